Background: an optimization exercise with open tools, aiming at small area, a short achievable clock period and few clock cycles. Do not read the settings as production practice.
RTL that was checked went through simulation tests only; none was proved equivalent to the original.
Runs are listed by start time; runs that overlapped did not see each other's results, and the first one shown may already differ from the original design.
Not every run is shown, and edits may drop behaviour that the tests do not exercise.
For runs 2 to 6, only the layout was checked, not whether the RTL still works.
Power and IR drop assume default switching activity.

==> design.v <==
package rv32cpu_type;
    typedef struct packed {
        logic   [31:0]      pc;
        logic   [31:0]      ir;
        logic   [1:0]       br_predicted;
    } instr_queue_entry_t;
    typedef struct packed {
        logic               valid;
        logic               rd_valid;
        logic               regf_we;
        logic   [4:0]       rd_s;
        logic   [31:0]      rd_v;
        logic   [31:0]      pc;
        logic               br;
        logic   [1:0]       br_predicted;
        logic               br_actual;
    } rob_entry_t;
    typedef struct packed {
        logic               valid;
        logic   [31:0]      rd_v;
        logic   [4:0]       rob_id;
    } cdb_entry_t;
    typedef struct packed {
        logic               valid;
        logic               br_en;
        logic               jalr;
        logic   [31:0]      pc_jalr;
        logic   [4:0]       rob_id;
    } br_entry_t;
    typedef struct packed {
        logic   [31:0]          inst;
        logic                   valid;  
        logic   [31:0]          pc;
        logic   [4:0]           ard_s;  
        logic   [2:0]           funct3;
        logic   [31:0]          imm;
        logic   [2:0]           funct;  
        logic   [6:0]           funct7;
        logic   [4:0]           ars1_s;
        logic   [4:0]           ars2_s;
        logic   [31:0]          rs1_val;
        logic   [31:0]          rs2_val;
        logic                   regf_we;
    } decode_t;
    typedef struct packed {
        logic         valid;
        logic [2:0]   funct3;
        logic         funct7;
        logic         rs1_renamed; 
        logic [31:0]  rs1_data;
        logic         rs2_renamed; 
        logic [31:0]  rs2_data;
        logic   [4:0] rob_id;
    } rs_entry_t;
    typedef struct packed {
        logic         valid;
        logic         committed;
        logic         resolved;
        logic [2:0]   funct3;
        logic [3:0]   mask;
        logic         rs1_renamed; 
        logic [31:0]  rs1_data;
        logic         rs2_renamed; 
        logic [31:0]  rs2_data;
        logic [11:0]  imm;
        logic   [4:0] rob_id;
    } rs_store_entry_t;
    typedef struct packed {
        logic         valid;
        logic [2:0]   funct3;
        logic         rs1_renamed; 
        logic [31:0]  rs1_data;
        logic [11:0]  imm;
        logic         store_resolved;
        logic [3:0]   store_id;
        logic   [4:0] rob_id;
    } rs_load_entry_t;
    typedef struct packed {
        logic           valid;
        logic   [63:0]  order;
        logic   [31:0]  inst;
        logic   [4:0]   rs1_addr;
        logic   [4:0]   rs2_addr;
        logic           rs1_renamed;
        logic           rs2_renamed;
        logic   [31:0]  rs1_rdata;
        logic   [31:0]  rs2_rdata;
        logic           regf_we;
        logic   [4:0]   rd_addr;
        logic   [31:0]  rd_v;
        logic   [31:0]  pc_rdata;
        logic   [31:0]  pc_wdata;
        logic   [31:0]  mem_addr;
        logic   [3:0]   mem_rmask;
        logic   [3:0]   mem_wmask;
        logic   [31:0]  mem_rdata;
        logic   [31:0]  mem_wdata;
    } monitor_t;
    typedef enum logic [2:0] {
        op_f_alu     =3'b000,
        op_f_mult    =3'b001,
        op_f_div     =3'b010,
        op_f_br      =3'b011,
        op_f_load    =3'b100,
        op_f_store   =3'b101
    } funct_t;
    typedef enum logic [6:0] {
        op_b_lui       = 7'b0110111,  
        op_b_auipc     = 7'b0010111,  
        op_b_jal       = 7'b1101111,  
        op_b_jalr      = 7'b1100111,  
        op_b_br        = 7'b1100011,  
        op_b_load      = 7'b0000011,  
        op_b_store     = 7'b0100011,  
        op_b_imm       = 7'b0010011,  
        op_b_reg       = 7'b0110011   
    } rv32i_opcode;
    typedef enum logic [2:0] {
        arith_f3_add   = 3'b000,  
        arith_f3_sll   = 3'b001,
        arith_f3_slt   = 3'b010,
        arith_f3_sltu  = 3'b011,
        arith_f3_xor   = 3'b100,
        arith_f3_sr    = 3'b101,  
        arith_f3_or    = 3'b110,
        arith_f3_and   = 3'b111
    } arith_f3_t;
    typedef enum logic [2:0]{
        mul_f3_mul     = 3'b000,
        mul_f3_mulh    = 3'b001,  
        mul_f3_mulhsu  = 3'b010,  
        mul_f3_mulhu   = 3'b011,  
        mul_f3_div     = 3'b100,
        mul_f3_divu    = 3'b101,
        mul_f3_rem     = 3'b110,  
        mul_f3_remu    = 3'b111   
    } mul_div_f3_t;
    typedef enum logic [6:0] {
        base           = 7'b0000000,
        multiply       = 7'b0000001,
        variant        = 7'b0100000
    } funct7_t;
    typedef enum logic [2:0] {
        load_f3_lb     = 3'b000,
        load_f3_lh     = 3'b001,
        load_f3_lw     = 3'b010,
        load_f3_lbu    = 3'b100,
        load_f3_lhu    = 3'b101
    } load_f3_t;
    typedef enum logic [2:0] {
        store_f3_sb    = 3'b000,
        store_f3_sh    = 3'b001,
        store_f3_sw    = 3'b010
    } store_f3_t;
    typedef enum logic [2:0] {
        branch_f3_beq  = 3'b000,
        branch_f3_bne  = 3'b001,
        branch_f3_blt  = 3'b100,
        branch_f3_bge  = 3'b101,
        branch_f3_bltu = 3'b110,
        branch_f3_bgeu = 3'b111
    } branch_f3_t;
    typedef enum logic [2:0] {
        alu_op_add     = 3'b000,
        alu_op_sll     = 3'b001,
        alu_op_sra     = 3'b010,
        alu_op_sub     = 3'b011,
        alu_op_xor     = 3'b100,
        alu_op_srl     = 3'b101,
        alu_op_or      = 3'b110,
        alu_op_and     = 3'b111
    } alu_ops;
    typedef union packed {
        logic [31:0] word;
        struct packed {
            logic [11:0] i_imm;
            logic [4:0]  rs1;
            logic [2:0]  funct3;
            logic [4:0]  rd;
            rv32i_opcode opcode;
        } i_type;
        struct packed {
            logic [6:0]  funct7;
            logic [4:0]  rs2;
            logic [4:0]  rs1;
            logic [2:0]  funct3;
            logic [4:0]  rd;
            rv32i_opcode opcode;
        } r_type;
        struct packed {
            logic [11:5] imm_s_top;
            logic [4:0]  rs2;
            logic [4:0]  rs1;
            logic [2:0]  funct3;
            logic [4:0]  imm_s_bot;
            rv32i_opcode opcode;
        } s_type;
        struct packed {
            logic [31:25] imm_b_top;
            logic [4:0] rs2;
            logic [4:0] rs1;
            logic [2:0] funct3;
            logic [11:7] imm_b_bot;
            rv32i_opcode opcode;
        } b_type;
        struct packed {
            logic [31:12] imm;
            logic [4:0]   rd;
            rv32i_opcode  opcode;
        } j_type;
        struct packed {
            logic [31:12] imm;
            logic [4:0]   rd;
            rv32i_opcode  opcode;
        } u_type;                
    } instr_t;
endpackage
module alu32
(
    input   logic   [31:0]      a, b,
    input   logic   [2:0]       op_funct3,
    input   logic               op_funct7,
    output  logic   [31:0]      out
);
    always_comb begin
        unique case (op_funct3)
            rv32cpu_type::arith_f3_add: out = a + (b ^ {32{op_funct7}}) + {31'd0, op_funct7};
            rv32cpu_type::arith_f3_sll: out = a << b[4:0];
            rv32cpu_type::arith_f3_slt: out = (signed'(a) < signed'(b)) ? 32'd1 : 32'd0;
            rv32cpu_type::arith_f3_sltu: out = (unsigned'(a) < unsigned'(b)) ? 32'd1 : 32'd0;
            rv32cpu_type::arith_f3_xor: out = a ^ b;
            rv32cpu_type::arith_f3_sr: out = (op_funct7) ? unsigned'(signed'(a) >>> b[4:0]) : a >> b[4:0];
            rv32cpu_type::arith_f3_or: out = a | b;
            rv32cpu_type::arith_f3_and: out = a & b;
            default: out = 'x;
        endcase
    end
endmodule
module arithmetic_station
#(
    parameter INDEX_WIDTH = 3,                                                       
    parameter WRITE_PORTS_IN = 4,                                                     
    parameter FUNC_UNITS = 2,
    localparam QUEUE_SIZE = 1 << INDEX_WIDTH
)
(
    input logic clk,
    input logic rst,
    input logic [1:0] enqueue,
    input logic [2*76-1:0] data_in,                                                  
    input logic [WRITE_PORTS_IN*38-1:0] broadcast,                                   
    output logic [FUNC_UNITS*38-1:0] data_out,                                       
    output logic [1:0] full
);                                    
    localparam FUNC_INDEX                      = $clog2(FUNC_UNITS);
    logic               slots_valid[0:QUEUE_SIZE-1];
    logic   [2:0]       slots_funct3[0:QUEUE_SIZE-1];
    logic               slots_funct7[0:QUEUE_SIZE-1];
    logic               slots_rs1_renamed[0:QUEUE_SIZE-1];
    logic   [31:0]      slots_rs1_data[0:QUEUE_SIZE-1];
    logic               slots_rs2_renamed[0:QUEUE_SIZE-1];
    logic   [31:0]      slots_rs2_data[0:QUEUE_SIZE-1];
    logic   [4:0]       slots_rob_id[0:QUEUE_SIZE-1];
    rv32cpu_type::rs_entry_t alu_slots_0, alu_slots_1;
    rv32cpu_type::rs_entry_t data_in_0, data_in_1;
    rv32cpu_type::cdb_entry_t bc_0, bc_1, bc_2, bc_3;
    rv32cpu_type::cdb_entry_t data_out_0, data_out_1;
    logic [INDEX_WIDTH-1:0] vacant[0:1], tree2[0:3], tree3[0:1], trees2[0:3], trees3[0:1];
    logic [31:0] tree1[0:7], trees1[0:7];
    logic                   assigned[0:1], treev1[0:7], treev2[0:3], treev3[0:1], treesv1[0:7], treesv2[0:3], treesv3[0:1];
    logic [31:0]            alu_out_0, alu_out_1, temp_i;
    logic                   invalidate[0:QUEUE_SIZE-1];
    logic                   cdb_valid[0:WRITE_PORTS_IN+FUNC_UNITS-1];
    logic   [4:0]           cdb_rob_id[0:WRITE_PORTS_IN+FUNC_UNITS-1];
    logic   [31:0]          cdb_rd_v[0:WRITE_PORTS_IN+FUNC_UNITS-1];
    assign data_in_0 = data_in[75:0];
    assign data_in_1 = data_in[151:76];
    assign bc_0 = broadcast[37:0];
    assign bc_1 = broadcast[75:38];
    assign bc_2 = broadcast[113:76];
    assign bc_3 = broadcast[151:114];
    assign data_out = {data_out_1, data_out_0};
    alu32 alu_array_0(
        .a(alu_slots_0.rs1_data),
        .b(alu_slots_0.rs2_data),
        .op_funct3(alu_slots_0.funct3),
        .op_funct7(alu_slots_0.funct7),
        .out(alu_out_0)
    );
    alu32 alu_array_1(
        .a(alu_slots_1.rs1_data),
        .b(alu_slots_1.rs2_data),
        .op_funct3(alu_slots_1.funct3),
        .op_funct7(alu_slots_1.funct7),
        .out(alu_out_1)
    );
    always_comb begin
        for (integer d = 0; d < 2; d++) vacant[d] = '0;
        for (integer d = 0; d < 2; d++) assigned[d] = 1'b1;
        for (integer d = 0; d < QUEUE_SIZE; d++) invalidate[d] = 1'b0;
        temp_i = '0;
        data_out_0 = '0;
        data_out_1 = '0;
        alu_slots_0 = '0;
        alu_slots_1 = '0;
        for (integer d = 0; d < 8; d++) begin tree1[d] = '0; trees1[d] = '0; treev1[d] = 1'b0; treesv1[d] = 1'b0; end
        for (integer d = 0; d < 4; d++) begin tree2[d] = '0; trees2[d] = '0; treev2[d] = 1'b0; treesv2[d] = 1'b0; end
        for (integer d = 0; d < 2; d++) begin tree3[d] = '0; trees3[d] = '0; treev3[d] = 1'b0; treesv3[d] = 1'b0; end
        for (integer unsigned i = 0; i < QUEUE_SIZE; i+=2) begin
            if(slots_valid[i] && ~slots_rs1_renamed[i] && ~slots_rs2_renamed[i]) begin
                tree1[i/2] = i;
                treev1[i/2] = 1'b1;
            end
            else if(slots_valid[i+1'b1] && ~slots_rs1_renamed[i+1'b1] && ~slots_rs2_renamed[i+1'b1]) begin
                tree1[i/2] = i+1'b1;
                treev1[i/2] = 1'b1;
            end
            else begin
                tree1[i/2] = '0;
                treev1[i/2] = 1'b0;
            end
            if(slots_valid[i+1'b1] && ~slots_rs1_renamed[i+1'b1] && ~slots_rs2_renamed[i+1'b1]) begin
                trees1[i/2] = i+1'b1;
                treesv1[i/2] = 1'b1;
            end
            else if(slots_valid[i] && ~slots_rs1_renamed[i] && ~slots_rs2_renamed[i]) begin
                trees1[i/2] = i;
                treesv1[i/2] = 1'b1;
            end
            else begin
                trees1[i/2] = '0;
                treesv1[i/2] = 1'b0;
            end
        end
        for(integer unsigned i = 0; i < 8; i+=2) begin
            if(treev1[i]) begin
                tree2[i/2] = tree1[i][INDEX_WIDTH-1:0];
                treev2[i/2] = 1'b1;
            end
            else if(treev1[i+1'b1]) begin
                tree2[i/2] = tree1[i+1'b1][INDEX_WIDTH-1:0];
                treev2[i/2] = 1'b1;
            end
            else begin
                tree2[i/2] = '0;
                treev2[i/2] = 1'b0;
            end
            if(treesv1[i+1'b1]) begin
                trees2[i/2] = trees1[i+1'b1][INDEX_WIDTH-1:0];
                treesv2[i/2] = 1'b1;
            end
            else if(treesv1[i]) begin
                trees2[i/2] = trees1[i][INDEX_WIDTH-1:0];
                treesv2[i/2] = 1'b1;
            end
            else begin
                trees2[i/2] = '0;
                treesv2[i/2] = 1'b0;
            end
        end
        for(integer unsigned i = 0; i < 4; i+=2) begin
            if(treev2[i]) begin
                tree3[i/2] = tree2[i];
                treev3[i/2] = 1'b1;
            end
            else if(treev2[i+1'b1]) begin
                tree3[i/2] = tree2[i+1'b1];
                treev3[i/2] = 1'b1;
            end
            else begin
                tree3[i/2] = '0;
                treev3[i/2] = 1'b0;
            end
            if(treesv2[i+1'b1]) begin
                trees3[i/2] = trees2[i+1'b1];
                treesv3[i/2] = 1'b1;
            end
            else if(treesv2[i]) begin
                trees3[i/2] = trees2[i];
                treesv3[i/2] = 1'b1;
            end
            else begin
                trees3[i/2] = '0;
                treesv3[i/2] = 1'b0;
            end
        end
        if(treev3[0]) begin
            alu_slots_0 = {slots_valid[tree3[0]], slots_funct3[tree3[0]], slots_funct7[tree3[0]], slots_rs1_renamed[tree3[0]], slots_rs1_data[tree3[0]],
                           slots_rs2_renamed[tree3[0]], slots_rs2_data[tree3[0]], slots_rob_id[tree3[0]]};
            data_out_0.valid = 1'b1;
            data_out_0.rob_id = alu_slots_0.rob_id;
            data_out_0.rd_v = alu_out_0;
            invalidate[tree3[0]] = 1'b1;
        end
        else if(treev3[1]) begin
            alu_slots_0 = {slots_valid[tree3[1]], slots_funct3[tree3[1]], slots_funct7[tree3[1]], slots_rs1_renamed[tree3[1]], slots_rs1_data[tree3[1]],
                           slots_rs2_renamed[tree3[1]], slots_rs2_data[tree3[1]], slots_rob_id[tree3[1]]};
            data_out_0.valid = 1'b1;
            data_out_0.rob_id = alu_slots_0.rob_id;
            data_out_0.rd_v = alu_out_0;
            invalidate[tree3[1]] = 1'b1;
        end
        if(treesv3[1]) begin
            alu_slots_1 = {slots_valid[trees3[1]], slots_funct3[trees3[1]], slots_funct7[trees3[1]], slots_rs1_renamed[trees3[1]], slots_rs1_data[trees3[1]],
                           slots_rs2_renamed[trees3[1]], slots_rs2_data[trees3[1]], slots_rob_id[trees3[1]]};
            data_out_1.valid = 1'b1;
            data_out_1.rob_id = alu_slots_1.rob_id;
            data_out_1.rd_v = alu_out_1;
            invalidate[trees3[1]] = 1'b1;
        end
        else if(treesv3[0]) begin
            alu_slots_1 = {slots_valid[trees3[0]], slots_funct3[trees3[0]], slots_funct7[trees3[0]], slots_rs1_renamed[trees3[0]], slots_rs1_data[trees3[0]],
                           slots_rs2_renamed[trees3[0]], slots_rs2_data[trees3[0]], slots_rob_id[trees3[0]]};
            data_out_1.valid = 1'b1;
            data_out_1.rob_id = alu_slots_1.rob_id;
            data_out_1.rd_v = alu_out_1;
            invalidate[trees3[0]] = 1'b1;
        end
        for (integer unsigned i = 0; i < QUEUE_SIZE; i++) begin
            if (~slots_valid[i]) begin
                assigned[1] = assigned[0];
                assigned[0] = '0;
                temp_i = i;
                vacant[1] = vacant[0];
                vacant[0] = temp_i[INDEX_WIDTH-1:0];
            end
        end
        full[0] = assigned[0];
        full[1] = assigned[1];
    end
    always_comb begin
        cdb_valid[0] = bc_0.valid; cdb_rob_id[0] = bc_0.rob_id; cdb_rd_v[0] = bc_0.rd_v;
        cdb_valid[1] = bc_1.valid; cdb_rob_id[1] = bc_1.rob_id; cdb_rd_v[1] = bc_1.rd_v;
        cdb_valid[2] = bc_2.valid; cdb_rob_id[2] = bc_2.rob_id; cdb_rd_v[2] = bc_2.rd_v;
        cdb_valid[3] = bc_3.valid; cdb_rob_id[3] = bc_3.rob_id; cdb_rd_v[3] = bc_3.rd_v;
        cdb_valid[4] = data_out_0.valid; cdb_rob_id[4] = data_out_0.rob_id; cdb_rd_v[4] = data_out_0.rd_v;
        cdb_valid[5] = data_out_1.valid; cdb_rob_id[5] = data_out_1.rob_id; cdb_rd_v[5] = data_out_1.rd_v;
    end
    always_ff @(posedge clk) begin
        if (rst) begin
            for (integer i = 0; i < QUEUE_SIZE; i++) begin
                slots_valid[i] <= '0;
                slots_funct3[i] <= '0;
                slots_funct7[i] <= '0;
                slots_rs1_renamed[i] <= '0;
                slots_rs1_data[i] <= '0;
                slots_rs2_renamed[i] <= '0;
                slots_rs2_data[i] <= '0;
                slots_rob_id[i] <= '0;
            end
        end else begin
            for (integer i = 0; i < QUEUE_SIZE; i++) begin
                if (slots_valid[i]) begin
                    for(integer j = 0; j < WRITE_PORTS_IN + FUNC_UNITS; j++) begin
                        if(slots_rs1_renamed[i] && cdb_valid[j] && slots_rs1_data[i][4:0] == cdb_rob_id[j]) begin
                            slots_rs1_data[i] <= cdb_rd_v[j];
                            slots_rs1_renamed[i] <= 1'b0;
                        end
                        if(slots_rs2_renamed[i] && cdb_valid[j] && slots_rs2_data[i][4:0] == cdb_rob_id[j]) begin
                            slots_rs2_data[i] <= cdb_rd_v[j];
                            slots_rs2_renamed[i] <= 1'b0;
                        end
                    end
                end
                if(invalidate[i]) begin
                    slots_valid[i] <= '0;
                    slots_funct3[i] <= '0;
                    slots_funct7[i] <= '0;
                    slots_rs1_renamed[i] <= '0;
                    slots_rs1_data[i] <= '0;
                    slots_rs2_renamed[i] <= '0;
                    slots_rs2_data[i] <= '0;
                    slots_rob_id[i] <= '0;
                end
            end
            if(enqueue[0]) begin
                slots_valid[vacant[0]] <= data_in_0.valid;
                slots_funct3[vacant[0]] <= data_in_0.funct3;
                slots_funct7[vacant[0]] <= data_in_0.funct7;
                slots_rs1_renamed[vacant[0]] <= data_in_0.rs1_renamed;
                slots_rs1_data[vacant[0]] <= data_in_0.rs1_data;
                slots_rs2_renamed[vacant[0]] <= data_in_0.rs2_renamed;
                slots_rs2_data[vacant[0]] <= data_in_0.rs2_data;
                slots_rob_id[vacant[0]] <= data_in_0.rob_id;
            end
            if(enqueue[1]) begin
                slots_valid[vacant[1]] <= data_in_1.valid;
                slots_funct3[vacant[1]] <= data_in_1.funct3;
                slots_funct7[vacant[1]] <= data_in_1.funct7;
                slots_rs1_renamed[vacant[1]] <= data_in_1.rs1_renamed;
                slots_rs1_data[vacant[1]] <= data_in_1.rs1_data;
                slots_rs2_renamed[vacant[1]] <= data_in_1.rs2_renamed;
                slots_rs2_data[vacant[1]] <= data_in_1.rs2_data;
                slots_rob_id[vacant[1]] <= data_in_1.rob_id;
            end
        end
    end
endmodule
==> run.sh <==
#!/bin/bash
# synth_recipe.tcl (not shown) runs the flow's synth.tcl, then flattens the netlist and writes it again
# the make line also repeats each setting of config.mk as NAME=value (left out here)
make -C /OpenROAD-flow-scripts/flow DESIGN_CONFIG=/design/flow/config.mk WORK_HOME=/design/flow/orfs CLKGATE_MAP_FILE= SYNTH_SCRIPT=/design/flow/synth_recipe.tcl finish
==> config.mk <==
export PLATFORM = sky130hd
export DESIGN_NAME = arithmetic_station
export DESIGN_NICKNAME = arithmetic_station
export VERILOG_FILES = /design/flow/design.v
export SDC_FILE = /design/flow/constraint.sdc
export NUM_CORES = 4
export LEC_CHECK = 0
export CAP_MARGIN = 20
export CORE_MARGIN = 2
export CORE_UTILIZATION = 18
export PLACE_DENSITY = 0.35
export SLEW_MARGIN = 20
==> constraint.sdc <==
create_clock -name core_clock -period 11.0 [get_ports {clk}]
set_input_delay 2.2000 -clock core_clock [delete_from_list [all_inputs] [get_ports {clk}]]
set_output_delay 2.2000 -clock core_clock [all_outputs]
set_load 0.01 [all_outputs]
==> results of run 1 <==
==> how the worst max path moves through the flow <==
stage,from,to,slack (ns),depth (start not counted)
after detailed placement,slots_valid[4]$_DFFE_PP_,data_out[73],0.89,23
after CTS,slots_valid[4]$_DFFE_PP_,data_out[73],0.08,23
after global placement,slots_valid[4]$_DFFE_PP_,data_out[73],0.77,23
final,slots_rs2_renamed[2]$_DFFE_PP_,data_out[26],0.17,24
after global routing,slots_rs2_renamed[2]$_DFFE_PP_,data_out[71],0.03,23
after floorplan,slots_valid[3]$_DFFE_PP_,data_out[35],2.24,31
==> layout by cell type, fill, tap and decap left out, types with 40 or more instances in the layout <==
master and instances:
nand3_1 226, diode_2 102, mux2i_1 623, a22oi_1 281, o21ai_1 62, or3_1 45
clkbuf_16 77, nor2_1 977, nor4_2 40, nand2_1 1140, buf_4 739, a222oi_1 88
o221ai_1 136, a21o_1 79, nor2b_1 56, nor4_1 45, a21oi_1 1138, nor3_1 167
o21ai_0 804, o2111ai_1 51, mux2_2 53, xor2_1 208, xnor2_1 390, nand2b_1 40
a22o_1 95, a31oi_1 190, a211oi_1 580, ha_1 254, edfxtp_1 608, a221oi_1 149
clkdlybuf4s50_1 352, mux4_2 41, o221a_2 43, a221o_1 46, and3_1 47, o22ai_1 53
o31ai_1 43, nand4_1 119, o211ai_1 285, inv_1 220
==> logic make-up (layout without fill, tap and decap cells) <==
group           after synthesis  in the layout  synth area share
compound gates             4513           4515            0.3542
xor+xnor                    598            598           0.06091
other cells                   0            102                 0
buf+inv                    1686           1519           0.08077
simple gates               3147           3147            0.1640
flops                       608            608            0.2123
mux                         718            718           0.09035
fa+ha+maj                   256            256           0.03742
==> per-stage QoR <==
step / power, uW / setup WS, ns / utilization / hold slack, ns / cell area, sq um
floorplan: 13460 / 2.245 / - / 0.9871 / 85990
global placement: 25360 / 0.7699 / 0.2082 / 1.131 / 98940
detailed placement: 25150 / 0.8934 / 0.2084 / 1.163 / 99030
CTS: 27890 / 0.07823 / 0.2136 / 1.176 / 101500
global route: 29270 / 0.02848 / 0.2142 / 1.237 / 101800
finish: 29230 / 0.1728 / 0.2146 / 1.204 / 102000
==> worst reg2reg max path, delay by kind of cell, from the launching register on <==
kind / cells / cell delay (ns)
AO/OA/AOI/OAI: 11 / 4.57
buffers and inverters: 5 / 1.58
AND/OR/NAND/NOR: 5 / 1.37
flip-flops: 1 / 0.45
adder cells (fa/ha/maj): 1 / 0.39
XOR/XNOR: 2 / 0.27
==> routing by layer <==
| metal | vias to the layer above | part of all wire | wire (um) | track usage |
|---|---|---|---|---|
| met1 | 55099 | 0.40 | 330200 | 0.4173 |
| met4 | 41 | 0.085 | 70540 | 0.2203 |
| li1 | 43179 | - | - | - |
| met2 | 9597 | 0.38 | 316100 | 0.4382 |
| met3 | 1925 | 0.14 | 114500 | 0.1409 |
| met5 | - | 0.00048 | 403 | 0.005601 |
==> power by group <==
group / leakage [uW] / internal, uW / total [uW] / switching (uW)
Combinational: 0.0273 / 6090 / 22900 / 16800
Sequential: 0.00641 / 3010 / 3590 / 575
Clock: 0.00119 / 1450 / 2720 / 1270
Total: 0.0349 / 10500 / 29200 / 18700
==> area by class of cell <==
cell class                      instances  share of cell area
Timing Repair Buffer                 1144             0.09753
Clock inverter                         44            0.004676
Inverter                              238            0.008811
Sequential cell                       608              0.1791
Antenna cell                          102            0.002504
Clock buffer                           93             0.01949
Tap cell                             6375             0.07824
Multi-Input combinational cell       9234              0.6097
==> timing repair <==
action                                  4_1_cts  5_1_grt
gates resized for setup                       0       16
endpoints found under the setup margin        0        7
buffers inserted                              0        9
==> registers in the layout (all words and copies together) (netlist names) <==
name               cells
slots_rob_id          40
slots_rs2_data       256
slots_funct3          24
slots_rs1_renamed      8
slots_funct7           8
slots_valid            8
slots_rs2_renamed      8
slots_rs1_data       256
==> results.sh, run 1 <==
export IMPL_synth_edf_count=608
export IMPL_io_pins=386
export IMPL_synth_seq_cells=608
export IMPL_tightest_slew_ns=1.322
export IMPL_hpwl_um=623400
export IMPL_synth_top_area_frac=0.2123
export IMPL_r2r_start="slots_rs2_renamed[2]$_DFFE_PP_"
export IMPL_hold_path_end="slots_valid[5]$_DFFE_PP_"
export IMPL_area_growth_pct=18.56
export IMPL_r2r_cells=24
export IMPL_worstHoldStart="slots_valid[5]$_DFFE_PP_"
export IMPL_drive_gt1_frac=0.1211
export IMPL_cp_common_cell="nand2_1"
export IMPL_regToRegSetupSlack_ns=1.93
export IMPL_synth_area_top_cells="edfxtp_1, mux2i_1, a21oi_1"
export IMPL_die_h_um=695.2
export IMPL_grtUsageTotal=0.3270
export IMPL_antenna_found_initial=121
export IMPL_ys_flop_type="edfxtp_1"
export IMPL_min_period_ns=10.83
export IMPL_setup_viol=0
export IMPL_ir_drop_mv=0.2455
export IMPL_cts_made_buffers=77
export IMPL_cp_max_fo=24
export IMPL_routed_wl_um=831700
export IMPL_drtIter0Drc=21474
export IMPL_cts_sinks=608
export IMPL_finalSetupTns_ns=0
export IMPL_place_congestion=1.066
export IMPL_status="complete, no violations"
export IMPL_cp_arrival_ns=8.63
export IMPL_cts_clk_slew_worst_paths_ns=0.07
export IMPL_rows=253
export IMPL_async_flop_share=0
export IMPL_syn_area_sq_mm=0.08599
export IMPL_synth_cell_type_count=121
export IMPL_crit_buf_inv=4
export IMPL_fp_dieW_um=695.2
export IMPL_yosysWarnings=20
export IMPL_clkLatencyLatePin_ns=0.75
export IMPL_hold_viol=0
export IMPL_max_slew_margin_rel=0.1146
export IMPL_slowest_delay_ns=0.74
export IMPL_viasPerCell=6.158
export IMPL_multi_input_area_sq_mm=0.06216
export IMPL_critPathTopFamily="compound AO/OA/AOI/OAI gates"
export IMPL_skew_ns=0.06355
export IMPL_grt_pass1_vias=96781
export IMPL_placedCellCount=17588
export IMPL_maxCapViolCount=0
export IMPL_synth_yosys_seq_area_share=0.2123
export IMPL_r2r_end="slots_rs1_data[7][26]$_DFFE_PP_"
export IMPL_die_area_sq_mm=0.4833
export IMPL_maxSlewViolCount=0
export IMPL_p_per_area_mw_per_mm2=286.7
export IMPL_root_buffer="clkbuf_16"
export IMPL_clk_path_buf_depth=3
export IMPL_path_cells="or3b_2 > a21oi_2 > o22a_4 > buf_4 > nand2_1 > a31oi_1 > nor2_1 > a31oi_1 > buf_4 > xnor2_1 > ha_1 > a21o_1 > a21o_1 > a21oi_1 > o2111ai_1 > nand2_1 > o21a_1 > nand2_1 > a21oi_1 > xor2_1 > a32oi_2 > nand2_1 > inv_1 > clkdlybuf4s50_1"
export IMPL_ff_latch_area_sq_mm=0.01826
export IMPL_cts_hold_buf=0
export IMPL_syn_mean_instance_area_sq_um=7.461
export IMPL_grt_pass1_wl_um=1055000
export IMPL_worst_hold_path_type="reg2reg"
export IMPL_cp_required_ns=8.80
export IMPL_nNetsFinal=11867
export IMPL_initial_core_util=0.1810
export IMPL_cts_tree="built"
export IMPL_layout_cells_non_filler=17838
export IMPL_synthTopCellsByCount="nand2_1, a21oi_1, nor2_1, clkbuf_1, o21ai_0"
export IMPL_rsz0062_at_grt="no"
export IMPL_drcViolationCount=0
export IMPL_wl_per_cell_um=46.62
export IMPL_syn_instance_count=11526
export IMPL_fillers=53156
export IMPL_power_leakage_uw=0.03491
export IMPL_slowest_stage="or3b_2"
export IMPL_end_kind="primary output"
export IMPL_max_freq_mhz=92.36
export IMPL_criticalPathCategory="reg2out"
export IMPL_start_kind="register"
export IMPL_yosysTopAreaCell="edfxtp_1"
export IMPL_yosysMostFrequentCell="nand2_1"
export IMPL_period_share=0.9843
export IMPL_num_vias=109841
export IMPL_hold_depth=2
export IMPL_globalRouteOverflowTotal=0
export IMPL_fp_coreArea_sq_mm=0.4751
export IMPL_h_tree_depth=3
export IMPL_port_buffers=385
export IMPL_grt_max_degree=115
export IMPL_drt_first_pass_iters=12
export IMPL_ant_nets=0
Testbench counts, summed over its fixed seeds: cycles 24,681.
==> inputs of run 2 (changes only) <==
==> design.v (replaced) <==
package rv32cpu_type;
    typedef struct packed {
        logic   [31:0]      pc;
        logic   [31:0]      ir;
        logic   [1:0]       br_predicted;
    } instr_queue_entry_t;
    typedef struct packed {
        logic               valid;
        logic               rd_valid;
        logic               regf_we;
        logic   [4:0]       rd_s;
        logic   [31:0]      rd_v;
        logic   [31:0]      pc;
        logic               br;
        logic   [1:0]       br_predicted;
        logic               br_actual;
    } rob_entry_t;
    typedef struct packed {
        logic               valid;
        logic   [31:0]      rd_v;
        logic   [4:0]       rob_id;
    } cdb_entry_t;
    typedef struct packed {
        logic               valid;
        logic               br_en;
        logic               jalr;
        logic   [31:0]      pc_jalr;
        logic   [4:0]       rob_id;
    } br_entry_t;
    typedef struct packed {
        logic   [31:0]          inst;
        logic                   valid;  
        logic   [31:0]          pc;
        logic   [4:0]           ard_s;  
        logic   [2:0]           funct3;
        logic   [31:0]          imm;
        logic   [2:0]           funct;  
        logic   [6:0]           funct7;
        logic   [4:0]           ars1_s;
        logic   [4:0]           ars2_s;
        logic   [31:0]          rs1_val;
        logic   [31:0]          rs2_val;
        logic                   regf_we;
    } decode_t;
    typedef struct packed {
        logic         valid;
        logic [2:0]   funct3;
        logic         funct7;
        logic         rs1_renamed; 
        logic [31:0]  rs1_data;
        logic         rs2_renamed; 
        logic [31:0]  rs2_data;
        logic   [4:0] rob_id;
    } rs_entry_t;
    typedef struct packed {
        logic         valid;
        logic         committed;
        logic         resolved;
        logic [2:0]   funct3;
        logic [3:0]   mask;
        logic         rs1_renamed; 
        logic [31:0]  rs1_data;
        logic         rs2_renamed; 
        logic [31:0]  rs2_data;
        logic [11:0]  imm;
        logic   [4:0] rob_id;
    } rs_store_entry_t;
    typedef struct packed {
        logic         valid;
        logic [2:0]   funct3;
        logic         rs1_renamed; 
        logic [31:0]  rs1_data;
        logic [11:0]  imm;
        logic         store_resolved;
        logic [3:0]   store_id;
        logic   [4:0] rob_id;
    } rs_load_entry_t;
    typedef struct packed {
        logic           valid;
        logic   [63:0]  order;
        logic   [31:0]  inst;
        logic   [4:0]   rs1_addr;
        logic   [4:0]   rs2_addr;
        logic           rs1_renamed;
        logic           rs2_renamed;
        logic   [31:0]  rs1_rdata;
        logic   [31:0]  rs2_rdata;
        logic           regf_we;
        logic   [4:0]   rd_addr;
        logic   [31:0]  rd_v;
        logic   [31:0]  pc_rdata;
        logic   [31:0]  pc_wdata;
        logic   [31:0]  mem_addr;
        logic   [3:0]   mem_rmask;
        logic   [3:0]   mem_wmask;
        logic   [31:0]  mem_rdata;
        logic   [31:0]  mem_wdata;
    } monitor_t;
    typedef enum logic [2:0] {
        op_f_alu     =3'b000,
        op_f_mult    =3'b001,
        op_f_div     =3'b010,
        op_f_br      =3'b011,
        op_f_load    =3'b100,
        op_f_store   =3'b101
    } funct_t;
    typedef enum logic [6:0] {
        op_b_lui       = 7'b0110111,  
        op_b_auipc     = 7'b0010111,  
        op_b_jal       = 7'b1101111,  
        op_b_jalr      = 7'b1100111,  
        op_b_br        = 7'b1100011,  
        op_b_load      = 7'b0000011,  
        op_b_store     = 7'b0100011,  
        op_b_imm       = 7'b0010011,  
        op_b_reg       = 7'b0110011   
    } rv32i_opcode;
    typedef enum logic [2:0] {
        arith_f3_add   = 3'b000,  
        arith_f3_sll   = 3'b001,
        arith_f3_slt   = 3'b010,
        arith_f3_sltu  = 3'b011,
        arith_f3_xor   = 3'b100,
        arith_f3_sr    = 3'b101,  
        arith_f3_or    = 3'b110,
        arith_f3_and   = 3'b111
    } arith_f3_t;
    typedef enum logic [2:0]{
        mul_f3_mul     = 3'b000,
        mul_f3_mulh    = 3'b001,  
        mul_f3_mulhsu  = 3'b010,  
        mul_f3_mulhu   = 3'b011,  
        mul_f3_div     = 3'b100,
        mul_f3_divu    = 3'b101,
        mul_f3_rem     = 3'b110,  
        mul_f3_remu    = 3'b111   
    } mul_div_f3_t;
    typedef enum logic [6:0] {
        base           = 7'b0000000,
        multiply       = 7'b0000001,
        variant        = 7'b0100000
    } funct7_t;
    typedef enum logic [2:0] {
        load_f3_lb     = 3'b000,
        load_f3_lh     = 3'b001,
        load_f3_lw     = 3'b010,
        load_f3_lbu    = 3'b100,
        load_f3_lhu    = 3'b101
    } load_f3_t;
    typedef enum logic [2:0] {
        store_f3_sb    = 3'b000,
        store_f3_sh    = 3'b001,
        store_f3_sw    = 3'b010
    } store_f3_t;
    typedef enum logic [2:0] {
        branch_f3_beq  = 3'b000,
        branch_f3_bne  = 3'b001,
        branch_f3_blt  = 3'b100,
        branch_f3_bge  = 3'b101,
        branch_f3_bltu = 3'b110,
        branch_f3_bgeu = 3'b111
    } branch_f3_t;
    typedef enum logic [2:0] {
        alu_op_add     = 3'b000,
        alu_op_sll     = 3'b001,
        alu_op_sra     = 3'b010,
        alu_op_sub     = 3'b011,
        alu_op_xor     = 3'b100,
        alu_op_srl     = 3'b101,
        alu_op_or      = 3'b110,
        alu_op_and     = 3'b111
    } alu_ops;
    typedef union packed {
        logic [31:0] word;
        struct packed {
            logic [11:0] i_imm;
            logic [4:0]  rs1;
            logic [2:0]  funct3;
            logic [4:0]  rd;
            rv32i_opcode opcode;
        } i_type;
        struct packed {
            logic [6:0]  funct7;
            logic [4:0]  rs2;
            logic [4:0]  rs1;
            logic [2:0]  funct3;
            logic [4:0]  rd;
            rv32i_opcode opcode;
        } r_type;
        struct packed {
            logic [11:5] imm_s_top;
            logic [4:0]  rs2;
            logic [4:0]  rs1;
            logic [2:0]  funct3;
            logic [4:0]  imm_s_bot;
            rv32i_opcode opcode;
        } s_type;
        struct packed {
            logic [31:25] imm_b_top;
            logic [4:0] rs2;
            logic [4:0] rs1;
            logic [2:0] funct3;
            logic [11:7] imm_b_bot;
            rv32i_opcode opcode;
        } b_type;
        struct packed {
            logic [31:12] imm;
            logic [4:0]   rd;
            rv32i_opcode  opcode;
        } j_type;
        struct packed {
            logic [31:12] imm;
            logic [4:0]   rd;
            rv32i_opcode  opcode;
        } u_type;                
    } instr_t;
endpackage
module alu32
(
    input   logic   [31:0]      a, b,
    input   logic   [2:0]       op_funct3,
    input   logic               op_funct7,
    output  logic   [31:0]      out
);
    logic        sub, left, arith;
    logic [31:0] bx, sum, sh_in, sh_out, sh_rev;
    logic        cout, lt, ltu;
    assign sub   = (op_funct3 == 3'b000) ? op_funct7 : op_funct3[1];
    assign bx    = b ^ {32{sub}};
    assign {cout, sum} = {1'b0, a} + {1'b0, bx} + {32'd0, sub};
    assign ltu   = ~cout;
    assign lt    = (a[31] ^ b[31]) ? a[31] : sum[31];
    assign left  = ~op_funct3[2];
    assign arith = op_funct7 & a[31];
    always_comb for (int i = 0; i < 32; i++) sh_in[i] = left ? a[31-i] : a[i];
    assign sh_out = $signed({arith & ~left, sh_in}) >>> b[4:0];
    always_comb for (int i = 0; i < 32; i++) sh_rev[i] = sh_out[31-i];
    always_comb begin
        case (op_funct3)
            3'b000: out = sum;
            3'b001: out = sh_rev;
            3'b010: out = {31'd0, lt};
            3'b011: out = {31'd0, ltu};
            3'b100: out = a ^ b;
            3'b101: out = sh_out;
            3'b110: out = a | b;
            default: out = a & b;
        endcase
    end
endmodule
module arithmetic_station
#(
    parameter N    = 2,      
    parameter AGE  = 0,      
    parameter SELF = 0       
)
(
    input  logic clk,
    input  logic rst,
    input  logic [1:0] enqueue,
    input  logic [151:0] data_in,
    input  logic [151:0] broadcast,
    output logic [75:0] data_out,
    output logic [1:0] full
);
    logic [N-1:0]        v, r1, r2, f7;
    logic [N-1:0][2:0]   f3;
    logic [N-1:0][31:0]  d1, d2;
    logic [N-1:0][4:0]   id;
    logic [N-1:0][N-1:0] older;      
    logic [N-1:0] rdy, g;
    always_comb begin
        rdy = v & ~r1 & ~r2;
        for (int i = 0; i < N; i++) begin
            g[i] = rdy[i];
            for (int j = 0; j < N; j++) if (j != i) begin
                if (AGE) begin
                    if (older[j][i]) g[i] = g[i] & ~rdy[j];
                end else if (j < i) g[i] = g[i] & ~rdy[j];
            end
        end
    end
    logic [31:0] a, b, y;
    logic [2:0]  op3;
    logic        op7;
    logic [4:0]  tag;
    always_comb begin
        a = '0; b = '0; op3 = '0; op7 = 1'b0; tag = '0;
        for (int i = 0; i < N; i++) begin
            a   = a   | ({32{g[i]}} & d1[i]);
            b   = b   | ({32{g[i]}} & d2[i]);
            op3 = op3 | ({3{g[i]}}  & f3[i]);
            op7 = op7 | (g[i] & f7[i]);
            tag = tag | ({5{g[i]}}  & id[i]);
        end
    end
    alu32 alu_0(.a(a), .b(b), .op_funct3(op3), .op_funct7(op7), .out(y));
    logic        qv;
    logic [31:0] qd;
    logic [4:0]  qt;
    always_ff @(posedge clk) begin
        if (rst) qv <= 1'b0;
        else     qv <= |g;
        qd <= y;
        qt <= tag;
    end
    assign data_out = {38'd0, qv, qd, qt};
    localparam NC = SELF ? 5 : 4;
    logic [NC-1:0]        cv;
    logic [NC-1:0][4:0]   ct;
    logic [NC-1:0][31:0]  cd;
    always_comb begin
        for (int j = 0; j < 4; j++) begin
            cv[j] = broadcast[38*j + 37];
            cd[j] = broadcast[38*j + 5 +: 32];
            ct[j] = broadcast[38*j +: 5];
        end
        if (SELF) begin
            cv[NC-1] = qv; cd[NC-1] = qd; ct[NC-1] = qt;
        end
    end
    logic [N-1:0] avail, e0, e1;
    logic         any0, any1;
    always_comb begin
        avail = ~v | g;
        any0 = 1'b0; any1 = 1'b0;
        for (int i = 0; i < N; i++) begin
            e0[i] = avail[i] & ~any0;
            e1[i] = avail[i] & any0 & ~any1;
            any1 = any1 | (avail[i] & any0);
            any0 = any0 | avail[i];
        end
    end
    assign full[0] = ~any0;
    assign full[1] = ~any1;
    logic [75:0] in0, in1;
    assign in0 = data_in[75:0];
    assign in1 = data_in[151:76];
    logic [N-1:0] we0, we1;
    assign we0 = enqueue[0] ? e0 : '0;
    assign we1 = enqueue[1] ? (enqueue[0] ? e1 : e0) : '0;
    always_ff @(posedge clk) begin
        for (int i = 0; i < N; i++) begin
            logic        m1, m2;
            logic [31:0] c1, c2;
            m1 = 1'b0; m2 = 1'b0; c1 = '0; c2 = '0;
            for (int j = 0; j < NC; j++) begin
                if (cv[j] && d1[i][4:0] == ct[j]) begin m1 = 1'b1; c1 = c1 | cd[j]; end
                if (cv[j] && d2[i][4:0] == ct[j]) begin m2 = 1'b1; c2 = c2 | cd[j]; end
            end
            if (we0[i]) begin
                f3[i] <= in0[74:72]; f7[i] <= in0[71]; id[i] <= in0[4:0];
                r1[i] <= in0[70]; d1[i] <= in0[69:38];
                r2[i] <= in0[37]; d2[i] <= in0[36:5];
            end else if (we1[i]) begin
                f3[i] <= in1[74:72]; f7[i] <= in1[71]; id[i] <= in1[4:0];
                r1[i] <= in1[70]; d1[i] <= in1[69:38];
                r2[i] <= in1[37]; d2[i] <= in1[36:5];
            end else begin
                if (r1[i] && m1) begin r1[i] <= 1'b0; d1[i] <= c1; end
                if (r2[i] && m2) begin r2[i] <= 1'b0; d2[i] <= c2; end
            end
            if (rst) v[i] <= 1'b0;
            else if (we0[i] || we1[i]) v[i] <= 1'b1;
            else if (g[i]) v[i] <= 1'b0;
            for (int j = 0; j < N; j++) begin
                if (we0[i] || we1[i]) older[i][j] <= we1[i] && we0[j];
                else if (we0[j] || we1[j]) older[i][j] <= 1'b1;
            end
        end
    end
endmodule
--- a/config.mk
+++ b/config.mk
@@ -9,4 +9,4 @@
 export CORE_MARGIN = 2
-export CORE_UTILIZATION = 18
-export PLACE_DENSITY = 0.35
+export CORE_UTILIZATION = 40
+export PLACE_DENSITY = 0.6
 export SLEW_MARGIN = 20
==> run 2 against run 1 <==
Still clean on timing, DRC and antenna. Fmax increased by 63%. Die area is 89% lower. Setup slack improved by 4.2 ns.
==> results.sh, run 2 <==
export IMPL_wl_met3_um=12500
export IMPL_cp_max_fo=47
export IMPL_wl_met1_um=39230
export IMPL_nNetsFinal=2890
export IMPL_layout_common_cells="clkdlybuf4s50_1, a21oi_1, edfxtp_1"
export IMPL_ir_drop_mv=0.1216
export IMPL_hpwl_um=70970
export IMPL_synth_yosys_seq_area_share=0.2682
export IMPL_clkLatencyLatePin_ns=0.49
export IMPL_p_per_area_mw_per_mm2=135.2
export IMPL_max_freq_mhz=150.5
export IMPL_drt_first_pass_iters=10
export IMPL_place_area_sq_mm=0.02344
export IMPL_syn_instance_count=2301
export IMPL_skew_ns=0.01401
export IMPL_cts_tree="built"
export IMPL_stdcell_area_sq_mm=0.02406
export IMPL_slowest_stage="a2111oi_1"
export IMPL_hold_ws_ns=0.4659
export IMPL_rows=81
export IMPL_yosysMostFrequentCell="a21oi_1"
export IMPL_start_kind="register"
export IMPL_synth_seq_cells=190
export IMPL_postLayoutCoreUtil=0.4924
export IMPL_synth_cell_type_count=89
export IMPL_status="complete, no violations"
export IMPL_synth_top_area_frac=0.2277
export IMPL_syn_mean_instance_area_sq_um=8.596
export IMPL_cp_common_cell="buf_4"
export IMPL_power_leakage_uw=0.009062
export IMPL_top_regs="d1: 64 flops, d2: 64 flops, qd: 32 flops"
export IMPL_synthTopCellsByCount="a21oi_1, clkbuf_1, edfxtp_1, o22ai_1, nand2_1"
export IMPL_final_common_cell="clkdlybuf4s50_1"
export IMPL_min_period_ns=6.645
export IMPL_cts_clk_slew_worst_paths_ns=0.08
export IMPL_grt_pass1_wl_um=142100
export IMPL_multi_input_area_sq_mm=0.01318
export IMPL_num_vias=22171
export IMPL_post_cts_buffers=0
export IMPL_ys_flop_type="edfxtp_1"
export IMPL_initial_core_util=0.4049
export IMPL_placedCellCount=3130
export IMPL_cts_hold_buf=0
export IMPL_synth_area_top_cells="edfxtp_1, a21oi_1, ha_1"
export IMPL_die_area_sq_mm=0.05125
export IMPL_maxSlewViolCount=0
export IMPL_slowest_delay_ns=0.85
export IMPL_async_flop_share=0
export IMPL_root_buffer="clkbuf_16"
export IMPL_cts_made_buffers=17
export IMPL_area_growth_pct=21.61
export IMPL_end_kind="register"
export IMPL_met2_length_um=41820
export IMPL_max_slew_margin_rel=0.2060
export IMPL_tightest_slew_ns=1.174
export IMPL_place_congestion=1.007
export IMPL_cp_required_ns=11.32
export IMPL_cts_resized=0
export IMPL_syn_area_sq_mm=0.01978
export IMPL_port_buffers=345
export IMPL_drcViolationCount=0
export IMPL_hold_viol=0
export IMPL_drive_gt1_frac=0.08123
export IMPL_wl_per_cell_um=31.06
export IMPL_routed_top_layer="met5"
export IMPL_fp_dieW_um=226.4
export IMPL_cts_sinks=190
export IMPL_drtIter0Drc=4391
export IMPL_grtUsageTotal=0.3764
export IMPL_grt_pass1_vias=20715
export IMPL_clk_path_buf_depth=2
export IMPL_routed_wl_um=98460
export IMPL_grt_max_degree=76
export IMPL_maxCapViolCount=0
export IMPL_fillers=4691
export IMPL_worst_hold_path_type="reg2reg"
export IMPL_die_h_um=226.4
export IMPL_ff_latch_area_sq_mm=0.005305
export IMPL_path_cells="buf_4 > or3b_2 > buf_4 > a31oi_1 > buf_4 > o21ai_4 > buf_4 > xnor2_1 > ha_1 > o2111ai_1 > a2111oi_1 > o211ai_1 > a21oi_1 > a211oi_1 > o21a_1 > o21ai_0 > a31oi_1"
export IMPL_io_pins=386
export IMPL_fp_coreArea_sq_mm=0.04885
export IMPL_setup_viol=0
export IMPL_yosysTopAreaCell="edfxtp_1"
export IMPL_synth_edf_count=150
export IMPL_yosysWarnings=2
export IMPL_cp_arrival_ns=6.97
export IMPL_h_tree_depth=4
export IMPL_rsz0062_at_grt="no"
export IMPL_criticalPathCategory="reg2reg"
export IMPL_regToRegSetupSlack_ns=4.36
export IMPL_globalRouteOverflowTotal=0
export IMPL_finalSetupTns_ns=0
export IMPL_ant_nets=0
export IMPL_layout_cells_non_filler=3170
export IMPL_antenna_found_initial=17
export IMPL_period_share=0.6041
export IMPL_viasPerCell=6.994
[run 2: cell count changes after synthesis, moves of 196 or more]
cell / previous run / this run
o211ai_1: 285 / 17
edfxtp_1: 608 / 150
xnor2_1: 390 / 62
buf_2: 218 / 22
mux2i_1: 623 / 100
a211oi_1: 586 / 22
a21oi_1: 1146 / 287
nand2_1: 1153 / 118
nand3_1: 232 / 26
nor2_1: 1008 / 111
o21ai_0: 810 / 57
clkbuf_1: 949 / 180
[run 2: logic make-up (layout without fill, tap and decap cells)]
family / after synthesis / count (layout) / share of synthesized area
muxes: 149 / 149 / 0.08381
buffers and inverters: 343 / 504 / 0.07787
other: 1 / 45 / 0.0001896
and+or+nand+nor: 414 / 414 / 0.1077
xor gates and xnor gates: 131 / 131 / 0.05800
DFF: 190 / 190 / 0.2682
AOI/OAI and AO/OA: 977 / 977 / 0.3432
adders and majority gates: 96 / 96 / 0.06110
[run 2: where the power goes]
| group | internal [uW] | switching, uW |
|---|---|---|
| Combinational | 638 | 979 |
| Sequential | 943 | 73.1 |
| Clock | 315 | 305 |
| Total | 1900 | 1360 |
[run 2: per-layer routing]
layer	up-vias	global-route usage
li1	9410	-
met1	10627	0.5130
met2	1817	0.5596
met3	299	0.09952
met4	18	0.1615
met5	-	0
[run 2: worst paths after layout]
path                                        to       startpoint  cells after the start
worst max-delay path            qd[28]$_DFF_P_  r1[0]$_DFFE_PP_                     17
worst min-delay path             qt[2]$_DFF_P_  id[7]$_DFFE_PP_                      1
worst max register to register  qd[28]$_DFF_P_  r1[0]$_DFFE_PP_                     17
worst min register to register   qt[2]$_DFF_P_  id[7]$_DFFE_PP_                      1
[run 2: critical path: cells and delay by family (launching register included)]
family | cells | cell delay (ns)
AOI/OAI and AO/OA | 10 | 3.46
xor gates and xnor gates | 1 | 0.16
adders and majority gates | 1 | 0.48
buffers and inverters | 4 | 1.75
DFF | 1 | 0.37
and+or+nand+nor | 1 | 0.25
[run 2: cell type report]
| type | instances | area share |
|---|---|---|
| clock buffers | 17 | 0.01768 |
| inverters | 73 | 0.01160 |
| repair buffers | 399 | 0.1612 |
| well taps | 664 | 0.03454 |
| multi-input cells | 1805 | 0.5478 |
| flip-flops and latches | 190 | 0.2205 |
| clock inverters | 15 | 0.005877 |
| diodes | 7 | 0.0007282 |
[run 2: through the flow]
step           worst slack, ns  total power [uW]
6_report                 4.355              3252
5_1_grt                  4.073              3382
4_1_cts                  4.255              3205
3_5_place_dp             4.305              2591
3_3_place_gp             4.450              2572
2_1_floorplan            5.596              1932
==> inputs of run 3 (changes only) <==
--- a/config.mk
+++ b/config.mk
@@ -11,2 +11,3 @@
 export PLACE_DENSITY = 0.6
+export SETUP_SLACK_MARGIN = 5
 export SLEW_MARGIN = 20
==> run 3 against run 2 <==
Utilization rose by 0.087 points. Cell area rose by 0.18%. Highest routed layer unchanged. Critical endpoint unchanged. Power rose by 0.13%. Wire length rose by 0.32%. Sequential share of layout area barely moved. Global-route usage barely moved. Largest power group unchanged. Count of clock-buffer cells in the layout did not move. Register-to-register slack improved by 0.80 ns. Clock skew rose by 0.0031 ns. Combinational power barely moved. Clock power barely moved. Still clean on timing, DRC and antenna.
==> results.sh, run 3 <==
export IMPL_cp_max_fo=36
export IMPL_synth_area_top_cells="edfxtp_1, a21oi_1, ha_1"
export IMPL_grt_max_degree=76
export IMPL_worst_hold_path_type="reg2reg"
export IMPL_area_growth_pct=21.83
export IMPL_io_pins=386
export IMPL_finalSetupTns_ns=0
export IMPL_synthTopCellsByCount="a21oi_1, clkbuf_1, edfxtp_1, o22ai_1, nand2_1"
export IMPL_maxSlewViolCount=0
export IMPL_yosysTopAreaCell="edfxtp_1"
export IMPL_placedCellCount=3130
export IMPL_synth_top_area_frac=0.2277
export IMPL_h_tree_depth=4
export IMPL_crit_buf_inv=3
export IMPL_synth_cell_type_count=89
export IMPL_cp_arrival_ns=6.17
export IMPL_period_share=0.5312
export IMPL_cts_made_buffers=17
export IMPL_num_vias=22183
export IMPL_ant_nets=0
export IMPL_wl_per_cell_um=31.16
export IMPL_slowest_delay_ns=0.55
export IMPL_max_freq_mhz=171.1
export IMPL_drcViolationCount=0
export IMPL_setup_viol=0
export IMPL_syn_instance_count=2301
export IMPL_slowest_stage="or3b_2"
export IMPL_layout_cells_non_filler=3170
export IMPL_drive_gt1_frac=0.08243
export IMPL_cp_required_ns=11.32
export IMPL_grt_pass1_wl_um=142100
export IMPL_final_common_cell="clkdlybuf4s50_1"
export IMPL_ys_flop_type="edfxtp_1"
export IMPL_fp_coreArea_sq_mm=0.04885
export IMPL_viasPerCell=6.998
export IMPL_drt_first_pass_iters=10
export IMPL_max_slew_margin_rel=0.2485
export IMPL_path_cells="or3b_2 > nor2_2 > buf_4 > a22oi_1 > buf_4 > o21ai_4 > buf_6 > xnor2_1 > ha_1 > o2111ai_1 > a2111oi_4 > o211ai_1 > a21oi_2 > a211oi_1 > o21a_1 > o21ai_0 > a31oi_1"
export IMPL_root_buffer="clkbuf_16"
export IMPL_post_cts_buffers=0
export IMPL_drtIter0Drc=4222
export IMPL_rows=81
export IMPL_grtUsageTotal=0.3763
export IMPL_synth_yosys_seq_area_share=0.2682
export IMPL_power_leakage_uw=0.009067
export IMPL_die_h_um=226.4
export IMPL_syn_mean_instance_area_sq_um=8.596
export IMPL_globalRouteOverflowTotal=0
export IMPL_cts_tree="built"
export IMPL_initial_core_util=0.4049
export IMPL_top_regs="d1: 64 flops, d2: 64 flops, qd: 32 flops"
export IMPL_syn_area_sq_mm=0.01978
export IMPL_grt_pass1_vias=20721
export IMPL_async_flop_share=0
export IMPL_synth_edf_count=150
export IMPL_status="complete, no violations"
export IMPL_start_kind="register"
export IMPL_yosysMostFrequentCell="a21oi_1"
export IMPL_layout_common_cells="clkdlybuf4s50_1, a21oi_1, edfxtp_1"
export IMPL_p_per_area_mw_per_mm2=135.1
export IMPL_skew_ns=0.01710
export IMPL_nNetsFinal=2890
export IMPL_port_buffers=345
export IMPL_fp_dieW_um=226.4
export IMPL_hpwl_um=70970
export IMPL_tightest_slew_ns=1.119
export IMPL_critPathTopFamily="compound AO/OA/AOI/OAI gates"
export IMPL_criticalPathCategory="reg2reg"
export IMPL_die_area_sq_mm=0.05125
export IMPL_clk_path_buf_depth=2
export IMPL_min_period_ns=5.844
export IMPL_hold_viol=0
export IMPL_antenna_found_initial=17
export IMPL_maxCapViolCount=0
export IMPL_routed_wl_um=98770
export IMPL_rsz0062_at_grt="no"
export IMPL_cp_common_cell="buf_4"
export IMPL_place_congestion=1.007
export IMPL_cts_sinks=190
export IMPL_yosysWarnings=2
export IMPL_clkLatencyLatePin_ns=0.49
export IMPL_end_kind="register"
export IMPL_ir_drop_mv=0.1215
export IMPL_synth_seq_cells=190
export IMPL_cts_clk_slew_worst_paths_ns=0.08
## run 3: cells by family (layout without fill, tap and decap cells)
logic type                 count (synthesis)  count (layout)  synth area share
AOI/OAI and AO/OA                        977             977            0.3432
xor gates and xnor gates                 131             131           0.05800
adders and majority gates                 96              96           0.06110
buffers and inverters                    343             504           0.07787
DFF                                      190             190            0.2682
muxes                                    149             149           0.08381
other                                      1              45         0.0001896
and+or+nand+nor                          414             414            0.1077
## run 3: final timing paths
path	endpoint	slack (ns)	cells past startpoint	startpoint
max reg2reg	qd[28]$_DFF_P_	5.16	17	r2[1]$_DFFE_PP_
max	qd[28]$_DFF_P_	5.16	17	r2[1]$_DFFE_PP_
min reg2reg	qt[2]$_DFF_P_	0.46	1	id[7]$_DFFE_PP_
min	qt[2]$_DFF_P_	0.46	1	id[7]$_DFFE_PP_
## run 3: stage by stage
step / cell area [sq um] / total power, uW / util / worst slack (ns) / hold WS (ns)
after floorplan: 19920 / 1932 / - / 5.596 / 0.4358
after global placement: 23440 / 2572 / 0.4798 / 4.450 / 0.4433
after detailed placement: 23440 / 2591 / 0.4799 / 4.305 / 0.4453
after CTS: 24020 / 3207 / 0.4918 / 5.097 / 0.4632
after global routing: 24090 / 3386 / 0.4932 / 5.055 / 0.4827
final: 24100 / 3256 / 0.4933 / 5.156 / 0.4624
## run 3: per-layer routing
| metal | GRT usage | share of wire |
|---|---|---|
| met3 | 0.09745 | 0.13 |
| met1 | 0.5141 | 0.40 |
| met4 | 0.1634 | 0.049 |
| met5 | 0 | 0.0011 |
| met2 | 0.5585 | 0.43 |
## run 3: power breakdown
| part | internal, uW | switching [uW] | leakage [uW] |
|---|---|---|---|
| logic | 640 | 981 | 0.00698 |
| registers | 943 | 73.2 | 0.00181 |
| clock network | 315 | 304 | 0.000273 |
## run 3: area by class of cell
cell class                 count  area, sq um
timing repair buffer         399         3894
multi-input combinational   1805        13210
clock buffer                  17        425.4
tap                          664        830.8
sequential                   190         5305
inverter                      73        279.0
clock inverter                15        141.4
fill                        4686        24750
antenna                        7        17.52
## run 3: worst reg2reg max path, cell delays in order, from the launching register on
cell       delay [ns]
edfxtp_1         0.44
or3b_2           0.55
nor2_2           0.16
buf_4            0.44
a22oi_1          0.17
buf_4            0.28
o21ai_4          0.24
buf_6            0.40
xnor2_1          0.15
ha_1             0.49
o2111ai_1        0.28
a2111oi_4        0.53
o211ai_1         0.37
a21oi_2          0.47
a211oi_1         0.20
o21a_1           0.22
o21ai_0          0.17
a31oi_1          0.13
## run 3: what timing repair did
| action | in CTS | in global routing |
|---|---|---|
| hold endpoints to repair | 0 | 0 |
| gates resized for setup | 4 | 5 |
| endpoints found under the setup margin | 9 | 12 |
| hold buffers | 0 | 0 |
| cloned | 0 | 0 |
==> inputs of run 4 (changes only) <==
--- a/design.v
+++ b/design.v
@@ -252,3 +252,3 @@
 #(
-    parameter N    = 2,      
+    parameter N    = 1,      
     parameter AGE  = 0,      
==> run 4 against run 3 <==
Sequential cell count fell by 76. Cell area down 25%. Utilization grew 3.0 points. Die area down 28%. Clock power decreased by 9.7%. Setup slack better by 0.31 ns. Count of clock-buffer cells in the layout grew 2. Sequential share of layout area is 5.3 points lower. Hold slack worse by 0.020 ns. First-iteration DRC count decreased by 59%. Power decreased by 36%. Critical path depth fell by 4. Largest cell class unchanged.
==> results.sh, run 4 <==
export IMPL_slowest_stage="nor3b_4"
export IMPL_root_buffer="clkbuf_16"
export IMPL_async_flop_share=0
export IMPL_yosysTopAreaCell="edfxtp_1"
export IMPL_p_per_area_mw_per_mm2=115.6
export IMPL_end_kind="register"
export IMPL_cts_hold_buf=0
export IMPL_hpwl_um=48900
export IMPL_path_cells="nor3b_4 > buf_4 > nand2_1 > xor2_1 > ha_1 > a21oi_1 > o221a_2 > o21a_1 > o41a_1 > o21ai_1 > a221oi_2 > mux2i_1 > or3_1"
export IMPL_post_cts_buffers=0
export IMPL_yosysWarnings=2
export IMPL_tightest_slew_ns=1.072
export IMPL_clk_path_buf_depth=2
export IMPL_status="complete, no violations"
export IMPL_crit_buf_inv=1
export IMPL_slowest_delay_ns=0.69
export IMPL_initial_core_util=0.4068
export IMPL_grt_max_degree=107
export IMPL_cts_sinks=114
export IMPL_place_congestion=0.9768
export IMPL_power_leakage_uw=0.007328
export IMPL_fp_dieW_um=191.7
export IMPL_viasPerCell=6.153
export IMPL_period_share=0.5029
export IMPL_min_period_ns=5.531
export IMPL_synthTopCellsByCount="nand2_1, a21oi_1, nor2_1, o21ai_0, a22oi_1"
export IMPL_cts_made_buffers=17
export IMPL_io_pins=386
export IMPL_syn_mean_instance_area_sq_um=7.909
export IMPL_criticalPathCategory="reg2reg"
export IMPL_cp_max_fo=70
export IMPL_drcViolationCount=0
export IMPL_synth_top_area_frac=0.1599
export IMPL_synth_seq_cells=114
export IMPL_globalRouteOverflowTotal=0
export IMPL_cts_resized=0
export IMPL_grt_pass1_vias=14537
export IMPL_yosysMostFrequentCell="nand2_1"
export IMPL_antenna_found_initial=6
export IMPL_max_slew_margin_rel=0.2842
export IMPL_final_common_cell="clkdlybuf4s50_1"
export IMPL_maxCapViolCount=0
export IMPL_place_ws_ns=5.428
export IMPL_worst_hold_path_type="reg2reg"
export IMPL_grt_pass1_wl_um=92780
export IMPL_drt_first_pass_iters=5
export IMPL_finalSetupTns_ns=0
export IMPL_rsz0062_at_grt="no"
export IMPL_wl_per_cell_um=25.49
export IMPL_cp_arrival_ns=5.85
export IMPL_max_freq_mhz=180.8
export IMPL_syn_instance_count=1781
export IMPL_layout_common_cells="clkdlybuf4s50_1, nand2_1, a21oi_1"
export IMPL_synth_cell_type_count=78
export IMPL_num_vias=15277
export IMPL_rows=68
export IMPL_drive_gt1_frac=0.07168
export IMPL_drtIter0Drc=1740
export IMPL_cts_tree="built"
export IMPL_synth_edf_count=75
export IMPL_finalWorstSetupSlack_ns=5.469
export IMPL_fp_coreArea_sq_mm=0.03463
export IMPL_syn_area_sq_mm=0.01409
export IMPL_h_tree_depth=4
export IMPL_synth_yosys_seq_area_share=0.2153
export IMPL_nNetsFinal=2414
export IMPL_clkLatencyLatePin_ns=0.45
export IMPL_area_growth_pct=28.63
export IMPL_hold_viol=0
export IMPL_ant_nets=0
export IMPL_setup_viol=0
export IMPL_cp_required_ns=11.32
export IMPL_start_kind="register"
export IMPL_ir_drop_mv=0.09214
export IMPL_critPathTopFamily="compound AO/OA/AOI/OAI gates"
export IMPL_die_h_um=191.7
export IMPL_die_area_sq_mm=0.03673
export IMPL_synth_area_top_cells="edfxtp_1, ha_1, a22oi_1"
export IMPL_ys_flop_type="edfxtp_1"
export IMPL_port_buffers=344
export IMPL_top_regs="d1: 32 flops, d2: 32 flops, qd: 32 flops"
export IMPL_maxSlewViolCount=0
export IMPL_grtUsageTotal=0.3396
export IMPL_cts_clk_slew_worst_paths_ns=0.06
export IMPL_routed_wl_um=63290
export IMPL_skew_ns=0.01595
-- run 4: kinds of logic (layout without fill, tap and decap cells) --
logic type      count (synthesis)  after routing  share of synthesized area
compound gates                586            586                     0.2662
simple gates                  501            501                     0.1609
buf+inv                       281            486                    0.09131
flops                         114            114                     0.2153
mux                           105            105                     0.1203
fa+ha+maj                      96             96                    0.08581
xor+xnor                       96             96                    0.05969
other cells                     2             44                  0.0005332
-- run 4: worst paths after layout --
check                                     start            end  slack (ns)  depth (start not counted)
worst max-delay path               r2$_DFFE_PP_  qd[0]$_DFF_P_        5.47                         13
worst min-delay path            id[0]$_DFFE_PP_  qt[0]$_DFF_P_        0.44                          1
worst max register to register     r2$_DFFE_PP_  qd[0]$_DFF_P_        5.47                         13
worst min register to register  id[0]$_DFFE_PP_  qt[0]$_DFF_P_        0.44                          1
-- run 4: worst reg2reg max path: cells and delay by family, from the launching register on --
family                     cells  cell delay (ns)
AOI/OAI and AO/OA              6             2.01
and+or+nand+nor                3             1.40
buffers and inverters          1             0.69
DFF                            1             0.51
adders and majority gates      1             0.46
xor gates and xnor gates       1             0.22
muxes                          1             0.13
-- run 4: power breakdown --
| group | internal, uW | total, uW | switching [uW] |
|---|---|---|---|
| combinational | 420 | 927 | 508 |
| sequential | 542 | 608 | 66.4 |
| clock | 333 | 559 | 227 |
| total | 1290 | 2100 | 801 |
-- run 4: cell type report --
| cell class | instances | area, sq um |
|---|---|---|
| clock inverter | 13 | 138.9 |
| inverter | 83 | 311.5 |
| antenna | 5 | 12.51 |
| clock buffer | 19 | 432.9 |
| multi-input combinational | 1423 | 9975 |
| tap | 455 | 569.3 |
| sequential | 114 | 3033 |
| fill | 3316 | 16510 |
| timing repair buffer | 371 | 3646 |
-- run 4: per-stage QoR --
| stage | instances | hold slack (ns) | total power, uW | cell area, sq um | utilization |
|---|---|---|---|---|---|
| after detailed placement | 2446 | 0.4342 | 1525 | 17530 | 0.5064 |
| after global routing | 2483 | 0.4665 | 2188 | 18120 | 0.5232 |
| after global placement | 2446 | 0.4226 | 1518 | 17530 | 0.5064 |
| after floorplan | 1818 | 0.4203 | 1149 | 14220 | - |
| after CTS | 2478 | 0.4465 | 2082 | 18110 | 0.5229 |
| final | 2483 | 0.4426 | 2095 | 18120 | 0.5232 |
-- run 4: metal layers --
layer | track usage | part of all wire | routed length (um)
met3 | 0.05518 | 0.074 | 4656
met2 | 0.5598 | 0.48 | 30380
met1 | 0.4503 | 0.42 | 26360
met4 | 0.1169 | 0.030 | 1887
met5 | 0 | 0.00021 | 13
==> inputs of run 5 (changes only) <==
--- a/design.v
+++ b/design.v
@@ -222,12 +222,13 @@
     input   logic               op_funct7,
+    input   logic               sub,         
     output  logic   [31:0]      out
 );
-    logic        sub, left, arith;
+    logic        left, arith, lt, ltu;
     logic [31:0] bx, sum, sh_in, sh_out, sh_rev;
-    logic        cout, lt, ltu;
-    assign sub   = (op_funct3 == 3'b000) ? op_funct7 : op_funct3[1];
-    assign bx    = b ^ {32{sub}};
-    assign {cout, sum} = {1'b0, a} + {1'b0, bx} + {32'd0, sub};
-    assign ltu   = ~cout;
-    assign lt    = (a[31] ^ b[31]) ? a[31] : sum[31];
+    logic [33:0] s;
+    assign bx  = b ^ {32{sub}};
+    assign s   = {1'b0, a, 1'b1} + {1'b0, bx, sub};
+    assign sum = s[32:1];
+    assign ltu = ~s[33];
+    assign lt  = (a[31] ^ b[31]) ? a[31] : sum[31];
     assign left  = ~op_funct3[2];
@@ -251,7 +252,2 @@
 module arithmetic_station
-#(
-    parameter N    = 1,      
-    parameter AGE  = 0,      
-    parameter SELF = 0       
-)
 (
@@ -265,34 +261,6 @@
 );
-    logic [N-1:0]        v, r1, r2, f7;
-    logic [N-1:0][2:0]   f3;
-    logic [N-1:0][31:0]  d1, d2;
-    logic [N-1:0][4:0]   id;
-    logic [N-1:0][N-1:0] older;      
-    logic [N-1:0] rdy, g;
-    always_comb begin
-        rdy = v & ~r1 & ~r2;
-        for (int i = 0; i < N; i++) begin
-            g[i] = rdy[i];
-            for (int j = 0; j < N; j++) if (j != i) begin
-                if (AGE) begin
-                    if (older[j][i]) g[i] = g[i] & ~rdy[j];
-                end else if (j < i) g[i] = g[i] & ~rdy[j];
-            end
-        end
-    end
-    logic [31:0] a, b, y;
-    logic [2:0]  op3;
-    logic        op7;
-    logic [4:0]  tag;
-    always_comb begin
-        a = '0; b = '0; op3 = '0; op7 = 1'b0; tag = '0;
-        for (int i = 0; i < N; i++) begin
-            a   = a   | ({32{g[i]}} & d1[i]);
-            b   = b   | ({32{g[i]}} & d2[i]);
-            op3 = op3 | ({3{g[i]}}  & f3[i]);
-            op7 = op7 | (g[i] & f7[i]);
-            tag = tag | ({5{g[i]}}  & id[i]);
-        end
-    end
-    alu32 alu_0(.a(a), .b(b), .op_funct3(op3), .op_funct7(op7), .out(y));
+    logic        v, r1, r2, f7, sb;
+    logic [2:0]  f3;
+    logic [31:0] d1, d2;
+    logic [4:0]  id;
     logic        qv;
@@ -300,72 +268,51 @@
     logic [4:0]  qt;
+    logic        go;
+    logic [31:0] y;
+    assign go = v & ~r1 & ~r2;
+    alu32 alu_0(.a(d1), .b(d2), .op_funct3(f3), .op_funct7(f7), .sub(sb), .out(y));
     always_ff @(posedge clk) begin
         if (rst) qv <= 1'b0;
-        else     qv <= |g;
+        else     qv <= go;
         qd <= y;
-        qt <= tag;
+        qt <= id;
     end
     assign data_out = {38'd0, qv, qd, qt};
-    localparam NC = SELF ? 5 : 4;
-    logic [NC-1:0]        cv;
-    logic [NC-1:0][4:0]   ct;
-    logic [NC-1:0][31:0]  cd;
+    assign full[0] = v & ~go;
+    assign full[1] = 1'b1;
+    logic        enq;
+    logic [75:0] in0;
+    assign enq = enqueue[0];
+    assign in0 = data_in[75:0];
+    logic [3:0] h1, h2;              
+    always_comb for (int j = 0; j < 4; j++) begin
+        h1[j] = broadcast[38*j + 37] && broadcast[38*j +: 5] == d1[4:0];
+        h2[j] = broadcast[38*j + 37] && broadcast[38*j +: 5] == d2[4:0];
+    end
+    logic [3:0]  s1, s2;
+    logic        k1, k2;             
+    assign s1 = {4{~enq & r1}} & h1;
+    assign s2 = {4{~enq & r2}} & h2;
+    assign k1 = ~enq & ~(r1 & |h1);
+    assign k2 = ~enq & ~(r2 & |h2);
+    logic [31:0] n1, n2;
     always_comb begin
+        n1 = ({32{enq}} & in0[69:38]) | ({32{k1}} & d1);
+        n2 = ({32{enq}} & in0[36:5])  | ({32{k2}} & d2);
         for (int j = 0; j < 4; j++) begin
-            cv[j] = broadcast[38*j + 37];
-            cd[j] = broadcast[38*j + 5 +: 32];
-            ct[j] = broadcast[38*j +: 5];
-        end
-        if (SELF) begin
-            cv[NC-1] = qv; cd[NC-1] = qd; ct[NC-1] = qt;
-        end
-    end
-    logic [N-1:0] avail, e0, e1;
-    logic         any0, any1;
-    always_comb begin
-        avail = ~v | g;
-        any0 = 1'b0; any1 = 1'b0;
-        for (int i = 0; i < N; i++) begin
-            e0[i] = avail[i] & ~any0;
-            e1[i] = avail[i] & any0 & ~any1;
-            any1 = any1 | (avail[i] & any0);
-            any0 = any0 | avail[i];
+            n1 = n1 | ({32{s1[j]}} & broadcast[38*j + 5 +: 32]);
+            n2 = n2 | ({32{s2[j]}} & broadcast[38*j + 5 +: 32]);
         end
     end
-    assign full[0] = ~any0;
-    assign full[1] = ~any1;
-    logic [75:0] in0, in1;
-    assign in0 = data_in[75:0];
-    assign in1 = data_in[151:76];
-    logic [N-1:0] we0, we1;
-    assign we0 = enqueue[0] ? e0 : '0;
-    assign we1 = enqueue[1] ? (enqueue[0] ? e1 : e0) : '0;
     always_ff @(posedge clk) begin
-        for (int i = 0; i < N; i++) begin
-            logic        m1, m2;
-            logic [31:0] c1, c2;
-            m1 = 1'b0; m2 = 1'b0; c1 = '0; c2 = '0;
-            for (int j = 0; j < NC; j++) begin
-                if (cv[j] && d1[i][4:0] == ct[j]) begin m1 = 1'b1; c1 = c1 | cd[j]; end
-                if (cv[j] && d2[i][4:0] == ct[j]) begin m2 = 1'b1; c2 = c2 | cd[j]; end
-            end
-            if (we0[i]) begin
-                f3[i] <= in0[74:72]; f7[i] <= in0[71]; id[i] <= in0[4:0];
-                r1[i] <= in0[70]; d1[i] <= in0[69:38];
-                r2[i] <= in0[37]; d2[i] <= in0[36:5];
-            end else if (we1[i]) begin
-                f3[i] <= in1[74:72]; f7[i] <= in1[71]; id[i] <= in1[4:0];
-                r1[i] <= in1[70]; d1[i] <= in1[69:38];
-                r2[i] <= in1[37]; d2[i] <= in1[36:5];
-            end else begin
-                if (r1[i] && m1) begin r1[i] <= 1'b0; d1[i] <= c1; end
-                if (r2[i] && m2) begin r2[i] <= 1'b0; d2[i] <= c2; end
-            end
-            if (rst) v[i] <= 1'b0;
-            else if (we0[i] || we1[i]) v[i] <= 1'b1;
-            else if (g[i]) v[i] <= 1'b0;
-            for (int j = 0; j < N; j++) begin
-                if (we0[i] || we1[i]) older[i][j] <= we1[i] && we0[j];
-                else if (we0[j] || we1[j]) older[i][j] <= 1'b1;
-            end
-        end
+        d1 <= n1;
+        d2 <= n2;
+        r1 <= enq ? in0[70] : (r1 & ~|h1);
+        r2 <= enq ? in0[37] : (r2 & ~|h2);
+        if (enq) begin
+            f3 <= in0[74:72]; f7 <= in0[71]; id <= in0[4:0];
+            sb <= (~in0[74] & in0[73]) | (in0[74:72] == 3'b000 && in0[71]);
+        end
+        if (rst) v <= 1'b0;
+        else if (enq) v <= 1'b1;
+        else if (go) v <= 1'b0;
     end
==> run 5 against run 4 <==
Sequential power fell by 5.8%. Register-to-register slack better by 1.3 ns. Critical path depth is 6 lower. Highest routed layer unchanged.
==> results.sh, run 5 <==
export IMPL_status="complete, no violations"
export IMPL_crit_buf_inv=1
export IMPL_p_seq_frac=0.261
export IMPL_num_vias=13052
export IMPL_synth_xor_area_share=0.07493
export IMPL_end_kind="register"
export IMPL_place_congestion=0.9672
export IMPL_start_kind="input port"
export IMPL_final_common_cell="clkdlybuf4s50_1"
export IMPL_grt_pass1_vias=12324
export IMPL_port_buffers=268
export IMPL_antenna_found_initial=1
export IMPL_wl_met1_um=21260
export IMPL_antennaDiodeCount=0
export IMPL_met2_length_um=22700
export IMPL_fin_total_pwr_uw=2193
export IMPL_die_h_um=176.6
export IMPL_slowest_delay_ns=0.76
export IMPL_criticalPathCategory="in2reg"
export IMPL_initial_core_util=0.4044
export IMPL_grt_pass1_wl_um=76790
export IMPL_worst_hold_path_type="reg2reg"
export IMPL_synth_compound_area_frac=0.2602
export IMPL_synthAdderAreaFrac=0.1049
export IMPL_rows=63
export IMPL_max_slew_margin_rel=0.2397
export IMPL_die_area_sq_mm=0.03120
export IMPL_yosysTopAreaCell="dfxtp_1"
export IMPL_skew_ns=0.01457
export IMPL_synth_cell_type_count=76
export IMPL_fp_dieW_um=176.6
export IMPL_cts_clk_slew_worst_paths_ns=0.05
export IMPL_synth_edf_count=10
export IMPL_synth_area_top_cells="dfxtp_1, ha_1, mux4_2"
export IMPL_nNetsFinal=2075
export IMPL_drive_gt1_frac=0.09048
export IMPL_period_share=0.3885
export IMPL_clkLatencyLatePin_ns=0.44
export IMPL_hpwl_um=38360
export IMPL_cts_made_buffers=17
export IMPL_maxCapViolCount=0
export IMPL_cts_hold_buf=0
export IMPL_drt_first_pass_iters=9
export IMPL_drtIter0Drc=2010
export IMPL_synth_yosys_seq_area_share=0.2015
export IMPL_cp_common_cell="nand3_1"
export IMPL_maxSlewViolCount=0
export IMPL_yosysWarnings=2
export IMPL_wl_met3_um=6237
export IMPL_hold_viol=0
export IMPL_area_growth_pct=28.61
export IMPL_min_period_ns=4.274
export IMPL_critPathTopFamily="simple AND/OR/NAND/NOR gates"
export IMPL_clk_path_buf_depth=2
export IMPL_postLayoutCoreUtil=0.5201
export IMPL_stdcell_area_sq_mm=0.01533
export IMPL_yosysMostFrequentCell="nand2_1"
export IMPL_synthTopCellsByCount="nand2_1, dfxtp_1, ha_1, a21oi_1, nor2_1"
export IMPL_io_pins=386
export IMPL_fp_coreArea_sq_mm=0.02948
export IMPL_ir_drop_mv=0.1123
export IMPL_routed_wl_um=51740
export IMPL_place_ws_ns=6.375
export IMPL_p_switching_uw=897.4
export IMPL_h_tree_depth=4
export IMPL_synth_top_area_frac=0.1763
export IMPL_grtUsageTotal=0.3264
export IMPL_cts_tree="built"
export IMPL_rsz0062_at_grt="no"
export IMPL_synth_simple_area_share=0.1456
export IMPL_max_freq_mhz=234.0
export IMPL_cts_sinks=115
export IMPL_wl_per_cell_um=24.99
export IMPL_syn_area_sq_mm=0.01192
export IMPL_synth_top_family_by_area="compound AO/OA/AOI/OAI gates"
export IMPL_p_sw_frac=0.4092
export IMPL_path_cells="clkdlybuf4s50_1 > xor2_1 > nor4_1 > nand3_1 > nor2_4 > a222oi_1 > nand3_1"
export IMPL_async_flop_share=0
export IMPL_ant_nets=0
export IMPL_cts_resized=0
export IMPL_routed_top_layer="met5"
export IMPL_globalRouteOverflowTotal=0
export IMPL_grt_max_degree=82
export IMPL_tightest_slew_ns=1.137
export IMPL_finalWorstSetupSlack_ns=6.726
export IMPL_cp_arrival_ns=4.63
export IMPL_drcViolationCount=0
export IMPL_post_cts_buffers=0
export IMPL_ys_flop_type="dfxtp_1"
export IMPL_cp_max_fo=32
export IMPL_top_regs="d1: 32 flops, d2: 32 flops, qd: 32 flops"
export IMPL_pwr_share_comb=0.480
export IMPL_p_per_area_mw_per_mm2=143.0
export IMPL_viasPerCell=6.305
export IMPL_syn_mean_instance_area_sq_um=8.155
export IMPL_finalSetupTns_ns=0
export IMPL_synth_seq_cells=115
export IMPL_layout_common_cells="clkdlybuf4s50_1, nand2_1, dfxtp_1"
export IMPL_p_clk_frac=0.259
export IMPL_setup_viol=0
export IMPL_power_leakage_uw=0.006308
export IMPL_syn_instance_count=1462
export IMPL_place_area_sq_mm=0.01474
export IMPL_slowest_stage="nor2_4"
export IMPL_synthMuxAreaShare=0.1247
export IMPL_root_buffer="clkbuf_16"
export IMPL_internal_power_uw=1296
export IMPL_cp_required_ns=11.35
-- run 5: changes by cell type in the layout (fill, tap and decap cells not counted), moves of 9 or more --
cell,before,now
clkdlybuf4s50_1,344,267
o21ai_0,138,68
a222oi_1,0,69
a22oi_1,134,69
edfxtp_1,75,10
dfxtp_1,39,103
nor2_1,145,81
a21oi_1,152,93
and2_1,20,3
inv_1,83,69
a31oi_1,20,9
nand4_1,16,6
and3_1,14,5
-- run 5: cell type report --
cell class | instances | area [sq um]
fillers | 2808 | 14150
well taps | 390 | 488.0
clock inverters | 14 | 151.4
multi-input cells | 1159 | 8658
flip-flops and latches | 115 | 2405
inverters | 75 | 281.5
clock buffers | 18 | 439.2
repair buffers | 299 | 2910
-- run 5: routing by layer --
metal	vias to the layer above	track usage
met5	-	0
met4	2	0.1112
met3	88	0.07045
met2	924	0.4871
met1	6206	0.4642
li1	5832	-
-- run 5: worst register-to-register path: cells and delay by family (launching register included) --
family                     cells  cell delay (ns)
AOI/OAI and AO/OA              9             2.79
xor gates and xnor gates       1             0.16
adders and majority gates      1             0.34
buffers and inverters          1             0.52
DFF                            1             0.31
-- run 5: kinds of logic after synthesis --
kind of cell	Yosys count
simple gates	396
buf+inv	225
fa+ha+maj	100
flops	115
mux	90
xor+xnor	102
other cells	2
compound gates	432
-- run 5: power groups by stage --
stage	sequential [uW]	clock, uW	combinational [uW]
CTS	569	576	1030
global placement	576	0	1020
global route	578	595	1140
finish	573	567	1050
detailed placement	578	0	1030
floorplan	549	0	659
-- run 5: stage by stage --
stage                     cells  hold WS, ns
after floorplan            1499       0.3233
after global placement     2038       0.3248
after detailed placement   2038       0.3269
after CTS                  2070       0.3404
after global routing       2070       0.3434
final                      2070       0.3383
-- run 5: worst paths after layout --
path         slack, ns             to             from  cells after the start
max reg2reg       6.79  qd[0]$_DFF_P_     sb$_DFFE_PP_                     12
min reg2reg       0.34  qt[3]$_DFF_P_  id[3]$_DFFE_PP_                      0
max               6.73  d2[0]$_DFF_P_    broadcast[40]                      7
min               0.34  qt[3]$_DFF_P_  id[3]$_DFFE_PP_                      0
==> inputs of run 6 (changes only) <==
==> flow/run.sh (new file) <==
#!/bin/bash
# Layout flow: the standard ORFS flow (standard.sh, all steps from the
# standard synthesis to finish) with two changes made through ORFS's own
# variables:
#  - every input and output port still gets a buffer, but a
#    sky130_fd_sc_hd__buf_1 instead of the default delay-buffer cell;
#  - timing repair (after CTS and after global routing) aims for extra setup
#    slack, so the layout runs faster than the 11 ns clock it is built for.
# The full output of the flow goes to standard.log in the work folder; ORFS
# keeps each tool's own log under orfs/logs/.
set -euo pipefail
export BUFFER_PORTS_ARGS="-buffer_cell sky130_fd_sc_hd__buf_1"
export SETUP_SLACK_MARGIN=8
bash standard.sh > standard.log 2>&1
==> standard.sh (new file) <==
#!/bin/bash
# synth_recipe.tcl (not shown) runs the flow's synth.tcl, then flattens the netlist and writes it again
# the make line also repeats each setting of config.mk as NAME=value (left out here)
make -C /OpenROAD-flow-scripts/flow DESIGN_CONFIG=/design/flow/config.mk WORK_HOME=/design/flow/orfs CLKGATE_MAP_FILE= SYNTH_SCRIPT=/design/flow/synth_recipe.tcl "${@:-finish}"
--- a/config.mk
+++ b/config.mk
@@ -11,3 +11,2 @@
 export PLACE_DENSITY = 0.6
-export SETUP_SLACK_MARGIN = 5
 export SLEW_MARGIN = 20
removed: run.sh
==> run 6 against run 5 <==
First-iteration DRC count is 8.1% lower. Register-to-register slack better by 0.87 ns. Highest routed layer unchanged. Global-route usage is 0.21 points higher. Setup slack better by 0.89 ns.
==> results.sh, run 6 <==
export IMPL_synth_seq_cells=115
export IMPL_r2r_start="sb$_DFFE_PP_"
export IMPL_clk_path_buf_depth=2
export IMPL_r2r_end="qd[31]$_DFF_P_"
export IMPL_cp_required_ns=11.30
export IMPL_syn_mean_instance_area_sq_um=8.155
export IMPL_clkLatencyLatePin_ns=0.44
export IMPL_syn_instance_count=1462
export IMPL_ant_nets=0
export IMPL_initial_core_util=0.4044
export IMPL_synth_top_family_by_area="compound AO/OA/AOI/OAI gates"
export IMPL_place_congestion=1.033
export IMPL_synthTopCellsByCount="nand2_1, dfxtp_1, ha_1, a21oi_1, nor2_1"
export IMPL_routed_wl_um=54410
export IMPL_min_period_ns=3.381
export IMPL_drtIter0Drc=1847
export IMPL_skew_ns=0.008180
export IMPL_area_growth_pct=32.60
export IMPL_drcViolationCount=0
export IMPL_max_slew_margin_rel=0.3053
export IMPL_io_pins=386
export IMPL_layout_common_cells="buf_1, nand2_1, ha_1"
export IMPL_yosysMostFrequentCell="nand2_1"
export IMPL_yosysTopAreaCell="dfxtp_1"
export IMPL_finalSetupTns_ns=0
export IMPL_maxCapViolCount=0
export IMPL_final_common_cell="buf_1"
export IMPL_cts_made_buffers=17
export IMPL_num_vias=13485
export IMPL_root_buffer="clkbuf_16"
export IMPL_fillers=2765
export IMPL_hpwl_um=37210
export IMPL_synthMuxAreaShare=0.1247
export IMPL_multi_input_area_sq_mm=0.009592
export IMPL_synth_top_area_frac=0.1763
export IMPL_cts_tree="built"
export IMPL_maxSlewViolCount=0
export IMPL_grt_pass1_vias=12633
export IMPL_regToRegSetupSlack_ns=7.66
export IMPL_die_area_sq_mm=0.03120
export IMPL_antenna_found_initial=2
export IMPL_cp_max_fo=16
export IMPL_drive_gt1_frac=0.2513
export IMPL_hold_depth=0
export IMPL_ff_latch_area_sq_mm=0.002437
export IMPL_grt_pass1_wl_um=77060
export IMPL_synth_compound_area_frac=0.2602
export IMPL_fp_coreArea_sq_mm=0.02948
export IMPL_grt_max_degree=52
export IMPL_nNetsFinal=2130
export IMPL_async_flop_share=0
export IMPL_wl_per_cell_um=25.58
export IMPL_synth_area_top_cells="dfxtp_1, ha_1, mux4_2"
export IMPL_top_regs="d1: 32 flops, d2: 32 flops, qd: 32 flops"
export IMPL_cp_arrival_ns=3.68
export IMPL_hold_ws_ns=0.3385
export IMPL_yosysWarnings=2
export IMPL_hold_path_end="qt[0]$_DFF_P_"
export IMPL_max_freq_mhz=295.8
export IMPL_drt_first_pass_iters=7
export IMPL_cts_clk_slew_worst_paths_ns=0.06
export IMPL_rows=63
export IMPL_synth_yosys_seq_area_share=0.2015
export IMPL_hold_viol=0
export IMPL_globalRouteOverflowTotal=0
export IMPL_setup_viol=0
export IMPL_power_leakage_uw=0.006639
export IMPL_port_buffers=268
export IMPL_r2r_cells=12
export IMPL_worstHoldStart="id[0]$_DFFE_PP_"
export IMPL_cts_sinks=115
export IMPL_fp_dieW_um=176.6
export IMPL_criticalPathCategory="in2reg"
export IMPL_die_h_um=176.6
export IMPL_status="complete, no violations"
export IMPL_viasPerCell=6.340
export IMPL_synthAdderAreaFrac=0.1049
export IMPL_end_kind="register"
export IMPL_period_share=0.3074
export IMPL_worst_hold_path_type="reg2reg"
export IMPL_h_tree_depth=4
export IMPL_grtUsageTotal=0.3285
export IMPL_synth_simple_area_share=0.1456
export IMPL_synth_edf_count=10
export IMPL_synth_cell_type_count=76
export IMPL_p_per_area_mw_per_mm2=150.9
export IMPL_synth_xor_area_share=0.07493
export IMPL_start_kind="input port"
export IMPL_ir_drop_mv=0.1224
export IMPL_tightest_slew_ns=1.038
export IMPL_syn_area_sq_mm=0.01192
export IMPL_ys_flop_type="dfxtp_1"
export IMPL_rsz0062_at_grt="yes"
-- run 6: cell types whose count changed in the layout (fill, tap and decap cells not counted), moves of 17 or more --
cell,delta
nand2_1,-38
nand2_4,+23
buf_1,+210
nand3_1,-25
clkdlybuf4s50_1,-267
buf_6,+23
nand3_2,+25
dfxtp_1,-18
buf_2,+31
buf_4,+19
o21ai_0,-28
o21ai_1,+17
-- run 6: timing repair --
item / 4_1_cts / 5_1_grt
buffers inserted: 32 / 11
pin swaps: 51 / 61
cloned: 8 / 6
hold buffers: 0 / 0
setup endpoints to repair: 138 / 134
gates resized for setup: 157 / 203
-- run 6: cell type report --
class,instances,share of cell area
Multi-Input combinational cell,1159,0.6067
Timing Repair Buffer,354,0.1497
Clock inverter,13,0.01076
Sequential cell,115,0.1542
Inverter,75,0.01884
Antenna cell,2,0.0003166
Clock buffer,19,0.02865
Tap cell,390,0.03087
-- run 6: critical path, stage by stage --
cell and delay (ns):
buf_6 0.10, xor2_1 0.14, nor4_2 0.38, nand3_2 0.17, nand4_1 0.18, a21oi_4 0.13, clkbuf_16 0.21, nand2_1 0.08
nand3_1 0.09
-- run 6: worst max-delay path by stage --
stage | startpoint | endpoint | slack [ns]
after floorplan | broadcast[39] | d1[11]$_DFF_P_ | 7.63
after global placement | enqueue[0] | d2[3]$_DFF_P_ | 6.36
after detailed placement | enqueue[0] | d2[3]$_DFF_P_ | 6.35
after CTS | sb$_DFFE_PP_ | qd[28]$_DFF_P_ | 7.65
after global routing | broadcast[115] | d1[31]$_DFF_P_ | 7.56
final | broadcast[2] | d1[28]$_DFF_P_ | 7.62
-- run 6: cell families after synthesis --
family                     Yosys count
xor gates and xnor gates           102
muxes                               90
and+or+nand+nor                    396
buffers and inverters              225
DFF                                115
adders and majority gates          100
other                                2
AOI/OAI and AO/OA                  432
-- run 6: routing by layer --
| layer | vias up | track usage | part of all wire | routed length (um) |
|---|---|---|---|---|
| met3 | 123 | 0.08892 | 0.13 | 6929 |
| met2 | 1029 | 0.5120 | 0.44 | 24190 |
| met5 | - | 0 | 0.00020 | 11 |
| li1 | 5946 | - | - | - |
| met4 | 2 | 0.1054 | 0.036 | 1945 |
| met1 | 6385 | 0.4405 | 0.39 | 21330 |
-- run 6: report_power, final --
group	switching (uW)	internal, uW	total (uW)
registers	104	487	592
clock network	229	372	600
logic	670	523	1190
total	1000	1380	2390
-- run 6: through the flow --
stage	setup WS, ns	instance area, sq um	util	power (uW)	std cells
6_report	7.619	15810	0.5362	2385	2127
4_1_cts	7.650	14800	0.5020	2253	2108
3_3_place_gp	6.359	13210	0.4480	1526	2036
2_1_floorplan	7.633	12470	-	1245	1499
5_1_grt	7.556	15810	0.5362	2495	2126
3_5_place_dp	6.355	13210	0.4480	1535	2036
==> inputs of run 7 (changes only) <==
--- a/design.v
+++ b/design.v
@@ -236,3 +236,3 @@
     always_comb for (int i = 0; i < 32; i++) sh_in[i] = left ? a[31-i] : a[i];
-    assign sh_out = $signed({arith & ~left, sh_in}) >>> b[4:0];
+    assign sh_out = signed'({arith & ~left, sh_in}) >>> b[4:0];
     always_comb for (int i = 0; i < 32; i++) sh_rev[i] = sh_out[31-i];
@@ -261,2 +261,11 @@
 );
+    logic [0:0]  e;                      
+    logic [0:0]  k;                      
+    assign e = 1'b0;
+    assign k = 1'b0;
+    logic [32:0] opa  [0:0];
+    logic [32:0] opb  [0:0];
+    logic [9:0]  ctl  [0:0];             
+    logic        vld  [0:0];
+    logic [37:0] res  [0:0];
     logic        v, r1, r2, f7, sb;
@@ -265,5 +274,6 @@
     logic [4:0]  id;
-    logic        qv;
-    logic [31:0] qd;
-    logic [4:0]  qt;
+    assign {r1, d1} = opa[e];
+    assign {r2, d2} = opb[e];
+    assign {f3, f7, sb, id} = ctl[e];
+    assign v = vld[e];
     logic        go;
@@ -272,9 +282,3 @@
     alu32 alu_0(.a(d1), .b(d2), .op_funct3(f3), .op_funct7(f7), .sub(sb), .out(y));
-    always_ff @(posedge clk) begin
-        if (rst) qv <= 1'b0;
-        else     qv <= go;
-        qd <= y;
-        qt <= id;
-    end
-    assign data_out = {38'd0, qv, qd, qt};
+    assign data_out = {38'd0, res[k]};
     assign full[0] = v & ~go;
@@ -305,14 +309,10 @@
     end
+    logic [9:0] ctl_in;
+    assign ctl_in = {in0[74:71], (~in0[74] & in0[73]) | (in0[74:72] == 3'b000 && in0[71]), in0[4:0]};
     always_ff @(posedge clk) begin
-        d1 <= n1;
-        d2 <= n2;
-        r1 <= enq ? in0[70] : (r1 & ~|h1);
-        r2 <= enq ? in0[37] : (r2 & ~|h2);
-        if (enq) begin
-            f3 <= in0[74:72]; f7 <= in0[71]; id <= in0[4:0];
-            sb <= (~in0[74] & in0[73]) | (in0[74:72] == 3'b000 && in0[71]);
-        end
-        if (rst) v <= 1'b0;
-        else if (enq) v <= 1'b1;
-        else if (go) v <= 1'b0;
+        opa[e] <= {enq ? in0[70] : (r1 & ~|h1), n1};
+        opb[e] <= {enq ? in0[37] : (r2 & ~|h2), n2};
+        ctl[e] <= enq ? ctl_in : {f3, f7, sb, id};
+        vld[e] <= ~rst & (enq | (v & ~go));
+        res[k] <= {~rst & go, y, id};
     end
--- a/config.mk
+++ b/config.mk
@@ -9,4 +9,4 @@
 export CORE_MARGIN = 2
-export CORE_UTILIZATION = 40
-export PLACE_DENSITY = 0.6
+export CORE_UTILIZATION = 55
+export PLACE_DENSITY = 0.7
 export SLEW_MARGIN = 20
==> run 7 against run 6 <==
Still clean on timing, DRC and antenna. First-iteration DRC count is 26% higher. Global-route usage is 12 points higher. Register-to-register slack worse by 0.03 ns. Setup slack worse by 0.16 ns. Cell area is 8.0% higher.
==> results.sh, run 7 <==
export IMPL_wl_per_cell_um=27.87
export IMPL_postLayoutCoreUtil=0.7545
export IMPL_cts_sinks=115
export IMPL_maxCapViolCount=0
export IMPL_rows=55
export IMPL_setup_viol=0
export IMPL_syn_mean_instance_area_sq_um=8.348
export IMPL_ir_drop_mv=0.08380
export IMPL_synth_seq_cells=115
export IMPL_globalRouteOverflowTotal=0
export IMPL_largest_reg_flops=38
export IMPL_synth_top_area_frac=0.1661
export IMPL_viasPerCell=7.103
export IMPL_criticalPathCategory="in2reg"
export IMPL_max_slew_margin_rel=0.3374
export IMPL_syn_area_sq_mm=0.01266
export IMPL_die_h_um=155.7
export IMPL_fillers=1653
export IMPL_routed_wl_um=58640
export IMPL_num_vias=14945
export IMPL_place_congestion=1.007
export IMPL_finalWorstSetupSlack_ns=7.460
export IMPL_async_flop_share=0
export IMPL_ant_nets=0
export IMPL_synth_area_top_cells="dfxtp_1, ha_1, mux4_2"
export IMPL_power_leakage_uw=0.007368
export IMPL_path_cells="buf_6 > xor2_1 > nor4_1 > nand3_1 > buf_4 > nor2_4 > buf_12 > buf_12 > a222oi_1 > nand3_2"
export IMPL_synth_yosys_seq_area_share=0.1898
export IMPL_finalSetupTns_ns=0
export IMPL_critPathTopFamily="buffers and inverters"
export IMPL_crit_buf_inv=4
export IMPL_slowest_delay_ns=0.49
export IMPL_hold_viol=0
export IMPL_io_pins=386
export IMPL_cts_tree="built"
export IMPL_cp_required_ns=11.29
export IMPL_drcViolationCount=0
export IMPL_max_freq_mhz=282.5
export IMPL_skew_ns=0.01907
export IMPL_area_growth_pct=34.97
export IMPL_cts_hold_buf=0
export IMPL_port_buffers=268
export IMPL_slowest_stage="a222oi_1"
export IMPL_drive_gt1_frac=0.3043
export IMPL_yosysTopAreaCell="dfxtp_1"
export IMPL_drt_first_pass_iters=17
export IMPL_grt_max_degree=43
export IMPL_layout_common_cells="buf_1, a21oi_1, dfxtp_1"
export IMPL_grtUsageTotal=0.4474
export IMPL_tightest_slew_ns=0.9929
export IMPL_ff_latch_area_sq_mm=0.002432
export IMPL_ys_flop_type="dfxtp_1"
export IMPL_yosysMostFrequentCell="nand2_1"
export IMPL_synth_cell_type_count=80
export IMPL_cp_arrival_ns=3.83
export IMPL_syn_instance_count=1516
export IMPL_p_per_area_mw_per_mm2=148.1
export IMPL_die_area_sq_mm=0.02424
export IMPL_fp_coreArea_sq_mm=0.02264
export IMPL_multi_input_area_sq_mm=0.01064
export IMPL_initial_core_util=0.5590
export IMPL_root_buffer="clkbuf_16"
export IMPL_yosysWarnings=2
export IMPL_cts_clk_slew_worst_paths_ns=0.07
export IMPL_stdcell_area_sq_mm=0.01708
export IMPL_end_kind="register"
export IMPL_largest_register="res"
export IMPL_worst_hold_path_type="reg2reg"
export IMPL_grt_pass1_vias=13376
export IMPL_period_share=0.3218
export IMPL_cp_common_cell="buf_12"
export IMPL_place_ws_ns=6.597
export IMPL_drtIter0Drc=2335
export IMPL_hold_ws_ns=0.3461
export IMPL_cts_made_buffers=17
export IMPL_status="complete, no violations"
export IMPL_nNetsFinal=2209
export IMPL_antenna_found_initial=4
export IMPL_clk_path_buf_depth=2
export IMPL_top_regs="res: 38 flops, opa: 33 flops, opb: 33 flops"
export IMPL_start_kind="input port"
export IMPL_clkLatencyLatePin_ns=0.45
export IMPL_regToRegSetupSlack_ns=7.63
export IMPL_maxSlewViolCount=0
export IMPL_fp_dieW_um=155.7
export IMPL_final_common_cell="buf_1"
export IMPL_min_period_ns=3.540
export IMPL_grt_pass1_wl_um=81290
export IMPL_synthTopCellsByCount="nand2_1, a21oi_1, dfxtp_1, ha_1, nand3_1"
export IMPL_rsz0062_at_grt="yes"
export IMPL_hpwl_um=37960
export IMPL_place_area_sq_mm=0.01348
export IMPL_h_tree_depth=4
export IMPL_cp_max_fo=6
export IMPL_synth_edf_count=10
## run 7: worst paths after layout
kind                       startpoint            endpoint  cells past startpoint
setup / recovery        broadcast[76]  opa[0][11]$_DFF_P_                     10
hold / removal    ctl[0][1]$_DFFE_PP_   res[0][1]$_DFF_P_                      0
setup reg to reg  ctl[0][5]$_DFFE_PP_  res[0][36]$_DFF_P_                     13
hold reg to reg   ctl[0][1]$_DFFE_PP_   res[0][1]$_DFF_P_                      0
## run 7: timing repair
item,4_1_cts,5_1_grt
buffers inserted,42,27
cloned,11,7
pin swaps,94,85
resized for setup,244,247
endpoints found under the setup margin,137,132
## run 7: final cells by class
cell class / instances / share of cell area
timing repair buffer: 386 / 0.1592
sequential: 115 / 0.1424
clock buffer: 17 / 0.02490
clock inverter: 15 / 0.01033
multi-input combinational: 1200 / 0.6229
antenna: 5 / 0.0007325
tap: 285 / 0.02088
inverter: 81 / 0.01861
## run 7: kinds of logic after synthesis
kind of cell | synth area share
buffers and inverters | 0.1044
AND/OR/NAND/NOR | 0.1389
adder cells (fa/ha/maj) | 0.09886
XOR/XNOR | 0.06713
flip-flops | 0.1898
multiplexers | 0.1414
AO/OA/AOI/OAI | 0.2589
other | 0.0005934
## run 7: per-stage QoR
stage / std cells / total power (uW)
detailed placement: 1980 / 1570
floorplan: 1553 / 1273
CTS: 2065 / 2311
finish: 2104 / 2530
global placement: 1980 / 1560
global route: 2103 / 2622
## run 7: report_power, final
part           leakage [uW]  internal (uW)  switching [uW]  total, uW
Clock              0.000296            308             277        586
Combinational       0.00609            595             752       1350
Sequential         0.000983            487             111        597
Total               0.00737           1390            1140       2530
## run 7: per-layer routing
| layer | up-vias | GRT usage | share of wire |
|---|---|---|---|
| met5 | - | 0 | 0.00022 |
| met4 | 2 | 0.2835 | 0.091 |
| met3 | 351 | 0.1108 | 0.14 |
| met2 | 1401 | 0.6804 | 0.43 |
| met1 | 6947 | 0.5683 | 0.34 |
| li1 | 6244 | - | - |
Testbench counts for the RTL of run 7, summed over its fixed seeds: cycles 48,072.
==> inputs of run 8 (changes only) <==
--- a/flow/run.sh
+++ b/flow/run.sh
@@ -12,3 +12,3 @@
 export BUFFER_PORTS_ARGS="-buffer_cell sky130_fd_sc_hd__buf_1"
-export SETUP_SLACK_MARGIN=8
+export SETUP_SLACK_MARGIN=7.5
 bash standard.sh > standard.log 2>&1
==> run 8 against run 7 <==
Clock power increased by 2%. First-iteration DRC count increased by 5.3%. Count of clock-buffer cells in the layout unchanged. Final cell count decreased by 3.6%. Power decreased by 12%. Synthesized cell count unchanged. Area after synthesis unchanged. Critical path type unchanged. Still clean on timing, DRC and antenna. Combinational power decreased by 24%. Register-to-register slack got worse by 0.09 ns.
==> results.sh, run 8 <==
export IMPL_die_area_sq_mm=0.02424
export IMPL_p_clk_frac=0.271
export IMPL_synth_area_top_cells="dfxtp_1, ha_1, mux4_2"
export IMPL_crit_buf_inv=3
export IMPL_area_growth_pct=13.90
export IMPL_async_flop_share=0
export IMPL_setup_viol=0
export IMPL_grtUsageTotal=0.4087
export IMPL_hold_ws_ns=0.3413
export IMPL_fp_dieW_um=155.7
export IMPL_postLayoutCoreUtil=0.6367
export IMPL_top_regs="res: 38 flops, opa: 33 flops, opb: 33 flops"
export IMPL_wl_per_cell_um=25.39
export IMPL_placedCellCount=1981
export IMPL_hold_viol=0
export IMPL_tightest_slew_ns=0.9282
export IMPL_min_period_ns=3.532
export IMPL_drcViolationCount=0
export IMPL_max_slew_margin_rel=0.3805
export IMPL_largest_register="res"
export IMPL_synth_edf_count=10
export IMPL_fin_total_pwr_uw=2214
export IMPL_synthTopCellsByCount="nand2_1, a21oi_1, dfxtp_1, ha_1, nand3_1"
export IMPL_io_pins=386
export IMPL_syn_area_sq_mm=0.01266
export IMPL_power_leakage_uw=0.005954
export IMPL_yosysWarnings=2
export IMPL_p_per_area_mw_per_mm2=153.6
export IMPL_synth_top_area_frac=0.1661
export IMPL_status="complete, no violations"
export IMPL_grt_pass1_vias=12419
export IMPL_rsz0062_at_grt="yes"
export IMPL_internal_power_uw=1248
export IMPL_grt_pass1_wl_um=75030
export IMPL_maxCapViolCount=0
export IMPL_drt_first_pass_iters=13
export IMPL_syn_instance_count=1516
export IMPL_cts_made_buffers=17
export IMPL_criticalPathCategory="in2reg"
export IMPL_largest_reg_flops=38
export IMPL_antenna_found_initial=2
export IMPL_final_common_cell="buf_1"
export IMPL_globalRouteOverflowTotal=0
export IMPL_clkLatencyLatePin_ns=0.44
export IMPL_max_freq_mhz=283.1
export IMPL_worst_hold_path_type="reg2reg"
export IMPL_syn_mean_instance_area_sq_um=8.348
export IMPL_start_kind="input port"
export IMPL_routed_wl_um=51500
export IMPL_slowest_stage="a222oi_1"
export IMPL_p_switching_uw=965.4
export IMPL_fillers=2074
export IMPL_period_share=0.3211
export IMPL_pwr_share_comb=0.466
export IMPL_clk_path_buf_depth=2
export IMPL_cp_arrival_ns=3.82
export IMPL_rows=55
export IMPL_multi_input_area_sq_mm=0.009204
export IMPL_yosysMostFrequentCell="nand2_1"
export IMPL_ant_nets=0
export IMPL_slowest_delay_ns=0.53
export IMPL_synth_seq_cells=115
export IMPL_viasPerCell=6.811
export IMPL_port_buffers=268
export IMPL_drtIter0Drc=2459
export IMPL_end_kind="register"
export IMPL_cp_max_fo=27
export IMPL_fp_coreArea_sq_mm=0.02264
export IMPL_h_tree_depth=4
export IMPL_root_buffer="clkbuf_16"
export IMPL_ys_flop_type="dfxtp_1"
export IMPL_nNetsFinal=2136
export IMPL_maxSlewViolCount=0
export IMPL_cts_sinks=115
export IMPL_drive_gt1_frac=0.1080
export IMPL_critPathTopFamily="buffers and inverters"
export IMPL_cts_hold_buf=0
export IMPL_layout_cells_non_filler=2028
export IMPL_p_seq_frac=0.263
export IMPL_synth_yosys_seq_area_share=0.1898
export IMPL_cts_tree="built"
export IMPL_skew_ns=0.01756
export IMPL_die_h_um=155.7
export IMPL_cp_required_ns=11.28
export IMPL_place_congestion=1.008
export IMPL_synth_cell_type_count=80
export IMPL_hpwl_um=37090
export IMPL_ir_drop_mv=0.1170
export IMPL_grt_max_degree=69
export IMPL_p_sw_frac=0.4361
export IMPL_ff_latch_area_sq_mm=0.002409
export IMPL_layout_common_cells="buf_1, nand2_1, a21oi_1"
export IMPL_finalSetupTns_ns=0
export IMPL_path_cells="buf_2 > buf_12 > nand2b_4 > nor2_4 > buf_6 > a222oi_1 > nand3_1"
export IMPL_yosysTopAreaCell="dfxtp_1"
export IMPL_initial_core_util=0.5590
export IMPL_cts_clk_slew_worst_paths_ns=0.06
export IMPL_num_vias=13812
==> run 8: cell counts after synthesis <==
No cell type changed its count.
==> run 8: layer usage <==
layer / GRT usage / up-vias / share of wire
met5: 0 / - / 0
met3: 0.09111 / 180 / 0.13
met2: 0.6148 / 1091 / 0.43
met1: 0.5568 / 6471 / 0.37
li1: - / 6070 / -
met4: 0.1940 / 0 / 0.057
==> run 8: path summary, 6_finish.rpt <==
| check | startpoint | to | slack [ns] | cells past startpoint |
|---|---|---|---|---|
| max | enqueue[0] | opa[0][12]$_DFF_P_ | 7.47 | 7 |
| min | ctl[0][2]$_DFFE_PP_ | res[0][2]$_DFF_P_ | 0.34 | 0 |
| max reg2reg | ctl[0][9]$_DFFE_PP_ | res[0][34]$_DFF_P_ | 7.54 | 10 |
| min reg2reg | ctl[0][2]$_DFFE_PP_ | res[0][2]$_DFF_P_ | 0.34 | 0 |
==> run 8: what timing repair did <==
action	in CTS	in global routing
resized for setup	19	32
pin swaps	4	19
endpoints found under the hold margin	0	0
gates cloned	1	2
endpoints found under the setup margin	87	74
buffers inserted	2	8
==> run 8: logic make-up after synthesis <==
group,count (synthesis),synth area share
compound gates,461,0.2589
simple gates,387,0.1389
buf+inv,239,0.1044
mux,115,0.1414
flops,115,0.1898
fa+ha+maj,100,0.09886
xor+xnor,97,0.06713
other cells,2,0.0005934
==> run 8: stage by stage <==
stage	setup slack (ns)	cell area, sq um
after floorplan	7.522	12790
after global placement	6.553	13440
after detailed placement	6.558	13440
after CTS	7.464	14180
after global routing	7.407	14420
final	7.468	14420
==> run 8: final cells by class <==
class,instances,share of cell area
Sequential cell,115,0.1671
Tap cell,285,0.02474
Clock buffer,17,0.02951
Inverter,81,0.02205
Multi-Input combinational cell,1199,0.6385
Timing Repair Buffer,314,0.1049
Clock inverter,15,0.01285
Antenna cell,2,0.0003472
==> run 8: power by group through the flow <==
| stage | combinational [uW] | clock, uW | sequential (uW) |
|---|---|---|---|
| 2_1_floorplan | 713 | 0 | 551 |
| 3_5_place_dp | 973 | 0 | 582 |
| 4_1_cts | 987 | 599 | 573 |
| 3_3_place_gp | 963 | 0 | 579 |
| 6_report | 1030 | 600 | 581 |
| 5_1_grt | 1110 | 620 | 584 |
==> inputs of run 9 (changes only) <==
--- a/design.v
+++ b/design.v
@@ -294,15 +294,17 @@
     end
-    logic [3:0]  s1, s2;
+    logic        fr;                 
+    logic        c1, c2;             
     logic        k1, k2;             
-    assign s1 = {4{~enq & r1}} & h1;
-    assign s2 = {4{~enq & r2}} & h2;
-    assign k1 = ~enq & ~(r1 & |h1);
-    assign k2 = ~enq & ~(r2 & |h2);
+    assign fr = ~v | go;
+    assign c1 = r1 & |h1;
+    assign c2 = r2 & |h2;
+    assign k1 = ~fr & ~c1;
+    assign k2 = ~fr & ~c2;
     logic [31:0] n1, n2;
     always_comb begin
-        n1 = ({32{enq}} & in0[69:38]) | ({32{k1}} & d1);
-        n2 = ({32{enq}} & in0[36:5])  | ({32{k2}} & d2);
+        n1 = ({32{fr}} & in0[69:38]) | ({32{k1}} & d1);
+        n2 = ({32{fr}} & in0[36:5])  | ({32{k2}} & d2);
         for (int j = 0; j < 4; j++) begin
-            n1 = n1 | ({32{s1[j]}} & broadcast[38*j + 5 +: 32]);
-            n2 = n2 | ({32{s2[j]}} & broadcast[38*j + 5 +: 32]);
+            n1 = n1 | ({32{~fr & r1 & h1[j]}} & broadcast[38*j + 5 +: 32]);
+            n2 = n2 | ({32{~fr & r2 & h2[j]}} & broadcast[38*j + 5 +: 32]);
         end
@@ -312,6 +314,6 @@
     always_ff @(posedge clk) begin
-        opa[e] <= {enq ? in0[70] : (r1 & ~|h1), n1};
-        opb[e] <= {enq ? in0[37] : (r2 & ~|h2), n2};
-        ctl[e] <= enq ? ctl_in : {f3, f7, sb, id};
-        vld[e] <= ~rst & (enq | (v & ~go));
+        opa[e] <= {fr ? in0[70] : r1 & ~c1, n1};
+        opb[e] <= {fr ? in0[37] : r2 & ~c2, n2};
+        ctl[e] <= fr ? ctl_in : {f3, f7, sb, id};
+        vld[e] <= ~rst & (enq | ~fr);
         res[k] <= {~rst & go, y, id};
==> run 9 against run 8 <==
Still clean on timing, DRC and antenna. Wire length decreased by 0.40%. Clock power decreased by 7.8%. Critical path depth increased by 1. Utilization is 0.91 points higher. Critical endpoint is now opb[0][24]$_DFF_P_. Largest power group unchanged.
==> results.sh, run 9 <==
export IMPL_status="complete, no violations"
export IMPL_criticalPathCategory="in2reg"
export IMPL_grtUsageTotal=0.4193
export IMPL_end_kind="register"
export IMPL_top_regs="res: 38 flops, opa: 33 flops, opb: 33 flops"
export IMPL_wl_per_cell_um=25.43
export IMPL_hold_viol=0
export IMPL_port_buffers=268
export IMPL_largest_register="res"
export IMPL_crit_buf_inv=2
export IMPL_synth_seq_cells=115
export IMPL_synth_area_top_cells="dfxtp_1, ha_1, mux4_2"
export IMPL_finalSetupTns_ns=0
export IMPL_max_freq_mhz=282.5
export IMPL_cp_max_fo=32
export IMPL_power_leakage_uw=0.005935
export IMPL_slowest_stage="a222oi_1"
export IMPL_cts_sinks=115
export IMPL_cp_arrival_ns=3.83
export IMPL_grt_max_degree=78
export IMPL_syn_mean_instance_area_sq_um=8.093
export IMPL_num_vias=13678
export IMPL_p_per_area_mw_per_mm2=169.8
export IMPL_hpwl_um=37010
export IMPL_fp_coreArea_sq_mm=0.02196
export IMPL_final_common_cell="buf_1"
export IMPL_yosysTopAreaCell="dfxtp_1"
export IMPL_place_area_sq_mm=0.01318
export IMPL_layout_common_cells="buf_1, nand2_1, a21oi_1"
export IMPL_path_cells="clkbuf_2 > xor2_1 > nor4_1 > and3_1 > and3_4 > buf_12 > a222oi_1 > nand3_1"
export IMPL_start_kind="input port"
export IMPL_yosysMostFrequentCell="nand2_1"
export IMPL_drtIter0Drc=1929
export IMPL_slowest_delay_ns=0.57
export IMPL_clkLatencyLatePin_ns=0.43
export IMPL_h_tree_depth=4
export IMPL_antenna_found_initial=2
export IMPL_fp_dieW_um=153.8
export IMPL_cp_required_ns=11.29
export IMPL_synth_cell_type_count=83
export IMPL_syn_instance_count=1525
export IMPL_routed_wl_um=51290
export IMPL_stdcell_area_sq_mm=0.01418
export IMPL_max_slew_margin_rel=0.2523
export IMPL_initial_core_util=0.5621
export IMPL_globalRouteOverflowTotal=0
export IMPL_worst_hold_path_type="reg2reg"
export IMPL_placedCellCount=1971
export IMPL_ir_drop_mv=0.09796
export IMPL_pwr_share_comb=0.516
export IMPL_yosysWarnings=2
export IMPL_largest_reg_flops=38
export IMPL_p_sw_frac=0.4577
export IMPL_place_ws_ns=6.779
export IMPL_period_share=0.3218
export IMPL_drcViolationCount=0
export IMPL_min_period_ns=3.539
export IMPL_layout_cells_non_filler=2017
export IMPL_rows=54
export IMPL_cts_tree="built"
export IMPL_maxCapViolCount=0
export IMPL_p_seq_frac=0.254
export IMPL_cts_clk_slew_worst_paths_ns=0.06
export IMPL_clk_path_buf_depth=2
export IMPL_drive_gt1_frac=0.1061
export IMPL_grt_pass1_vias=12736
export IMPL_place_congestion=1.017
export IMPL_synth_yosys_seq_area_share=0.1946
export IMPL_ant_nets=0
export IMPL_drt_first_pass_iters=12
export IMPL_syn_area_sq_mm=0.01234
export IMPL_skew_ns=0.01138
export IMPL_synth_edf_count=10
export IMPL_grt_pass1_wl_um=75980
export IMPL_p_clk_frac=0.230
export IMPL_ys_flop_type="dfxtp_1"
export IMPL_synth_top_area_frac=0.1703
export IMPL_area_growth_pct=14.89
export IMPL_tightest_slew_ns=1.117
export IMPL_viasPerCell=6.781
export IMPL_maxSlewViolCount=0
export IMPL_rsz0062_at_grt="yes"
export IMPL_die_area_sq_mm=0.02365
export IMPL_root_buffer="clkbuf_16"
export IMPL_synthTopCellsByCount="nand2_1, a21oi_1, dfxtp_1, ha_1, nor2_1"
export IMPL_async_flop_share=0
export IMPL_die_h_um=153.8
export IMPL_cts_hold_buf=0
export IMPL_critPathTopFamily="simple AND/OR/NAND/NOR gates"
export IMPL_p_switching_uw=1102
export IMPL_internal_power_uw=1305
export IMPL_nNetsFinal=2130
export IMPL_finalWorstSetupSlack_ns=7.461
export IMPL_cts_made_buffers=17
export IMPL_setup_viol=0
export IMPL_io_pins=386
[run 9: cell types whose count changed after synthesis, moves of 10 or more]
cell | before | now
inv_1 | 79 | 69
mux4_2 | 45 | 35
nor2_1 | 74 | 90
clkbuf_8 | 13 | 0
mux2i_1 | 40 | 51
o211ai_1 | 29 | 18
[run 9: timing repair]
action | in CTS | in global routing
endpoints found under the setup margin | 63 | 74
cloned | 2 | 2
pin swaps | 5 | 13
gates resized for setup | 25 | 46
buffers inserted | 5 | 3
[run 9: path summary, 6_finish.rpt]
| kind | endpoint | start | cells past startpoint | slack, ns |
|---|---|---|---|---|
| setup / recovery | opb[0][24]$_DFF_P_ | broadcast[40] | 8 | 7.46 |
| hold / removal | res[0][2]$_DFF_P_ | ctl[0][2]$_DFFE_PN_ | 0 | 0.34 |
| setup reg to reg | res[0][18]$_DFF_P_ | ctl[0][7]$_DFFE_PN_ | 8 | 7.60 |
| hold reg to reg | res[0][2]$_DFF_P_ | ctl[0][2]$_DFFE_PN_ | 0 | 0.34 |
[run 9: power groups by stage]
stage | clock, uW | sequential (uW) | combinational, uW
floorplan | 0 | 575 | 838
global placement | 0 | 612 | 1160
detailed placement | 0 | 614 | 1170
CTS | 552 | 603 | 1190
global route | 569 | 616 | 1340
finish | 553 | 611 | 1240
[run 9: layout make-up]
class,instances,area (sq um)
fillers,1972,7779
multi-input cells,1209,9086
inverters,75,282.8
flip-flops and latches,115,2409
clock inverters,14,128.9
diodes,2,5.005
clock buffers,18,439.2
well taps,280,350.3
repair buffers,304,1479
[run 9: stage by stage]
stage                     hold WS, ns  utilization  power, uW
after global placement         0.3234       0.6004       1770
after CTS                      0.3432       0.6352       2350
final                          0.3422       0.6458       2407
after floorplan                0.3233            -       1413
after global routing           0.3453       0.6458       2525
after detailed placement       0.3285       0.6004       1779
[run 9: logic make-up after synthesis]
kind of cell               synth area share
muxes                                0.1223
adders and majority gates            0.1014
buffers and inverters               0.09276
other                             0.0006085
DFF                                  0.1946
xor gates and xnor gates            0.07097
AOI/OAI and AO/OA                    0.2747
and+or+nand+nor                      0.1426
[run 9: metal layers]
layer  global-route usage  vias to the layer above  part of all wire
met5                    0                        -                 0
met4               0.2092                        0             0.058
met3              0.09667                      173              0.13
met2               0.6358                     1098              0.43
met1               0.5620                     6336              0.38
li1                     -                     6071                 -
Testbench counts for the RTL of run 9, summed over its fixed seeds: cycles 48,072.
==> inputs of run 10 (changes only) <==
--- a/config.mk
+++ b/config.mk
@@ -10,2 +10,3 @@
 export CORE_UTILIZATION = 55
+export CTS_BUF_LIST = sky130_fd_sc_hd__clkbuf_8
 export PLACE_DENSITY = 0.7
==> run 10 against run 9 <==
Area after synthesis unchanged. Register-to-register slack got worse by 0.08 ns. Sequential share of layout area increased by 0.30 points. Die area unchanged. Still clean. First-iteration DRC count increased by 10%. Hold slack improved by 0.0057 ns.
==> results.sh, run 10 <==
export IMPL_status="complete, no violations"
export IMPL_ir_drop_mv=0.09446
export IMPL_synthTopCellsByCount="nand2_1, a21oi_1, dfxtp_1, ha_1, nor2_1"
export IMPL_min_period_ns=3.481
export IMPL_synth_seq_cells=115
export IMPL_drt_first_pass_iters=14
export IMPL_skew_ns=0.01594
export IMPL_path_cells="mux2i_1 > mux4_2 > and2_1 > o31ai_1 > mux2i_1 > nor2_1 > a211o_1 > o211a_1"
export IMPL_worst_hold_path_type="reg2reg"
export IMPL_cp_common_cell="mux2i_1"
export IMPL_criticalPathCategory="reg2reg"
export IMPL_postLayoutCoreUtil=0.6344
export IMPL_h_tree_depth=4
export IMPL_die_area_sq_mm=0.02365
export IMPL_rsz0062_at_grt="yes"
export IMPL_cp_arrival_ns=3.89
export IMPL_r2r_start="opa[0][2]$_DFF_P_"
export IMPL_yosysWarnings=2
export IMPL_maxCapViolCount=0
export IMPL_wl_per_cell_um=25.48
export IMPL_die_h_um=153.8
export IMPL_hold_depth=0
export IMPL_drcViolationCount=0
export IMPL_yosysTopAreaCell="dfxtp_1"
export IMPL_async_flop_share=0
export IMPL_finalSetupTns_ns=0
export IMPL_clk_path_buf_depth=2
export IMPL_period_share=0.3164
export IMPL_drive_gt1_frac=0.1009
export IMPL_cts_tree="built"
export IMPL_place_congestion=1.017
export IMPL_fin_total_pwr_uw=2251
export IMPL_slowest_delay_ns=0.89
export IMPL_cts_clk_slew_worst_paths_ns=0.08
export IMPL_synth_cell_type_count=83
export IMPL_antenna_found_initial=1
export IMPL_globalRouteOverflowTotal=0
export IMPL_crit_cells=8
export IMPL_root_buffer="clkbuf_8"
export IMPL_start_kind="register"
export IMPL_area_growth_pct=12.88
export IMPL_end_kind="register"
export IMPL_critPathTopFamily="multiplexers"
export IMPL_synth_top_area_frac=0.1703
export IMPL_nNetsFinal=2130
export IMPL_routed_wl_um=51370
export IMPL_ant_nets=0
export IMPL_ys_flop_type="dfxtp_1"
export IMPL_port_buffers=268
export IMPL_final_common_cell="buf_1"
export IMPL_io_pins=386
export IMPL_initial_core_util=0.5621
export IMPL_regToRegSetupSlack_ns=7.52
export IMPL_maxSlewViolCount=0
export IMPL_ff_latch_area_sq_mm=0.002409
export IMPL_tightest_slew_ns=1.111
export IMPL_slowest_stage="dfxtp_1"
export IMPL_drtIter0Drc=2123
export IMPL_cp_max_fo=14
export IMPL_num_vias=13731
export IMPL_r2r_end="res[0][11]$_DFF_P_"
export IMPL_crit_buf_inv=0
export IMPL_hold_ws_ns=0.3479
export IMPL_syn_instance_count=1525
export IMPL_syn_area_sq_mm=0.01234
export IMPL_largest_register="res"
export IMPL_hpwl_um=37010
export IMPL_max_freq_mhz=287.3
export IMPL_synth_yosys_seq_area_share=0.1946
export IMPL_cp_required_ns=11.41
export IMPL_synth_area_top_cells="dfxtp_1, ha_1, mux4_2"
export IMPL_cts_made_buffers=17
export IMPL_fp_dieW_um=153.8
export IMPL_viasPerCell=6.811
export IMPL_fillers=2007
export IMPL_syn_mean_instance_area_sq_um=8.093
export IMPL_cts_sinks=115
export IMPL_yosysMostFrequentCell="nand2_1"
export IMPL_grtUsageTotal=0.4146
export IMPL_clkLatencyLatePin_ns=0.48
export IMPL_fp_coreArea_sq_mm=0.02196
export IMPL_layout_common_cells="buf_1, nand2_1, a21oi_1"
export IMPL_power_leakage_uw=0.005803
export IMPL_r2r_cells=8
export IMPL_grt_pass1_wl_um=75210
export IMPL_p_per_area_mw_per_mm2=161.6
export IMPL_worstHoldStart="ctl[0][4]$_DFFE_PN_"
export IMPL_multi_input_area_sq_mm=0.009045
export IMPL_max_slew_margin_rel=0.2568
export IMPL_largest_reg_flops=38
export IMPL_rows=54
export IMPL_hold_path_end="res[0][4]$_DFF_P_"
export IMPL_grt_pass1_vias=12687
export IMPL_setup_viol=0
export IMPL_top_regs="res: 38 flops, opa: 33 flops, opb: 33 flops"
export IMPL_grt_max_degree=78
export IMPL_synth_edf_count=10
export IMPL_hold_viol=0
[run 10: logic make-up (layout without fill, tap and decap cells)]
| family | Yosys count | count (layout) | share of synthesized area |
|---|---|---|---|
| AO/OA/AOI/OAI | 472 | 472 | 0.2747 |
| AND/OR/NAND/NOR | 394 | 394 | 0.1426 |
| buffers and inverters | 238 | 411 | 0.09276 |
| flip-flops | 115 | 115 | 0.1946 |
| multiplexers | 104 | 104 | 0.1223 |
| adder cells (fa/ha/maj) | 100 | 100 | 0.1014 |
| XOR/XNOR | 100 | 100 | 0.07097 |
| other | 2 | 40 | 0.0006085 |
[run 10: worst max-delay path by stage]
| stage | from | end |
|---|---|---|
| 6_report | opa[0][2]$_DFF_P_ | res[0][11]$_DFF_P_ |
| 5_1_grt | broadcast[3] | opb[0][24]$_DFF_P_ |
| 4_1_cts | opb[0][0]$_DFF_P_ | res[0][11]$_DFF_P_ |
| 3_3_place_gp | broadcast[76] | opb[0][2]$_DFF_P_ |
| 3_5_place_dp | broadcast[79] | opb[0][2]$_DFF_P_ |
| 2_1_floorplan | broadcast[76] | opb[0][10]$_DFF_P_ |
[run 10: cell type report]
cell class,count,area share
flip-flops and latches,115,0.1729
clock inverters,14,0.009251
inverters,75,0.02030
multi-input cells,1209,0.6493
repair buffers,304,0.1052
diodes,1,0.0001796
well taps,280,0.02515
clock buffers,18,0.01778
[run 10: through the flow]
step                instance area, sq um  setup WS, ns  std cells
floorplan                          12510         7.440       1562
global placement                   13180         6.754       1971
detailed placement                 13180         6.779       1971
CTS                                13660         7.500       2006
global route                       13930         7.457       2016
finish                             13930         7.519       2016
[run 10: per-layer routing]
layer / share of wire / vias to the layer above / GRT usage / routed length [um]
met1: 0.38 / 6379 / 0.5578 / 19450
met2: 0.43 / 1121 / 0.6308 / 22210
met5: 0 / - / 0 / 0
met3: 0.13 / 155 / 0.09245 / 6895
met4: 0.055 / 0 / 0.2020 / 2815
li1: - / 6076 / - / -
[run 10: repair_timing]
| action | 4_1_cts | 5_1_grt |
|---|---|---|
| pin swaps | 2 | 11 |
| gates resized for setup | 18 | 38 |
| buffers inserted | 3 | 4 |
| gates cloned | 0 | 5 |
| hold buffers | 0 | 0 |
| setup endpoints to repair | 59 | 68 |
[run 10: power by group]
part / internal (uW) / switching (uW)
registers: 497 / 112
logic: 487 / 752
clock network: 186 / 216
==> inputs of run 11 (changes only) <==
==> run.sh (new file) <==
#!/bin/bash
# synth_recipe.tcl (not shown) runs the flow's synth.tcl, then flattens the netlist and writes it again
# the make line also repeats each setting of config.mk as NAME=value (left out here)
make -C /OpenROAD-flow-scripts/flow DESIGN_CONFIG=/design/flow/config.mk WORK_HOME=/design/flow/orfs CLKGATE_MAP_FILE= SYNTH_SCRIPT=/design/flow/synth_recipe.tcl finish
--- a/config.mk
+++ b/config.mk
@@ -12,2 +12,3 @@
 export PLACE_DENSITY = 0.7
+export SETUP_SLACK_MARGIN = 5
 export SLEW_MARGIN = 20
removed: flow/run.sh
removed: standard.sh
==> run 11 against run 10 <==
Still clean. Utilization increased by 6.5 points. Wire length up 2.7%. Critical path depth up 1. Setup slack got worse by 1.0 ns. Critical path type is now in2reg. Critical endpoint is now opb[0][12]$_DFF_P_. Highest routed layer unchanged.
==> results.sh, run 11 <==
export IMPL_io_pins=386
export IMPL_fp_dieW_um=153.8
export IMPL_synth_edf_count=10
export IMPL_drt_first_pass_iters=9
export IMPL_postLayoutCoreUtil=0.6989
export IMPL_met3_usage=0.1144
export IMPL_root_buffer="clkbuf_8"
export IMPL_min_period_ns=4.503
export IMPL_busiest_layer="met2"
export IMPL_cp_required_ns=11.40
export IMPL_grt_pass1_vias=12853
export IMPL_ir_drop_mv=0.1058
export IMPL_die_area_sq_mm=0.02365
export IMPL_yosysWarnings=2
export IMPL_r2r_cells=8
export IMPL_r2r_start="ctl[0][9]$_DFFE_PN_"
export IMPL_multi_input_area_sq_mm=0.008989
export IMPL_fp_coreArea_sq_mm=0.02196
export IMPL_antenna_found_initial=4
export IMPL_tightest_slew_ns=1.019
export IMPL_fillers=1883
export IMPL_nNetsFinal=2116
export IMPL_criticalPathCategory="in2reg"
export IMPL_globalRouteOverflowTotal=0
export IMPL_viasPerCell=6.993
export IMPL_wl_per_cell_um=26.32
export IMPL_finalSetupTns_ns=0
export IMPL_slowest_stage="a21oi_4"
export IMPL_async_flop_share=0
export IMPL_cp_endpoint="opb[0][12]$_DFF_P_"
export IMPL_crit_buf_inv=2
export IMPL_ff_latch_area_sq_mm=0.002405
export IMPL_final_common_cell="clkdlybuf4s50_1"
export IMPL_skew_ns=0.02409
export IMPL_cts_resized=0
export IMPL_h_tree_depth=4
export IMPL_met1_usage=0.5581
export IMPL_grt_pass1_wl_um=77340
export IMPL_cp_arrival_ns=4.90
export IMPL_place_ws_ns=6.156
export IMPL_drtIter0Drc=2518
export IMPL_p_per_area_mw_per_mm2=158.2
export IMPL_largest_reg_flops=38
export IMPL_ys_flop_type="dfxtp_1"
export IMPL_ant_nets=0
export IMPL_place_congestion=1.053
export IMPL_synth_cell_type_count=83
export IMPL_period_share=0.4093
export IMPL_syn_mean_instance_area_sq_um=8.093
export IMPL_yosysMostFrequentCell="nand2_1"
export IMPL_regToRegSetupSlack_ns=6.79
export IMPL_post_cts_buffers=0
export IMPL_setup_viol=0
export IMPL_path_cells="clkdlybuf4s50_1 > xor2_1 > nor4_1 > and3_1 > nor4_1 > inv_1 > a21oi_4 > nand2_1 > nand3_1"
export IMPL_port_buffers=268
export IMPL_cts_clk_slew_worst_paths_ns=0.08
export IMPL_slowest_delay_ns=0.82
export IMPL_max_slew_margin_rel=0.3181
export IMPL_synth_seq_cells=115
export IMPL_start_kind="input port"
export IMPL_area_growth_pct=24.35
export IMPL_synth_area_top_cells="dfxtp_1, ha_1, mux4_2"
export IMPL_cts_hold_buf=0
export IMPL_cp_max_fo=32
export IMPL_status="complete, no violations"
export IMPL_drive_gt1_frac=0.07554
export IMPL_drcViolationCount=0
export IMPL_clk_path_buf_depth=2
export IMPL_synth_top_area_frac=0.1703
export IMPL_synth_yosys_seq_area_share=0.1946
export IMPL_hold_viol=0
export IMPL_fin_total_pwr_uw=2428
export IMPL_initial_core_util=0.5621
export IMPL_use_met2=0.6508
export IMPL_cts_made_buffers=17
export IMPL_yosysTopAreaCell="dfxtp_1"
export IMPL_layout_common_cells="clkdlybuf4s50_1, nand2_1, a21oi_1"
export IMPL_startpoint="broadcast[76]"
export IMPL_top_regs="res: 38 flops, opa: 33 flops, opb: 33 flops"
export IMPL_grtUsageTotal=0.4285
export IMPL_routed_wl_um=52780
export IMPL_critPathTopFamily="simple AND/OR/NAND/NOR gates"
export IMPL_syn_area_sq_mm=0.01234
export IMPL_synthTopCellsByCount="nand2_1, a21oi_1, dfxtp_1, ha_1, nor2_1"
export IMPL_maxSlewViolCount=0
export IMPL_grt_max_degree=77
export IMPL_rows=54
export IMPL_hpwl_um=38140
export IMPL_finalWorstSetupSlack_ns=6.497
export IMPL_maxCapViolCount=0
export IMPL_die_h_um=153.8
export IMPL_clkLatencyLatePin_ns=0.48
export IMPL_largest_register="res"
export IMPL_cts_sinks=115
export IMPL_r2r_end="res[0][6]$_DFF_P_"
export IMPL_syn_instance_count=1525
export IMPL_max_freq_mhz=222.1
export IMPL_power_leakage_uw=0.006404
export IMPL_num_vias=14021
export IMPL_worst_hold_path_type="reg2reg"
export IMPL_cts_tree="built"
export IMPL_cp_common_cell="nor4_1"
export IMPL_end_kind="register"
export IMPL_rsz0062_at_grt="no"
export IMPL_crit_cells=9
## run 11: changes by cell type in the layout (fill, tap and decap cells not counted), sizes merged
| cell | previous run | this run |
|---|---|---|
| buf | 285 | 22 |
| diode | 1 | 4 |
| bufinv | 1 | 5 |
| inv | 76 | 77 |
| clkdlybuf4s50 | 0 | 268 |
| clkbuf | 37 | 17 |
| clkinvlp | 4 | 2 |
| clkinv | 8 | 6 |
## run 11: area by class of cell
cell class | instances | share of cell area
inverter | 75 | 0.01834
tap | 280 | 0.02283
clock buffer | 17 | 0.01525
antenna | 4 | 0.0006522
sequential | 115 | 0.1567
clock inverter | 15 | 0.01500
timing repair buffer | 290 | 0.1856
multi-input combinational | 1209 | 0.5857
## run 11: metrics by stage
stage / hold slack (ns) / std cells / cell area [sq um]
floorplan: 0.3233 / 1562 / 12480
global placement: 0.3246 / 1969 / 14870
detailed placement: 0.3302 / 1969 / 14870
CTS: 0.3516 / 2001 / 15340
global route: 0.3597 / 2005 / 15350
finish: 0.3488 / 2005 / 15350
## run 11: cell families after synthesis
kind of cell / share of synthesized area
AOI/OAI and AO/OA: 0.2747
other: 0.0006085
DFF: 0.1946
adders and majority gates: 0.1014
xor gates and xnor gates: 0.07097
and+or+nand+nor: 0.1426
buffers and inverters: 0.09276
muxes: 0.1223
## run 11: worst reg2reg max path: stages, from the launching register on
cell	delay, ns
edfxtp_1	0.85
buf_4	0.75
mux4_2	0.70
o221ai_1	0.43
mux2i_1	0.21
mux2i_1	0.52
o21a_1	0.30
o221ai_1	0.19
o21a_1	0.16
## run 11: per-layer routing
| metal | wire length, um | vias to the layer above |
|---|---|---|
| li1 | - | 6048 |
| met1 | 18850 | 6510 |
| met2 | 22850 | 1229 |
| met3 | 7900 | 234 |
| met4 | 3182 | 0 |
| met5 | 0 | - |
## run 11: where the power goes
group / switching (uW) / total [uW] / internal [uW]
registers: 120 / 617 / 497
logic: 751 / 1320 / 568
clock network: 219 / 492 / 272
total: 1090 / 2430 / 1340
## run 11: worst min-delay path by stage
| stage | start | endpoint | slack, ns | cells past startpoint |
|---|---|---|---|---|
| after floorplan | ctl[0][0]$_DFFE_PN_ | res[0][0]$_DFF_P_ | 0.32 | 0 |
| after global placement | ctl[0][4]$_DFFE_PN_ | res[0][4]$_DFF_P_ | 0.32 | 0 |
| after detailed placement | ctl[0][4]$_DFFE_PN_ | res[0][4]$_DFF_P_ | 0.33 | 0 |
| after CTS | ctl[0][4]$_DFFE_PN_ | res[0][4]$_DFF_P_ | 0.35 | 0 |
| after global routing | ctl[0][0]$_DFFE_PN_ | res[0][0]$_DFF_P_ | 0.36 | 0 |
| final | ctl[0][4]$_DFFE_PN_ | res[0][4]$_DFF_P_ | 0.35 | 0 |

-- what the ideal ports hide --
No port has a modelled driver above. Below, the same layouts with a new extraction and two added sets of constraints.
Step 1, drivers: a clkbuf_16 drives clk and a buf_2 each remaining input, both assumed.
Step 2 adds t to the input delays and takes it off the output delays; t is the mean of the earliest and latest rising clock arrival at the registers after step 1. Input paths then give back, and output paths get back, about the clock's delay inside the block.
Three values: ideal, step 1, step 2; two values: the first two.
run	t, ns	setup slack, ns	cell pins on the clock port's net
run 1	0.824	0.173 / 0.065 / 0.889	1
run 2	0.544	4.355 / 4.355 / 4.355	1
run 3	0.542	5.156 / 5.156 / 5.156	1
run 4	0.498	5.469 / 5.469 / 5.387	1
run 5	0.484	6.726 / 6.748 / 6.263	1
run 6	0.485	7.619 / 7.625 / 7.150	1
run 7	0.487	7.460 / 7.474 / 6.987	1
run 8	0.477	7.468 / 7.496 / 7.018	1
run 9	0.474	7.461 / 7.485 / 7.012	1
run 10	0.515	7.519 / 7.499 / 7.009	1
run 11	0.521	6.497 / 6.512 / 5.991	1
After both steps every run listed still meets setup and hold. For run 10, which loses most, drivers alone change the setup slack by -0.020 ns; drivers and shift together by -0.510 ns.
